Source: an optimization exercise on an open RTL-to-GDS flow (aim: small area). Production flows keep margins and buffers that such runs may drop.
Where RTL was checked, it was by simulation tests only, not by an equivalence proof against the original.
Runs are listed by start time; runs that overlapped did not see each other's results, and the first one shown may already differ from the original design.
Some runs may be left out. An edit can pass the tests and still lose a function that they never use.
Only the layout flow was run in runs 1 and 2; the RTL was not checked for function there.
Power is estimated from default activity; no workload was simulated.

===== flow/constraint.sdc =====
create_clock -name core_clock -period 12.0 [get_ports {clk}]
set_input_delay 2.4000 -clock core_clock [delete_from_list [all_inputs] [get_ports {clk}]]
set_output_delay 2.4000 -clock core_clock [all_outputs]
set_load 0.01 [all_outputs]

===== flow/design.v =====
module ControlUnit(
    input [6:0] opcode,
    input [2:0] funct3,
    input [6:0] funct7,
    output reg regWrite,
    output reg aluSrc,
    output reg memWrite,
    output reg memRead,
    output reg memToReg,
    output reg branch,
    output reg jump,
    output reg jumpback,
    output reg [3:0] aluControl
);
always @(*) begin
    regWrite = 0; aluSrc = 0; memWrite = 0; memRead = 0; memToReg = 0; branch = 0; jump = 0; jumpback = 0; aluControl = 4'b1111;
    case (opcode)
        7'b0110011: begin  
            regWrite = 1; aluSrc = 0; memWrite = 0; memRead = 0; memToReg = 0; branch = 0; jump = 0;
            case (funct3)
                3'b000: aluControl = (funct7 == 7'b0000000) ? 4'b0000 :  
                                      (funct7 == 7'b0100000) ? 4'b0001 :  
                                      4'b1111;  
                3'b111: aluControl = 4'b0010;  
                3'b110: aluControl = 4'b0011;  
                3'b100: aluControl = 4'b0100;  
                default: aluControl = 4'b1111;  
            endcase
        end
         7'b0000011: begin  
             aluControl=4'b0000; regWrite = 1; aluSrc = 1; memWrite = 0; memRead = 1; memToReg = 1; branch = 0; jump = 0;
            end
        7'b0100011: begin  
            aluControl = 4'b0000; regWrite = 0; aluSrc = 1; memWrite = 1; memRead = 0; memToReg = 0; branch = 0; jump = 0;jumpback=0;
            end
        7'b0010011: begin  
            regWrite = 1; aluSrc = 1; memWrite = 0; memRead = 0; memToReg = 0; branch = 0; jump = 0;
            case (funct3)
                3'b000: aluControl = 4'b0000;  
                3'b111: aluControl = 4'b0010;  
                3'b110: aluControl = 4'b0011;  
                3'b100: aluControl = 4'b0100;  
                default: aluControl = 4'b1111;  
            endcase
        end
        7'b1100011: begin  
            aluSrc = 0; regWrite = 0; memWrite = 0; memRead = 0; memToReg = 0; branch = 1; jump = 0;
            case (funct3)
                3'b000: aluControl = 4'b0101;  
                3'b001: aluControl = 4'b0110;  
                3'b100: aluControl = 4'b0111;  
                3'b101: aluControl = 4'b1000;  
                3'b110: aluControl = 4'b1001;  
                3'b111: aluControl = 4'b1010;  
                default: aluControl = 4'b1111;  
            endcase
        end
        7'b1101111: begin  
            aluControl = 4'b0000; regWrite = 1; aluSrc = 1; memWrite = 0; memRead = 0; memToReg = 0; branch = 0; jump = 1;
        end
         7'b1100111: begin  
            aluControl = 4'b0000; regWrite = 1; aluSrc = 1; memWrite = 0; memRead = 0; memToReg = 0; branch = 0; jump = 0;jumpback=1;
        end
        default: begin
            aluControl=4'b1111;regWrite = 0; aluSrc = 0; memWrite = 0; memRead = 0; memToReg = 0; branch = 0; jump = 0;jumpback=0;
        end
    endcase
end
endmodule
module ImmediateExtender(
    input [31:0] instruction,
    output reg [31:0] immExt
);
wire [6:0] opcode = instruction[6:0];
always @(*) begin
    case (opcode)
        7'b0010011: immExt = {{20{instruction[31]}}, instruction[31:20]};  
        7'b0000011: immExt = {{20{instruction[31]}}, instruction[31:20]};  
        7'b0100011: immExt = {{20{instruction[31]}}, instruction[31:25], instruction[11:7]};  
        7'b1100011: immExt = {{20{instruction[31]}}, instruction[7], instruction[30:25], instruction[11:8], 1'b0};  
        7'b1101111: immExt = {{12{instruction[31]}}, instruction[19:12], instruction[20], instruction[30:21], 1'b0};  
        7'b1100111: immExt = {{20{instruction[31]}}, instruction[31:20]};  
        default: immExt = 32'b0;
    endcase
end
endmodule
module RegisterFile(
    input clk,
    input reset,
    input regWrite,
    input [4:0] rs1,
    input [4:0] rs2,
    input [4:0] rd,
    input [31:0] writeData,
    output [31:0] rd1,
    output [31:0] rd2
);
integer i;
reg [31:0] regFile [1:31];
always @(posedge clk or posedge reset) begin
    if (reset) begin
          for ( i = 1; i < 32; i = i + 1)
            regFile[i] <= 32'b0;
    end else if (regWrite && rd != 5'd0)
        regFile[rd] <= writeData;
end
assign rd1 = (rs1 == 5'd0) ? 32'b0 : regFile[rs1];
assign rd2 = (rs2 == 5'd0) ? 32'b0 : regFile[rs2];
endmodule
module ID(
    input clk,
    input reset,
    input [31:0] instruction,
    input [31:0] writeData,
    output regWrite,
    output [4:0] rd,
    output [4:0] rs1,
    output [4:0] rs2,
    output [31:0] rd1,
    output [31:0] rd2,
    output aluSrc,
    output memWrite,
    output memRead,
    output memToReg,
    output branch,
    output jump,
    output jumpback,
    output [3:0] aluControl
);
assign rd = instruction[11:7];
assign rs1 = instruction[19:15];
assign rs2 = instruction[24:20];
wire [6:0] opcode = instruction[6:0];
wire [2:0] funct3 = instruction[14:12];
wire [6:0] funct7 = instruction[31:25];
ControlUnit control_unit(
    .opcode(opcode),
    .funct3(funct3),
    .funct7(funct7),
    .regWrite(regWrite),
    .aluSrc(aluSrc),
    .memWrite(memWrite),
    .memRead(memRead),
    .memToReg(memToReg),
    .branch(branch),
    .jump(jump),
    .jumpback(jumpback),
    .aluControl(aluControl)
);
RegisterFile register_file(
    .clk(clk),
    .reset(reset),
    .regWrite(regWrite),
    .rs1(rs1),
    .rs2(rs2),
    .rd(rd),
    .writeData(writeData),
    .rd1(rd1),
    .rd2(rd2)
);
endmodule
module EX(
    input [31:0] rd1,
    input [31:0] rd2,
    input [31:0] immExt,
    input aluSrc,
    input [3:0] aluControl,
    output reg [31:0] aluResult,
    output reg zero
);
always @(*) begin
    case (aluControl)
        4'b0000: aluResult = rd1 + (aluSrc ? immExt : rd2);  
        4'b0001: aluResult = rd1 - (aluSrc ? immExt : rd2);  
        4'b0010: aluResult = rd1 & (aluSrc ? immExt : rd2);  
        4'b0011: aluResult = rd1 | (aluSrc ? immExt : rd2);  
        4'b0100: aluResult = rd1 ^ (aluSrc ? immExt : rd2);  
        4'b0101: aluResult = (rd1 == rd2) ? 32'b1 : 32'b0;  
        4'b0110: aluResult = (rd1 != rd2) ? 32'b1 : 32'b0;  
        4'b0111: aluResult = ($signed(rd1) < $signed(rd2)) ? 32'b1 : 32'b0;  
        4'b1000: aluResult = ($signed(rd1) >= $signed(rd2)) ? 32'b1 : 32'b0;  
        4'b1001: aluResult = (rd1 < rd2) ? 32'b1 : 32'b0;  
        4'b1010: aluResult = (rd1 >= rd2) ? 32'b1 : 32'b0;  
        default: aluResult = 32'b0;
    endcase
    zero = (aluResult == 32'b0)?1'b1:1'b0;
end
endmodule
module MEM(
    input [31:0]instruction,
    input memWrite,
    input memRead,
    input [31:0] aluResult,
    input [31:0] rd2,
    output reg [31:0] memReadData,
    output [31:0] dmem_addr,
    output        dmem_re,
    output reg [3:0] dmem_wmask,
    output [31:0] dmem_wdata,
    input  [31:0] dmem_rdata
);
wire [2:0]func3;
assign func3=instruction[14:12];
assign dmem_addr  = aluResult;    
assign dmem_re    = memRead;
assign dmem_wdata = rd2;
always @(*) begin
    dmem_wmask = 4'b0000;
    if (memWrite) begin
        case (func3)
            3'b000: dmem_wmask = 4'b0001;  
            3'b001: dmem_wmask = 4'b0011;  
            3'b010: dmem_wmask = 4'b1111;  
            default: dmem_wmask = 4'b0000;
        endcase
    end
end
always @(*) begin
    memReadData = 32'b0;
    if (memRead) begin
        case (func3)
            3'b000: memReadData = {{24{dmem_rdata[7]}}, dmem_rdata[7:0]};  
            3'b001: memReadData = {{16{dmem_rdata[15]}}, dmem_rdata[15:0]};  
            3'b010: memReadData = dmem_rdata;  
            default: memReadData = 32'b0;
        endcase
    end
end
endmodule
module WB(
    input [31:0] aluResult,
    input [31:0] caller_reg,
    input [31:0] memReadData,
    input memToReg,
    input branch,
    input jump,
    output reg [31:0] writeData
);
always @(*) begin
    if (branch | jump) 
        writeData = caller_reg;   
    else
        writeData = memToReg ? memReadData : aluResult;
end
endmodule
module SingleCycleRiscV(
    input clk,
    input reset,
    output [31:0] pc,
    input  [31:0] instr,
    output [31:0] dmem_addr,
    output        dmem_re,
    output [3:0]  dmem_wmask,
    output [31:0] dmem_wdata,
    input  [31:0] dmem_rdata
);
reg [31:0] pcNext,caller_reg;
reg [31:0] pcReg;
wire [31:0]immExt,memReadData,rd1,rd2, writeData,instruction,aluResult;
wire [4:0] rd, rs1, rs2;
wire regWrite, aluSrc, memWrite, memRead, memToReg, jump,jumpback;
wire [3:0] aluControl;
wire zero,branch;
assign pc = pcReg;
assign instruction = instr;
always @(posedge clk or posedge reset) begin
    if (reset)
        pcReg <= 0;
    else
        pcReg<= pcNext;
end
ImmediateExtender imm_ext(
    .instruction(instruction),
    .immExt(immExt)
);
ID id_stage(
    .clk(clk),
    .reset(reset),
    .instruction(instruction),
    .writeData(writeData),
    .regWrite(regWrite),
    .rd(rd),
    .rs1(rs1),
    .rs2(rs2),
    .rd1(rd1),
    .rd2(rd2),
    .aluSrc(aluSrc),
    .memWrite(memWrite),
    .memRead(memRead),
    .memToReg(memToReg),
    .branch(branch),
    .jump(jump),
    .jumpback(jumpback),
    .aluControl(aluControl)
);
EX ex_stage(
    .rd1(rd1),
    .rd2(rd2),
    .immExt(immExt),
    .aluSrc(aluSrc),
    .aluControl(aluControl),
    .aluResult(aluResult),
    .zero(zero)
);
MEM mem_stage(
    .instruction(instruction),
    .memWrite(memWrite),
    .memRead(memRead),
    .aluResult(aluResult),
    .rd2(rd2),
    .memReadData(memReadData),
    .dmem_addr(dmem_addr),
    .dmem_re(dmem_re),
    .dmem_wmask(dmem_wmask),
    .dmem_wdata(dmem_wdata),
    .dmem_rdata(dmem_rdata)
);
WB wb_stage(
    .aluResult(aluResult),
    .caller_reg(caller_reg),
    .memReadData(memReadData),
    .memToReg(memToReg),
    .branch(branch),
    .jump(jump | jumpback),
    .writeData(writeData)
);
always @(*) begin
    caller_reg=pcReg+4;
    if (branch && !zero)begin
        pcNext = pcReg + immExt;  
        end
    else if (jump)begin
        pcNext = pcReg + immExt;  
        end
    else if (jumpback)begin
        pcNext = {aluResult[31:1], 1'b0};
        end
    else
        pcNext = pcReg + 4;  
end
endmodule

===== flow/config.mk =====
export PLATFORM = sky130hd
export DESIGN_NAME = SingleCycleRiscV
export DESIGN_NICKNAME = SingleCycleRiscV
export VERILOG_FILES = /design/flow/design.v
export SDC_FILE = /design/flow/constraint.sdc
export NUM_CORES = 4
export LEC_CHECK = 0
export CAP_MARGIN = 20
export CORE_MARGIN = 2
export CORE_UTILIZATION = 30
export PLACE_DENSITY = 0.45
export SETUP_SLACK_MARGIN = 0.3
export SLEW_MARGIN = 20

===== flow/run.sh =====
#!/bin/bash
# synth_recipe.tcl (not shown) runs the flow's synth.tcl, then flattens the netlist and writes it again
# the make line also repeats each setting of config.mk as NAME=value (left out here)
make -C /OpenROAD-flow-scripts/flow DESIGN_CONFIG=/design/flow/config.mk WORK_HOME=/design/flow/orfs CLKGATE_MAP_FILE= SYNTH_SCRIPT=/design/flow/synth_recipe.tcl finish

==> results.py, run 1 <==
metrics = {
    "outcome": {
        "outcome": "complete, no violations",
    },
    "finish": {
        "drive_gt1_share_pct": 12.6,
        "nets": 7223,
        "fillers": 20100,
        "design_area_mm2": 0.0700,
        "syn_to_final_growth_pct": 19.3,
        "layout.cells.non_filler": 9653,
    },
    "logic_synthesis": {
        "syn_nets": 7120,
        "synth_cells": 6892,
        "syn_area_mm2": 0.0587,
        "seq_area_frac_synth_pct": 43.7,
        "synth_area_leaders": "dfrtp_1, o21ai_0, nand2_1",
        "ys_async_sr_fraction_pct": 100,
        "synth.avg_cell_area_um2": 8.51,
        "ys.flop_type": "dfrtp_1",
        "synth_edf_count": 0,
        "yosysMostFrequentCell": "nand2_1",
        "ys_seq_elements": 1024,
        "synth_top_area_share_pct": 43.7,
        "synth_top_cell_by_area": "dfrtp_1",
        "ys_types": 104,
        "yosys_warnings": 8,
        "synth_common_cells": "nand2_1, o21ai_0, dfrtp_1",
    },
    "critical_path": {
        "r2r.worst_path.cells": 28,
        "cp-start-kind": "input port",
        "criticalPathCategory": "input port to output port",
        "r2r-end": "id_stage.register_file.regFile[4][25]",
        "r2r_slack_ns": 4.58,
        "worstPathArrival_ns": 9.21,
        "required_ns": 9.60,
        "end_kind": "output port",
        "timing.rr.start": "id_stage.register_file.regFile[3][9]",
        "critPathMaxFanout": 21,
    },
    "timing": {
        "final_hold_viol_count": 0,
        "fin_crit_sh_pct": 96.7,
        "min_period_ns": 11.61,
        "finClkSkew_ns": 0.0588,
        "finalMaxSlewViolations": 0,
        "rsz0062_at_grt": "no",
        "tightest_slew_ns": 1.20,
        "relSlewSlack_pct": 19.5,
        "setup_viol": 0,
        "max_freq_ghz": 0.0862,
    },
    "place": {
        "dp_cells": 9379,
        "hpwl_um": 239000,
        "place.gp.congestion": 1.00,
        "port_buffers": 166,
        "placed_area_mm2": 0.0653,
    },
    "power": {
        "swShare_pct": 29.3,
        "power.leakage_nw": 31.0,
        "p_sw_w": 0.00251,
        "power.total_w": 0.00857,
        "pwr-share-seq_pct": 42.1,
        "power_frac_comb_pct": 13.9,
        "power.internal_w": 0.00606,
        "peakVddDrop_uv": 123,
        "p_per_area_mw_per_mm2": 122,
        "pwr-share-clk_pct": 44.0,
    },
    "floorplan": {
        "ios": 167,
        "die-area_mm2": 0.199,
        "fp.dieW_um": 446,
        "die_h_um": 446,
        "initial_core_util_pct": 30.1,
        "num_rows": 162,
        "core_area_mm2": 0.195,
    },
    "grt": {
        "grt_pass1_wl_um": 486000,
        "gr-usage-all-layers_pct": 34.9,
        "grt_pass1_vias": 56900,
        "grt_max_degree": 172,
        "antenna_found_initial": 28,
        "gr-total-overflow": 0,
    },
    "min_path": {
        "hold_path.class": "flip-flop to flip-flop",
        "whs_endpoint": "id_stage.register_file.regFile[25][5]",
        "hold_path_depth": 2,
        "min-delay-start": "id_stage.register_file.regFile[25][5]",
    },
    "clock_tree": {
        "clk-insertion-delay-late_ns": 0.81,
        "root_buffer": "clkbuf_16",
        "clk_pin_slew_ns": 0.06,
        "cts_buffers": 116,
        "cts_tree": "yes",
        "cts_hold_buf": 0,
        "clockBufferDepth": 3,
        "htreeDepth": 3,
        "numClockSinks": 1024,
    },
    "detailed_routing": {
        "vias": 61300,
        "vias_per_cell": 6.35,
        "drc": 0,
        "ant_nets": 0,
        "dr.pass1.iters": 10,
        "drtIter0Drc": 9619,
        "routed_wl_um": 356000,
        "wire_per_inst_um": 36.9,
    },
    "flow_run": {
        "max-cap-violations": 0,
    },
}
## per-stage QoR
stage / setup TNS (ns) / hold WS [ns] / setup slack [ns] / util, %
floorplan: -4622.27 / 0.462 / -4.51 / -
global placement: 0 / 0.480 / 0.0412 / 33.6
detailed placement: 0 / 0.487 / 0.159 / 33.6
CTS: 0 / 0.501 / 0.297 / 35.6
global route: 0 / 0.526 / 0.296 / 35.9
finish: 0 / 0.504 / 0.395 / 36.0
## worst max path at each step
stage	start	end	slack, ns	depth (start not counted)
global placement	instr[24]	dmem_addr[31]	0.04	30
global route	instr[24]	dmem_addr[30]	0.30	30
floorplan	reset	id_stage.register_file.regFile[10][0]	-4.51	1
detailed placement	instr[24]	dmem_addr[31]	0.16	30
CTS	instr[24]	dmem_addr[25]	0.30	28
finish	instr[24]	dmem_addr[25]	0.39	27
## cells by family (layout without fill, tap and decap cells)
logic type      count (synthesis)  after routing  synth area share (%)
buf+inv                       796            991                  5.42
other cells                     0             24                     0
xor+xnor                      115            115                  1.74
mux                            27             27                 0.497
flops                        1024           1024                  43.7
fa+ha+maj                     162            162                  3.48
simple gates                 2328           2328                  18.3
compound gates               2440           2440                  26.9
## registers in the layout (all words and copies together), names as in the netlist
register / count
pcReg: 32
id_stage.register_file.regFile: 992
## per-layer routing
| layer | share of wire (%) | GRT usage [%] | wire length, um | up-vias |
|---|---|---|---|---|
| li1 | - | - | - | 25300 |
| met1 | 39 | 45.3 | 140000 | 30100 |
| met2 | 42 | 51.4 | 149000 | 4570 |
| met3 | 12 | 9.85 | 41700 | 1285 |
| met4 | 7.1 | 20.3 | 25300 | 22 |
| met5 | 0.071 | 0.537 | 254 | - |
## critical path, cell delays in order
cell and delay, ns:
clkbuf_4 0.28, buf_6 0.30, or3_1 0.38, o32ai_1 0.18
buf_4 0.18, a221oi_1 0.47, and4_1 0.31, a21oi_1 0.17
mux2i_2 0.29, inv_2 0.09, or4_4 0.47, nor2_4 0.23
a21oi_1 0.11, xnor2_1 0.14, ha_1 0.37, o21a_1 0.13
a21oi_1 0.21, a31oi_1 0.13, o22a_1 0.19, o211ai_1 0.21
a21boi_0 0.19, o21ai_1 0.30, a21oi_1 0.14, o21a_1 0.20
o31ai_1 0.37, buf_4 0.19, clkdlybuf4s50_1 0.52
## cell usage in the layout (no fill, tap or decap), types with 31 or more instances in the layout
cell type and n:
nand2_1 1166, o21ai_0 1091, dfrtp_1 1024, a22oi_1 494, buf_4 418, and3_1 262, nand3_1 233, nor2_1 219
a21oi_1 208, ha_1 158, clkdlybuf4s50_1 158, inv_1 147, a22o_1 139, clkbuf_16 119, nand4_1 117, a221oi_1 115
xnor2_1 71, nor2_4 60, a2111oi_0 46, xor2_1 42, o211ai_1 40, a21o_1 40, buf_12 36, a222oi_1 32
o31ai_2 31
## power by group through the flow
stage / combinational [W] / sequential (W) / clock, W
floorplan: 0.000602 / 0.00366 / 0
global placement: 0.00114 / 0.00367 / 0
detailed placement: 0.00115 / 0.00367 / 0
CTS: 0.00115 / 0.00361 / 0.00380
global route: 0.00126 / 0.00361 / 0.00393
finish: 0.00119 / 0.00361 / 0.00377
## final cells by class
cell class	count	area, um2	share of cell area, %
timing repair buffer	626	5590	7.99
clock inverter	35	475	0.679
clock buffer	175	3450	4.93
sequential	1024	25600	36.6
multi-input combinational	5072	31000	44.3
inverter	155	586	0.837
antenna	24	60.1	0.0858
tap	2542	3180	4.55
## repair_timing
action	in CTS	in global routing
cloned	0	1
pin swaps	1	14
setup endpoints to repair	3	13
gates resized for setup	5	63
buffers inserted	1	38
==> inputs of run 2 (changes only) <==
==> flow/design.v (replaced) <==
module RegBit(
    input clk,
    input we,
    input keep,
    input wd,
    output reg q
);
always @(posedge clk)
    q <= (q & keep) | (wd & we);
endmodule
module Aoi222(input a0, s0, a1, s1, a2, s2, output y);
assign y = ~((a0 & s0) | (a1 & s1) | (a2 & s2));
endmodule
module Nand3(input a, b, c, output y);
assign y = ~(a & b & c);
endmodule
module Nand4(input a, b, c, d, output y);
assign y = ~(a & b & c & d);
endmodule
module Or3(input a, b, c, output y);
assign y = a | b | c;
endmodule
module ReadBit(
    input [31:1] sel,
    input [31:1] d,
    output y
);
wire [10:0] n;
genvar k;
generate
    for (k = 0; k < 10; k = k + 1) begin : g
        Aoi222 u(.a0(d[3*k+1]), .s0(sel[3*k+1]), .a1(d[3*k+2]), .s1(sel[3*k+2]),
                 .a2(d[3*k+3]), .s2(sel[3*k+3]), .y(n[k]));
    end
endgenerate
Nand2 u31(.a(d[31]), .b(sel[31]), .y(n[10]));
wire o0, o1, o2;
Nand4 c0(.a(n[0]), .b(n[1]), .c(n[2]), .d(n[3]), .y(o0));
Nand4 c1(.a(n[4]), .b(n[5]), .c(n[6]), .d(n[7]), .y(o1));
Nand3 c2(.a(n[8]), .b(n[9]), .c(n[10]), .y(o2));
Or3 c3(.a(o0), .b(o1), .c(o2), .y(y));
endmodule
module RegDecode(
    input clk,
    input reset,
    input regWrite,
    input [4:0] rs1,
    input [4:0] rs2,
    input [4:0] rd,
    output reg [31:1] we,
    output reg [31:1] keep,
    output reg [31:1] sel1,
    output reg [31:1] sel2
);
reg [31:1] valid;
integer i;
always @(posedge clk or posedge reset) begin
    if (reset)
        valid <= 31'b0;
    else
        valid <= valid | we;
end
always @(*) begin
    for (i = 1; i < 32; i = i + 1) begin
        we[i]   = regWrite && rd == i;
        keep[i] = !we[i];
        sel1[i] = valid[i] && rs1 == i;
        sel2[i] = valid[i] && rs2 == i;
    end
end
endmodule
module RegisterFile(
    input clk,
    input reset,
    input regWrite,
    input [4:0] rs1,
    input [4:0] rs2,
    input [4:0] rd,
    input [31:0] writeData,
    output [31:0] rd1,
    output [31:0] rd2
);
wire [31:1] we, keep, sel1, sel2;
RegDecode dec(
    .clk(clk), .reset(reset), .regWrite(regWrite),
    .rs1(rs1), .rs2(rs2), .rd(rd),
    .we(we), .keep(keep), .sel1(sel1), .sel2(sel2)
);
genvar r, b;
generate
    for (b = 0; b < 32; b = b + 1) begin : rbit
        wire [31:1] col;
        for (r = 1; r < 32; r = r + 1) begin : row
            RegBit u(.clk(clk), .we(we[r]), .keep(keep[r]), .wd(writeData[b]), .q(col[r]));
        end
        ReadBit p1(.sel(sel1), .d(col), .y(rd1[b]));
        ReadBit p2(.sel(sel2), .d(col), .y(rd2[b]));
    end
endgenerate
endmodule
module Nand2(input a, b, output y);
assign y = ~(a & b);
endmodule
module CarE(input p, g, c, output cn);
assign cn = ~((p & c) | g);
endmodule
module CarO(input pn, gn, cn, output c);
assign c = ~((pn | cn) & gn);
endmodule
module PGn(input a, b, output pn, gn);
Xnor2 x(.a(a), .b(b), .y(pn));
Nand2 n(.a(a), .b(b), .y(gn));
endmodule
module Ha(input a, b, output s, c);
assign s = a ^ b;
assign c = a & b;
endmodule
module Xnor2(input a, b, output y);
assign y = ~(a ^ b);
endmodule
module BlkGP(input [3:0] p, g, output G, P);
wire g1 = g[1] | (p[1] & g[0]);
wire g2 = g[2] | (p[2] & g1);
assign G = g[3] | (p[3] & g2);
assign P = &p;
endmodule
module BlkC(input [2:0] p, g, input ci, output c1, c2, c3);
assign c1 = g[0] | (p[0] & ci);
assign c2 = g[1] | (p[1] & c1);
assign c3 = g[2] | (p[2] & c2);
endmodule
module PreGP(input Gh, Ph, Gl, Pl, output G, P);
assign G = Gh | (Ph & Gl);
assign P = Ph & Pl;
endmodule
module PreG(input Gh, Ph, Gl, output G);
assign G = Gh | (Ph & Gl);
endmodule
module Cla32(input [31:0] p, g, input cin, output [32:1] c);
wire [7:0] G, P;
wire [8:0] C;
genvar k;
assign C[0] = cin;
generate
    for (k = 1; k < 9; k = k + 1) begin : co
        assign C[k] = c[4*k];
    end
endgenerate
generate
    for (k = 0; k < 8; k = k + 1) begin : blk
        BlkGP gp(.p(p[4*k+3:4*k]), .g(g[4*k+3:4*k]), .G(G[k]), .P(P[k]));
    end
endgenerate
wire a3, a5, a7, q3, q5, q7;          
wire b6, b7, r6, r7;                  
PreG  l0 (.Gh(G[0]), .Ph(P[0]), .Gl(cin), .G(c[4]));
PreG  l1 (.Gh(G[1]), .Ph(P[1]), .Gl(c[4]), .G(c[8]));
PreGP l3 (.Gh(G[3]), .Ph(P[3]), .Gl(G[2]), .Pl(P[2]), .G(a3), .P(q3));
PreGP l5 (.Gh(G[5]), .Ph(P[5]), .Gl(G[4]), .Pl(P[4]), .G(a5), .P(q5));
PreGP l7 (.Gh(G[7]), .Ph(P[7]), .Gl(G[6]), .Pl(P[6]), .G(a7), .P(q7));
PreG  m2 (.Gh(G[2]), .Ph(P[2]), .Gl(c[8]), .G(c[12]));
PreG  m3 (.Gh(a3), .Ph(q3), .Gl(c[8]), .G(c[16]));
PreGP m6 (.Gh(G[6]), .Ph(P[6]), .Gl(a5), .Pl(q5), .G(b6), .P(r6));
PreGP m7 (.Gh(a7), .Ph(q7), .Gl(a5), .Pl(q5), .G(b7), .P(r7));
PreG  n4 (.Gh(G[4]), .Ph(P[4]), .Gl(c[16]), .G(c[20]));
PreG  n5 (.Gh(a5), .Ph(q5), .Gl(c[16]), .G(c[24]));
PreG  n6 (.Gh(b6), .Ph(r6), .Gl(c[16]), .G(c[28]));
PreG  n7 (.Gh(b7), .Ph(r7), .Gl(c[16]), .G(c[32]));
generate
    for (k = 0; k < 8; k = k + 1) begin : rin
        BlkC bc(.p(p[4*k+2:4*k]), .g(g[4*k+2:4*k]), .ci(C[k]),
                .c1(c[4*k+1]), .c2(c[4*k+2]), .c3(c[4*k+3]));
    end
endgenerate
endmodule
module CarryChain #(parameter N = 16) (
    input  [2*N-1:0] pg_p,
    input  [2*N-1:0] pg_g,
    input  cin,
    output [2*N:1] cc
);
genvar k;
generate
    for (k = 0; k < N; k = k + 1) begin : s
        if (k == 0) begin : f
            CarE e(.p(pg_p[0]), .g(pg_g[0]), .c(cin), .cn(cc[1]));
        end else begin : n
            CarE e(.p(pg_p[2*k]), .g(pg_g[2*k]), .c(cc[2*k]), .cn(cc[2*k+1]));
        end
        CarO o(.pn(pg_p[2*k+1]), .gn(pg_g[2*k+1]), .cn(cc[2*k+1]), .c(cc[2*k+2]));
    end
endgenerate
endmodule
module SingleCycleRiscV(
    input clk,
    input reset,
    output [31:0] pc,
    input  [31:0] instr,
    output [31:0] dmem_addr,
    output        dmem_re,
    output [3:0]  dmem_wmask,
    output [31:0] dmem_wdata,
    input  [31:0] dmem_rdata
);
reg [31:1] pcReg;
wire [31:0] pcFull = {pcReg, 1'b0};
assign pc = pcFull;
wire [6:0] op = instr[6:0];
wire [2:0] f3 = instr[14:12];
wire isOp     = op == 7'b0110011;
wire isOpImm  = op == 7'b0010011;
wire isLoad   = op == 7'b0000011;
wire isStore  = op == 7'b0100011;
wire isBranch = op == 7'b1100011;
wire isJal    = op == 7'b1101111;
wire isJalr   = op == 7'b1100111;
wire isAlu    = isOp | isOpImm;
wire regWrite = isAlu | isLoad | isJal | isJalr;
wire f3is000  = f3 == 3'b000;
wire f7ok     = !instr[31] && instr[29:25] == 5'b0;
wire [31:0] a, r2, writeData;
RegisterFile rf(
    .clk(clk), .reset(reset), .regWrite(regWrite),
    .rs1(instr[19:15]), .rs2(instr[24:20]), .rd(instr[11:7]),
    .writeData(writeData), .rd1(a), .rd2(r2)
);
wire s = instr[31];
wire [31:0] imm = {{21{s}}, instr[30:25], isStore ? instr[11:7] : instr[24:20]};
wire selR = isOp | isBranch;
wire sub  = isBranch | (isOp & f3is000 & instr[30]);
wire [31:0] b = selR ? (r2 ^ {32{sub}}) : imm;
genvar i;
wire [31:0] p = a ^ b;
wire [31:0] g = a & b;
wire [32:0] cc;
assign cc[0] = sub;
Cla32 aluc(.p(p), .g(g), .cin(sub), .c(cc[32:1]));
wire [31:0] sum = p ^ cc[31:0];
wire eq  = &p;
wire ltu = !cc[32];
wire lt  = p[31] ? sum[31] : g[31];
wire cnd = f3[2] ? (f3[1] ? ltu : lt) : eq;
wire taken = isBranch & (f3[2] | !f3[1]) & (cnd ^ f3[0]);
wire [31:0] pc4;
wire [31:3] c4;
assign pc4[1:0] = pcFull[1:0];
assign pc4[2] = !pcFull[2];
assign c4[3] = pcFull[2];
generate
    for (i = 3; i < 31; i = i + 1) begin : inc
        Ha h(.a(pcFull[i]), .b(c4[i]), .s(pc4[i]), .c(c4[i+1]));
    end
endgenerate
assign pc4[31] = pcFull[31] ^ c4[31];
wire [31:0] immBJ = isJal ? {{12{s}}, instr[19:12], instr[20], instr[30:21], 1'b0}
                          : {{20{s}}, instr[7], instr[30:25], instr[11:8], 1'b0};
wire [31:0] tP, tG;
wire [32:0] tc;
assign tP[1:0] = 2'b00; assign tG[1:0] = 2'b00;
generate
    for (i = 2; i < 32; i = i + 2) begin : tpe
        assign tP[i] = pcFull[i] ^ immBJ[i];
        assign tG[i] = pcFull[i] & immBJ[i];
        PGn po(.a(pcFull[i+1]), .b(immBJ[i+1]), .pn(tP[i+1]), .gn(tG[i+1]));
    end
endgenerate
wire c2 = pcFull[1] & immBJ[1];
assign tc[2] = c2;
CarryChain #(15) pcc(.pg_p(tP[31:2]), .pg_g(tG[31:2]), .cin(c2), .cc(tc[32:3]));
wire [31:0] pcImm;
assign pcImm[0] = 1'b0;
assign pcImm[1] = pcFull[1] ^ immBJ[1];
generate
    for (i = 2; i < 32; i = i + 2) begin : tsum
        assign pcImm[i] = tP[i] ^ tc[i];
        assign pcImm[i+1] = tP[i+1] ^ tc[i+1];
    end
endgenerate
wire sSum = isAlu & f3is000 & (isOpImm | f7ok);
wire sP   = isAlu & f3[2] & !f3[0];                  
wire sG   = isAlu & f3[2] & f3[1];                   
wire sLink = isJal | isJalr;
wire ldB = isLoad & f3 == 3'b000;
wire ldH = isLoad & f3 == 3'b001;
wire ldW = isLoad & f3 == 3'b010;
wire [31:0] ld = {dmem_rdata[31:16] & {16{ldW}},
                  dmem_rdata[15:8] & {8{ldW | ldH}},
                  dmem_rdata[7:0] & {8{ldW | ldH | ldB}}};
wire ext8  = ldB & dmem_rdata[7];
wire ext16 = ext8 | (ldH & dmem_rdata[15]);
wire [31:0] ext = {{16{ext16}}, {8{ext8}}, 8'b0};
assign writeData = (sum & {32{sSum}}) | (p & {32{sP}}) | (g & {32{sG}}) |
                   (pc4 & {32{sLink}}) | ld | ext;
assign dmem_addr  = sum;
assign dmem_re    = isLoad;
assign dmem_wdata = r2;
assign dmem_wmask = {{2{isStore & f3 == 3'b010}},
                     isStore & (f3 == 3'b001 | f3 == 3'b010),
                     isStore & (f3 == 3'b000 | f3 == 3'b001 | f3 == 3'b010)};
wire selImm = isJal | taken;
wire sel4   = !(isJal | isJalr | taken);
wire [31:1] pcNext = (sum[31:1] & {31{isJalr}}) | (pcImm[31:1] & {31{selImm}}) |
                     (pc4[31:1] & {31{sel4}});
always @(posedge clk or posedge reset) begin
    if (reset)
        pcReg <= 31'b0;
    else
        pcReg <= pcNext;
end
endmodule
==> flow/flow/run.sh (new file) <==
#!/bin/bash
# The standard layout (standard.sh, unchanged synthesis and steps) with two
# settings passed through the environment:
#  - port buffers are buf_1 cells instead of the default clkdlybuf4s50_1
#  - clock tree synthesis without dummy loads and with larger sink clusters
# make's full output goes to standard.log in the work folder; the tools' own
# logs stay under orfs/logs.
set -euo pipefail
export BUFFER_PORTS_ARGS="-buffer_cell sky130_fd_sc_hd__buf_1"
export CTS_ARGS="-sink_clustering_enable -repair_clock_nets -dont_use_dummy_load -buf_list sky130_fd_sc_hd__clkbuf_8 -sink_clustering_size 12 -sink_clustering_max_diameter 80"
bash standard.sh > standard.log 2>&1
==> flow/standard.sh (new file) <==
#!/bin/bash
# synth_recipe.tcl (not shown) runs the flow's synth.tcl, then flattens the netlist and writes it again
# the make line also repeats each setting of config.mk as NAME=value (left out here)
make -C /OpenROAD-flow-scripts/flow DESIGN_CONFIG=/design/flow/config.mk WORK_HOME=/design/flow/orfs CLKGATE_MAP_FILE= SYNTH_SCRIPT=/design/flow/synth_recipe.tcl "${@:-finish}"
--- a/flow/config.mk
+++ b/flow/config.mk
@@ -7,7 +7,8 @@
 export LEC_CHECK = 0
 export CAP_MARGIN = 20
 export CORE_MARGIN = 2
-export CORE_UTILIZATION = 30
-export PLACE_DENSITY = 0.45
-export SETUP_SLACK_MARGIN = 0.3
+export CORE_UTILIZATION = 40
+export PLACE_DENSITY = 0.5
+export SETUP_SLACK_MARGIN = 0.1
 export SLEW_MARGIN = 20
+export SYNTH_HIERARCHICAL = 1
removed: flow/run.sh
==> run 2 against run 1 <==
  * Design area down 28%
  * Critical path type unchanged
  * Critical path depth down 7
  * Sequential share of layout area up 5.7 points
  * Synthesized cell count down 42%
==> results.py, run 2 <==
metrics = {
    "power": {
        "p_per_area_mw_per_mm2": 125,
        "pwr-share-clk_pct": 31.4,
        "power.total_w": 0.00633,
        "power.leakage_nw": 19.3,
        "peakVddDrop_uv": 84.7,
        "pwr-share-seq_pct": 57.3,
        "p_sw_w": 0.00178,
        "power_frac_comb_pct": 11.3,
        "power.internal_w": 0.00455,
        "swShare_pct": 28.1,
    },
    "detailed_routing": {
        "wire_per_inst_um": 40.5,
        "vias_per_cell": 7.78,
        "drtIter0Drc": 10500,
        "drc": 0,
        "dr.pass1.iters": 14,
        "ant_nets": 0,
        "routed_wl_um": 238000,
        "vias": 45700,
    },
    "clock_tree": {
        "root_buffer": "clkbuf_8",
        "cts_hold_buf": 0,
        "ctsResizeCount": 0,
        "cts_tree": "yes",
        "clk-insertion-delay-late_ns": 0.83,
        "htreeDepth": 3,
        "cts_setup_buffers": 0,
        "clk_pin_slew_ns": 0.06,
        "clockBufferDepth": 3,
        "numClockSinks": 1054,
        "cts_buffers": 99,
    },
    "floorplan": {
        "die-area_mm2": 0.116,
        "fp.dieW_um": 341,
        "ios": 167,
        "die_h_um": 341,
        "num_rows": 123,
        "initial_core_util_pct": 40.3,
        "core_area_mm2": 0.112,
    },
    "finish": {
        "fin_util_pct": 45.0,
        "drive_gt1_share_pct": 9.57,
        "multi_input_area_mm2": 0.0239,
        "seq_area_mm2": 0.0214,
        "nets": 4515,
        "largest_reg_flops": 992,
        "largestRegisters": "rf.rbit.row.u.q: 992 flops, pcReg: 31 flops, rf.dec.valid: 31 flops",
        "final_cell_mix": "a22o_1, dfxtp_1, a222oi_1, buf_1, buf_4",
        "fillers": 10700,
        "syn_to_final_growth_pct": 11.7,
        "largest_register": "rf.rbit.row.u.q",
    },
    "timing": {
        "tns_ns": 0,
        "relSlewSlack_pct": 12.9,
        "finalMaxSlewViolations": 0,
        "setup_viol": 0,
        "tightest_slew_ns": 1.29,
        "fin_ws_ns": 1.11,
        "finClkSkew_ns": 0.103,
        "whs_ns": 0.465,
        "fin_crit_sh_pct": 90.7,
        "min_period_ns": 10.89,
        "rsz0062_at_grt": "no",
        "final_hold_viol_count": 0,
        "max_freq_ghz": 0.0919,
    },
    "critical_path": {
        "required_ns": 9.60,
        "r2r.worst_path.cells": 32,
        "cp.depth": 20,
        "criticalPathCategory": "input port to output port",
        "cp-start-kind": "input port",
        "cpLargestDelayFamily": "compound AO/OA/AOI/OAI gates",
        "worst_path_most_repeated_cell": "a21o_1",
        "worst_path_max_delay_cell": "and3_2",
        "slowest_delay_ns": 1.02,
        "critPathMaxFanout": 32,
        "worst-path-buf-inv": 2,
        "cp_cell_sequence": "buf_1 > nor3b_1 > and3_2 > a222oi_1 > nand4_1 > or3_1 > xnor2_1 > nor2_1 > a21oi_1 > ha_1 > a21oi_1 > o21ai_1 > a21o_1 > a21o_1 > a21o_1 > a21o_1 > a21o_1 > a31o_1 > fa_1 > buf_1",
        "r2r_slack_ns": 3.91,
        "worstPathArrival_ns": 8.49,
        "end_kind": "output port",
    },
    "grt": {
        "antenna_found_initial": 14,
        "grt_pass1_vias": 41600,
        "grt_pass1_wl_um": 331000,
        "gr-total-overflow": 0,
        "grt_max_degree": 60,
        "gr-usage-all-layers_pct": 39.1,
    },
    "logic_synthesis": {
        "syn_nets": 4172,
        "synth.avg_cell_area_um2": 11.2,
        "syn_area_mm2": 0.0453,
        "yosys_warnings": 9,
        "synth_cells": 4029,
    },
    "flow_run": {
        "max-cap-violations": 0,
    },
    "place": {
        "dp_slack_ns": 1.38,
        "place.gp.congestion": 1.01,
        "port_buffers": 165,
        "hpwl_um": 152000,
    },
    "min_path": {
        "hold_path_depth": 1,
        "hold_path.class": "flip-flop to flip-flop",
    },
    "outcome": {
        "outcome": "complete, no violations",
    },
}
-- run 2: stage by stage --
step,cells,instance area [um2]
CTS,5868,50500
finish,5875,50600
floorplan,4029,45300
global route,5872,50600
detailed placement,5769,49100
global placement,5760,48900
-- run 2: path summary, 6_finish.rpt --
check,end,from
hold reg to reg,rf.dec.valid[7],rf.dec.valid[7]
hold / removal,rf.dec.valid[7],rf.dec.valid[7]
setup reg to reg,rf.rbit[30].row[31].u.q,pcReg[2]
setup / recovery,dmem_addr[31],instr[22]
min in group asynchronous,rf.dec.valid[13],reset
max in group asynchronous,pcReg[31],reset
-- run 2: power groups by stage --
stage / registers, W / logic, W / clock network, W
CTS: 0.00363 / 0.000701 / 0.00200
floorplan: 0.00370 / 0.000426 / 0
detailed placement: 0.00371 / 0.000697 / 0
global placement: 0.00371 / 0.000699 / 0
global route: 0.00364 / 0.000761 / 0.00213
finish: 0.00363 / 0.000717 / 0.00199
-- run 2: layout make-up --
type                            instances  share of cell area, %
Timing Repair Buffer                  325                   3.91
Antenna cell                            5                 0.0247
Inverter                                7                 0.0519
Tap cell                             1500                   3.71
Multi-Input combinational cell       2885                   47.3
Clock buffer                           99                   2.69
Sequential cell                      1054                   42.3
-- run 2: routing by layer --
layer	wire length [um]	share of wire (%)	global-route usage [%]
met1	94700	40	53.4
met2	96800	41	55.2
met3	30900	13	10.7
met4	15600	6.6	22.7
met5	70	0.029	0
==> inputs of run 3 (changes only) <==
--- a/flow/design.v
+++ b/flow/design.v
@@ -111,10 +111,6 @@
 Xnor2 x(.a(a), .b(b), .y(pn));
 Nand2 n(.a(a), .b(b), .y(gn));
 endmodule
-module Ha(input a, b, output s, c);
-assign s = a ^ b;
-assign c = a & b;
-endmodule
 module Xnor2(input a, b, output y);
 assign y = ~(a ^ b);
 endmodule
@@ -242,16 +238,8 @@
 wire cnd = f3[2] ? (f3[1] ? ltu : lt) : eq;
 wire taken = isBranch & (f3[2] | !f3[1]) & (cnd ^ f3[0]);
 wire [31:0] pc4;
-wire [31:3] c4;
 assign pc4[1:0] = pcFull[1:0];
-assign pc4[2] = !pcFull[2];
-assign c4[3] = pcFull[2];
-generate
-    for (i = 3; i < 31; i = i + 1) begin : inc
-        Ha h(.a(pcFull[i]), .b(c4[i]), .s(pc4[i]), .c(c4[i+1]));
-    end
-endgenerate
-assign pc4[31] = pcFull[31] ^ c4[31];
+assign pc4[31:2] = pcFull[31:2] + 30'd1;
 wire [31:0] immBJ = isJal ? {{12{s}}, instr[19:12], instr[20], instr[30:21], 1'b0}
                           : {{20{s}}, instr[7], instr[30:25], instr[11:8], 1'b0};
 wire [31:0] tP, tG;
==> flow/run.sh (new file) <==
#!/bin/bash
# synth_recipe.tcl (not shown) runs the flow's synth.tcl, then flattens the netlist and writes it again
# the make line also repeats each setting of config.mk as NAME=value (left out here)
make -C /OpenROAD-flow-scripts/flow DESIGN_CONFIG=/design/flow/config.mk WORK_HOME=/design/flow/orfs CLKGATE_MAP_FILE= SYNTH_SCRIPT=/design/flow/synth_recipe.tcl finish
--- a/flow/config.mk
+++ b/flow/config.mk
@@ -7,8 +7,8 @@
 export LEC_CHECK = 0
 export CAP_MARGIN = 20
 export CORE_MARGIN = 2
-export CORE_UTILIZATION = 40
-export PLACE_DENSITY = 0.5
+export CORE_UTILIZATION = 45
+export PLACE_DENSITY = 0.6
 export SETUP_SLACK_MARGIN = 0.1
 export SLEW_MARGIN = 20
 export SYNTH_HIERARCHICAL = 1
removed: flow/flow/run.sh
removed: flow/standard.sh
==> run 3 against run 2 <==
  * Synthesized cell count grew 1.5%
  * Wire length is 3.5% lower
  * Register-to-register slack better by 0.45 ns
  * Maximum frequency decreased by 7.3%
  * Synthesized area increased by 0.38%
  * Global-route usage rose by 3.3 points
  * Setup slack worse by 0.85 ns
  * Power grew 30%
  * Critical path type unchanged
  * Largest cell class unchanged
  * Largest power group is now the clock network
==> results.py, run 3 <==
metrics = {
    "outcome": {
        "outcome": "complete, no violations",
    },
    "timing": {
        "setup_viol": 0,
        "tightest_slew_ns": 1.21,
        "final_hold_viol_count": 0,
        "whs_ns": 0.472,
        "rsz0062_at_grt": "no",
        "min_period_ns": 11.74,
        "tns_ns": 0,
        "fin_crit_sh_pct": 97.8,
        "max_freq_ghz": 0.0852,
        "relSlewSlack_pct": 19.4,
        "finClkSkew_ns": 0.0351,
        "finalMaxSlewViolations": 0,
    },
    "finish": {
        "fillers": 8833,
        "largest_register": "rf.rbit.row.u.q",
        "syn_to_final_growth_pct": 19.2,
        "nets": 4585,
        "final_cell_mix": "a22o_1, dfxtp_1, a222oi_1, nand2_1, buf_4",
        "largest_reg_flops": 992,
        "drive_gt1_share_pct": 10.7,
        "largestRegisters": "rf.rbit.row.u.q: 992 flops, pcReg: 31 flops, rf.dec.valid: 31 flops",
        "layout.cells.non_filler": 5863,
        "layout_commonest_cell": "a22o_1",
    },
    "logic_synthesis": {
        "synth.avg_cell_area_um2": 11.1,
        "yosys_warnings": 9,
        "syn_area_mm2": 0.0455,
        "synth_cells": 4088,
        "syn_nets": 4204,
    },
    "floorplan": {
        "fp.dieW_um": 322,
        "initial_core_util_pct": 45.4,
        "die-area_mm2": 0.104,
        "core_area_mm2": 0.100,
        "die_h_um": 322,
        "ios": 167,
        "num_rows": 116,
    },
    "grt": {
        "grt_pass1_vias": 42800,
        "gr-total-overflow": 0,
        "antenna_found_initial": 7,
        "gr-usage-all-layers_pct": 42.5,
        "grt_pass1_wl_um": 322000,
        "grt_max_degree": 44,
    },
    "clock_tree": {
        "clk-insertion-delay-late_ns": 0.72,
        "root_buffer": "clkbuf_16",
        "cts_tree": "yes",
        "htreeDepth": 3,
        "clockBufferDepth": 3,
        "numClockSinks": 1054,
        "cts_hold_buf": 0,
        "cts_buffers": 109,
        "clk_pin_slew_ns": 0.07,
        "cts_setup_buffers": 0,
        "ctsResizeCount": 0,
    },
    "power": {
        "power.total_w": 0.00820,
        "power.leakage_nw": 20.9,
        "p_per_area_mw_per_mm2": 151,
        "peakVddDrop_uv": 125,
    },
    "place": {
        "port_buffers": 165,
        "dp_cells": 5652,
        "place.gp.congestion": 0.998,
        "hpwl_um": 144000,
    },
    "critical_path": {
        "required_ns": 9.60,
        "worst_path_max_delay_cell": "and3_2",
        "worst_path_most_repeated_cell": "a21o_1",
        "worstPathArrival_ns": 9.34,
        "slowest_delay_ns": 1.02,
        "criticalPathCategory": "input port to output port",
        "cp_cell_sequence": "clkdlybuf4s50_1 > nor2b_1 > and3_2 > a222oi_1 > nand4_1 > or3_1 > xor2_1 > nor2_1 > a21oi_1 > ha_1 > and4_1 > a21o_1 > a21o_1 > a21o_1 > a21o_1 > a21o_1 > a31o_1 > fa_1 > clkdlybuf4s50_1",
        "critPathMaxFanout": 32,
        "cpLargestDelayFamily": "simple AND/OR/NAND/NOR gates",
        "cp-start-kind": "input port",
        "end_kind": "output port",
        "worst-path-buf-inv": 2,
    },
    "detailed_routing": {
        "dr.pass1.iters": 15,
        "vias_per_cell": 8.01,
        "drtIter0Drc": 11600,
        "routed_wl_um": 230000,
        "wire_per_inst_um": 39.2,
        "vias": 47000,
        "drc": 0,
        "ant_nets": 0,
    },
    "min_path": {
        "hold_path.class": "flip-flop to flip-flop",
    },
    "flow_run": {
        "max-cap-violations": 0,
    },
}
-- run 3: cell type report --
type / count / area (um2) / share of cell area (%)
multi-input cells: 2934 / 23900 / 44.2
repair buffers: 347 / 3150 / 5.82
inverters: 23 / 86.3 / 0.159
well taps: 1298 / 1620 / 3.00
diodes: 4 / 10.0 / 0.0185
clock buffers: 158 / 3260 / 6.01
flip-flops and latches: 1054 / 21400 / 39.5
clock inverters: 45 / 704 / 1.30
-- run 3: path summary, 6_finish.rpt --
check                            startpoint              end  slack [ns]  cells past startpoint
setup / recovery                  instr[20]    dmem_addr[31]        0.26                     19
hold reg to reg             rf.dec.valid[8]  rf.dec.valid[8]        0.47                      1
setup reg to reg           rf.dec.valid[22]        pcReg[17]        4.36                     24
min in group asynchronous             reset  rf.dec.valid[6]        2.28                      3
hold / removal              rf.dec.valid[8]  rf.dec.valid[8]        0.47                      1
max in group asynchronous             reset        pcReg[16]        9.27                      3
-- run 3: per-layer routing --
metal | track usage, % | up-vias | wire length (um)
li1 | - | 18900 | -
met1 | 55.8 | 23000 | 87000
met2 | 59.2 | 4190 | 91700
met5 | 1.75 | - | 320
met3 | 13.6 | 840 | 33200
met4 | 27.7 | 12 | 17600
-- run 3: power breakdown --
part / internal, W / switching (W) / leakage (nW)
sequential: 0.00356 / 0.000109 / 8.78
clock: 0.00223 / 0.00153 / 1.94
combinational: 0.000329 / 0.000444 / 10.2
total: 0.00612 / 0.00209 / 20.9
-- run 3: metrics by stage --
stage                     cell area [um2]  utilization (%)  setup slack, ns
after floorplan                     45500                -             1.85
after detailed placement            50100             50.1            0.612
after global placement              50100             50.0            0.717
final                               54200             54.1            0.260
after CTS                           54100             54.0            0.597
after global routing                54200             54.1            0.107
==> inputs of run 4 (changes only) <==
--- a/flow/design.v
+++ b/flow/design.v
@@ -111,6 +111,10 @@
 Xnor2 x(.a(a), .b(b), .y(pn));
 Nand2 n(.a(a), .b(b), .y(gn));
 endmodule
+module Ha(input a, b, output s, c);
+assign s = a ^ b;
+assign c = a & b;
+endmodule
 module Xnor2(input a, b, output y);
 assign y = ~(a ^ b);
 endmodule
@@ -224,7 +228,8 @@
 wire [31:0] imm = {{21{s}}, instr[30:25], isStore ? instr[11:7] : instr[24:20]};
 wire selR = isOp | isBranch;
 wire sub  = isBranch | (isOp & f3is000 & instr[30]);
-wire [31:0] b = selR ? (r2 ^ {32{sub}}) : imm;
+wire [31:0] k = selR ? {32{sub}} : imm;
+wire [31:0] b = (r2 & {32{selR}}) ^ k;
 genvar i;
 wire [31:0] p = a ^ b;
 wire [31:0] g = a & b;
@@ -238,8 +243,16 @@
 wire cnd = f3[2] ? (f3[1] ? ltu : lt) : eq;
 wire taken = isBranch & (f3[2] | !f3[1]) & (cnd ^ f3[0]);
 wire [31:0] pc4;
+wire [31:3] c4;
 assign pc4[1:0] = pcFull[1:0];
-assign pc4[31:2] = pcFull[31:2] + 30'd1;
+assign pc4[2] = !pcFull[2];
+assign c4[3] = pcFull[2];
+generate
+    for (i = 3; i < 31; i = i + 1) begin : inc
+        Ha h(.a(pcFull[i]), .b(c4[i]), .s(pc4[i]), .c(c4[i+1]));
+    end
+endgenerate
+assign pc4[31] = pcFull[31] ^ c4[31];
 wire [31:0] immBJ = isJal ? {{12{s}}, instr[19:12], instr[20], instr[30:21], 1'b0}
                           : {{20{s}}, instr[7], instr[30:25], instr[11:8], 1'b0};
 wire [31:0] tP, tG;
==> flow/flow/run.sh (new file) <==
#!/bin/bash
# The standard layout (standard.sh, unchanged synthesis and steps) with two
# settings passed through the environment:
#  - port buffers are buf_1 cells instead of the default clkdlybuf4s50_1
#  - clock tree synthesis without dummy loads and with larger sink clusters
# make's full output goes to standard.log in the work folder; the tools' own
# logs stay under orfs/logs.
set -euo pipefail
export BUFFER_PORTS_ARGS="-buffer_cell sky130_fd_sc_hd__buf_1"
export CTS_ARGS="-sink_clustering_enable -repair_clock_nets -dont_use_dummy_load -buf_list sky130_fd_sc_hd__clkbuf_8 -sink_clustering_size 12 -sink_clustering_max_diameter 80"
bash standard.sh > standard.log 2>&1
==> flow/standard.sh (new file) <==
#!/bin/bash
# synth_recipe.tcl (not shown) runs the flow's synth.tcl, then flattens the netlist and writes it again
# the make line also repeats each setting of config.mk as NAME=value (left out here)
make -C /OpenROAD-flow-scripts/flow DESIGN_CONFIG=/design/flow/config.mk WORK_HOME=/design/flow/orfs CLKGATE_MAP_FILE= SYNTH_SCRIPT=/design/flow/synth_recipe.tcl "${@:-finish}"
--- a/flow/config.mk
+++ b/flow/config.mk
@@ -7,8 +7,8 @@
 export LEC_CHECK = 0
 export CAP_MARGIN = 20
 export CORE_MARGIN = 2
-export CORE_UTILIZATION = 45
-export PLACE_DENSITY = 0.6
+export CORE_UTILIZATION = 40
+export PLACE_DENSITY = 0.5
 export SETUP_SLACK_MARGIN = 0.1
 export SLEW_MARGIN = 20
 export SYNTH_HIERARCHICAL = 1
removed: flow/run.sh
==> run 4 against run 3 <==
  * Global-route usage fell by 2.2 points
  * Wire length is 6.4% higher
  * Sequential share of layout area increased by 3.1 points
  * Core utilization down 9.4 points
  * Synthesized area down 0.61%
  * Setup slack better by 0.49 ns
  * Via count down 2.4%
  * First-iteration DRC count is 4.8% lower
  * Critical path type unchanged
  * Critical endpoint unchanged
==> results.py, run 4 <==
metrics = {
    "finish": {
        "largest_reg_flops": 992,
        "drive_gt1_share_pct": 9.13,
        "largest_register": "rf.rbit.row.u.q",
        "largestRegisters": "rf.rbit.row.u.q: 992 flops, pcReg: 31 flops, rf.dec.valid: 31 flops",
        "design_area_mm2": 0.0503,
        "nets": 4481,
        "layout.cells.non_filler": 5846,
        "final_cell_mix": "a22o_1, dfxtp_1, a222oi_1, buf_1, nand4_1",
        "fillers": 10800,
        "syn_to_final_growth_pct": 11.2,
    },
    "place": {
        "place.gp.congestion": 0.987,
        "hpwl_um": 156000,
        "dp_cells": 5734,
        "dp_slack_ns": 0.950,
        "port_buffers": 165,
        "placed_area_mm2": 0.0488,
    },
    "logic_synthesis": {
        "yosys_warnings": 9,
        "synth.avg_cell_area_um2": 11.2,
        "syn_area_mm2": 0.0452,
        "syn_nets": 4161,
        "synth_cells": 4018,
    },
    "clock_tree": {
        "htreeDepth": 3,
        "clk-insertion-delay-late_ns": 0.82,
        "clockBufferDepth": 3,
        "numClockSinks": 1054,
        "cts_tree": "yes",
        "ctsResizeCount": 0,
        "cts_buffers": 98,
        "root_buffer": "clkbuf_8",
        "cts_hold_buf": 0,
        "cts_setup_buffers": 0,
        "clk_pin_slew_ns": 0.09,
    },
    "detailed_routing": {
        "wire_per_inst_um": 41.8,
        "vias_per_cell": 7.84,
        "vias": 45800,
        "drtIter0Drc": 11000,
        "ant_nets": 0,
        "dr.pass1.iters": 14,
        "routed_wl_um": 245000,
        "drc": 0,
    },
    "critical_path": {
        "timing.rr.start": "rf.dec.valid[9]",
        "end_kind": "output port",
        "r2r-end": "pcReg[23]",
        "criticalPathCategory": "input port to output port",
        "worstPathArrival_ns": 8.85,
        "critPathMaxFanout": 32,
        "required_ns": 9.60,
        "r2r.worst_path.cells": 23,
        "startpoint": "instr[24]",
        "r2r_slack_ns": 3.70,
        "cp-start-kind": "input port",
        "cp-endpoint": "dmem_addr[31]",
    },
    "timing": {
        "finClkSkew_ns": 0.0824,
        "relSlewSlack_pct": 14.8,
        "whs_ns": 0.479,
        "fin_ws_ns": 0.749,
        "finalMaxSlewViolations": 0,
        "min_period_ns": 11.25,
        "final_hold_viol_count": 0,
        "setup_viol": 0,
        "tightest_slew_ns": 1.28,
        "rsz0062_at_grt": "no",
        "tns_ns": 0,
        "max_freq_ghz": 0.0889,
        "fin_crit_sh_pct": 93.8,
    },
    "outcome": {
        "outcome": "complete, no violations",
    },
    "power": {
        "power.leakage_nw": 19.2,
        "p_per_area_mw_per_mm2": 124,
        "peakVddDrop_uv": 87.3,
    },
    "grt": {
        "grt_pass1_vias": 42200,
        "grt_pass1_wl_um": 338000,
        "gr-usage-all-layers_pct": 40.3,
        "grt_max_degree": 38,
        "antenna_found_initial": 19,
        "gr-total-overflow": 0,
    },
    "floorplan": {
        "fp.dieW_um": 340,
        "ios": 167,
        "die_h_um": 340,
        "core_area_mm2": 0.112,
        "num_rows": 123,
        "initial_core_util_pct": 40.2,
        "die-area_mm2": 0.116,
    },
    "flow_run": {
        "max-cap-violations": 0,
    },
    "min_path": {
        "hold_path.class": "flip-flop to flip-flop",
    },
}
[run 4: cell types whose count changed in the layout (fill, tap and decap cells not counted), sizes merged, moves of 27 or more]
cell | before | now
buf | 182 | 295
xnor2 | 81 | 29
ha | 49 | 76
nor2b | 8 | 36
clkbuf | 159 | 99
clkdlybuf4s50 | 164 | 0
[run 4: how the worst min path moves through the flow]
| stage | startpoint | cells after the start | slack [ns] | endpoint |
|---|---|---|---|---|
| floorplan | rf.dec.valid[10] | 1 | 0.43 | rf.dec.valid[10] |
| global placement | rf.dec.valid[13] | 1 | 0.45 | rf.dec.valid[13] |
| detailed placement | rf.dec.valid[30] | 1 | 0.45 | rf.dec.valid[30] |
| CTS | rf.dec.valid[30] | 1 | 0.48 | rf.dec.valid[30] |
| global route | rf.dec.valid[13] | 1 | 0.49 | rf.dec.valid[13] |
| finish | rf.dec.valid[30] | 1 | 0.48 | rf.dec.valid[30] |
[run 4: area by class of cell]
class,instances,area [um2],share of cell area (%)
inverter,15,56.3,0.112
antenna,10,25.0,0.0498
multi-input combinational,2873,23800,47.4
tap,1500,1880,3.73
timing repair buffer,296,1730,3.44
sequential,1054,21400,42.6
clock buffer,98,1350,2.68
[run 4: stage by stage]
stage	power [W]	utilization, %
finish	0.00623	44.8
detailed placement	0.00431	43.5
CTS	0.00623	44.7
global placement	0.00431	43.4
global route	0.00641	44.7
floorplan	0.00405	-
[run 4: routing by layer]
metal	wire length (um)	GRT usage [%]	vias to the layer above
li1	-	-	18500
met2	101000	58.6	3713
met1	97000	54.4	22900
met3	29900	9.75	742
met4	16700	22.8	12
met5	100	0	-
[run 4: worst max-delay path, cell delays in order]
cell,delay (ns)
buf_1,0.36
and3b_1,0.32
and3_2,0.64
a222oi_1,0.59
nand4_1,0.33
or3_1,0.52
mux2_2,0.29
o21ai_1,0.13
ha_1,0.36
and4_1,0.24
a21o_1,0.26
a21o_1,0.31
a21o_1,0.37
a21o_1,0.27
a21o_1,0.22
a31o_1,0.25
fa_1,0.76
buf_1,0.20
[run 4: power by group]
part	switching (W)	leakage [nW]	internal (W)
Sequential	0.0000668	8.80	0.00355
Combinational	0.000407	9.65	0.000224
Clock	0.00126	0.705	0.000725
==> inputs of run 5 (changes only) <==
--- a/flow/flow/run.sh
+++ b/flow/flow/run.sh
@@ -7,5 +7,5 @@
 # logs stay under orfs/logs.
 set -euo pipefail
 export BUFFER_PORTS_ARGS="-buffer_cell sky130_fd_sc_hd__buf_1"
-export CTS_ARGS="-sink_clustering_enable -repair_clock_nets -dont_use_dummy_load -buf_list sky130_fd_sc_hd__clkbuf_8 -sink_clustering_size 12 -sink_clustering_max_diameter 80"
+export CTS_ARGS="-sink_clustering_enable -repair_clock_nets -dont_use_dummy_load -buf_list sky130_fd_sc_hd__clkbuf_8 -sink_clustering_size 13 -sink_clustering_max_diameter 80"
 bash standard.sh > standard.log 2>&1
==> flow/config.mk (replaced) <==
export PLATFORM = sky130hd
export DESIGN_NAME = SingleCycleRiscV
export DESIGN_NICKNAME = SingleCycleRiscV
export VERILOG_FILES = /design/flow/design.v
export SDC_FILE = /design/flow/constraint.sdc
export NUM_CORES = 4
export LEC_CHECK = 0
export CAP_MARGIN = 10
export CORE_MARGIN = 2
export CORE_UTILIZATION = 45
export PLACE_DENSITY = 0.65
export SETUP_SLACK_MARGIN = 0.1
export SLEW_MARGIN = 10
export SYNTH_HIERARCHICAL = 1
==> run 5 against run 4 <==
  * Still clean on timing, DRC and antenna
  * Sequential share of layout area is 0.43 points higher
  * Maximum frequency is 1.7% lower
  * Wire length is 8.4% lower
  * Register-to-register slack better by 0.20 ns
  * Final cell count is 3.5% lower
  * Design area is 0.99% lower
  * Setup slack worse by 0.19 ns
  * Clock skew is 0.015 ns higher
  * Critical path depth is 1 higher
  * Via count is 0.57% higher
  * Non-clock buffer count is 2 higher
  * Global-route usage is 1.2 points higher
  * Critical path type unchanged
==> results.py, run 5 <==
metrics = {
    "outcome": {
        "outcome": "complete, no violations",
    },
    "min_path": {
        "hold_path.class": "flip-flop to flip-flop",
    },
    "timing": {
        "rsz0062_at_grt": "no",
        "finClkSkew_ns": 0.0973,
        "tns_ns": 0,
        "relSlewSlack_pct": 6.66,
        "final_hold_viol_count": 0,
        "min_period_ns": 11.44,
        "max_freq_ghz": 0.0874,
        "setup_viol": 0,
        "fin_crit_sh_pct": 95.3,
        "finalMaxSlewViolations": 0,
        "tightest_slew_ns": 1.40,
        "whs_ns": 0.473,
        "fin_ws_ns": 0.559,
    },
    "finish": {
        "fin_util_pct": 49.8,
        "drive_gt1_share_pct": 8.28,
        "final_cell_mix": "a22o_1, dfxtp_1, a222oi_1, buf_1, nand2_1",
        "nets": 4479,
        "largestRegisters": "rf.rbit.row.u.q: 992 flops, pcReg: 31 flops, rf.dec.valid: 31 flops",
        "syn_to_final_growth_pct": 10.1,
        "largest_reg_flops": 992,
        "largest_register": "rf.rbit.row.u.q",
    },
    "clock_tree": {
        "cts_buffers": 94,
        "clk_pin_slew_ns": 0.10,
        "htreeDepth": 3,
        "numClockSinks": 1054,
        "root_buffer": "clkbuf_8",
        "ctsResizeCount": 0,
        "cts_hold_buf": 0,
        "cts_tree": "yes",
        "clk-insertion-delay-late_ns": 0.83,
        "clockBufferDepth": 3,
        "cts_setup_buffers": 0,
    },
    "critical_path": {
        "worstPathArrival_ns": 9.04,
        "critPathMaxFanout": 17,
        "required_ns": 9.60,
        "cp-start-kind": "input port",
        "criticalPathCategory": "input port to output port",
        "end_kind": "output port",
    },
    "detailed_routing": {
        "vias": 46100,
        "routed_wl_um": 224000,
        "wire_per_inst_um": 39.7,
        "ant_nets": 0,
        "drc": 0,
        "drtIter0Drc": 11400,
        "dr.pass1.iters": 13,
        "vias_per_cell": 8.17,
    },
    "floorplan": {
        "num_rows": 116,
        "fp.dieW_um": 321,
        "die_h_um": 321,
        "initial_core_util_pct": 45.3,
        "core_area_mm2": 0.0999,
        "die-area_mm2": 0.103,
        "ios": 167,
    },
    "logic_synthesis": {
        "synth.avg_cell_area_um2": 11.2,
        "syn_area_mm2": 0.0452,
        "synth_cells": 4018,
        "yosys_warnings": 9,
        "syn_nets": 4161,
    },
    "grt": {
        "gr-usage-all-layers_pct": 41.5,
        "gr-total-overflow": 0,
        "grt_pass1_vias": 41800,
        "antenna_found_initial": 14,
        "grt_pass1_wl_um": 314000,
        "grt_max_degree": 39,
    },
    "place": {
        "hpwl_um": 140000,
        "place.gp.congestion": 1.04,
        "port_buffers": 165,
        "dp_slack_ns": 0.885,
    },
    "power": {
        "power.total_w": 0.00616,
        "power.leakage_nw": 19.0,
        "peakVddDrop_uv": 79.5,
        "p_per_area_mw_per_mm2": 124,
    },
    "flow_run": {
        "max-cap-violations": 0,
    },
}
run 5: layout make-up:
| class | count | area, um2 |
|---|---|---|
| Fill cell | 9186 | 50100 |
| Multi-Input combinational cell | 2873 | 23700 |
| Sequential cell | 1054 | 21400 |
| Timing Repair Buffer | 298 | 1630 |
| Tap cell | 1298 | 1620 |
| Clock buffer | 94 | 1290 |
| Inverter | 15 | 56.3 |
| Antenna cell | 12 | 30.0 |
run 5: routing by layer:
layer  track usage [%]  vias to the layer above  wire (um)
met5              1.99                        -        368
met4              26.1                       16      16600
met3              14.4                      794      33200
met2              58.2                     4170      90100
met1              54.0                    22600      83600
li1                  -                    18500          -
run 5: through the flow:
stage          instances  instance area [um2]
3_3_place_gp        5537                48400
2_1_floorplan       4018                45200
6_report            5644                49800
3_5_place_dp        5537                48400
5_1_grt             5635                49800
4_1_cts             5631                49700
run 5: final timing paths:
check,startpoint,endpoint,slack (ns),cells after the start
setup / recovery,instr[20],dmem_addr[31],0.56,19
hold / removal,rf.dec.valid[23],rf.dec.valid[23],0.47,1
setup reg to reg,rf.dec.valid[7],pcReg[5],3.90,23
hold reg to reg,rf.dec.valid[23],rf.dec.valid[23],0.47,1
max in group asynchronous,reset,pcReg[19],9.60,3
min in group asynchronous,reset,pcReg[1],1.62,2
run 5: report_power, final:
part / internal [W] / total [W] / switching [W] / leakage [nW]
sequential: 0.00355 / 0.00362 / 0.0000759 / 8.80
combinational: 0.000224 / 0.000623 / 0.000400 / 9.56
clock: 0.000697 / 0.00191 / 0.00122 / 0.676
run 5: worst max-delay path, stage by stage:
cell and delay (ns):
buf_1 0.22, nor2b_1 0.60, and3_1 1.07, buf_4 0.45, a222oi_1 0.16, nand4_1 0.19, or3_1 0.28, mux2_2 0.21
o21ai_1 0.06, ha_1 0.44, and4_1 0.25, a21o_1 0.27, a21o_1 0.32, a21o_1 0.34, a21o_1 0.25, a21o_1 0.23
a31o_1 0.27, fa_1 0.70, buf_1 0.29
==> inputs of run 6 (changes only) <==
--- a/flow/design.v
+++ b/flow/design.v
@@ -125,9 +125,9 @@
 assign P = &p;
 endmodule
 module BlkC(input [2:0] p, g, input ci, output c1, c2, c3);
-assign c1 = g[0] | (p[0] & ci);
-assign c2 = g[1] | (p[1] & c1);
-assign c3 = g[2] | (p[2] & c2);
+PreG u1(.Gh(g[0]), .Ph(p[0]), .Gl(ci), .G(c1));
+PreG u2(.Gh(g[1]), .Ph(p[1]), .Gl(c1), .G(c2));
+PreG u3(.Gh(g[2]), .Ph(p[2]), .Gl(c2), .G(c3));
 endmodule
 module PreGP(input Gh, Ph, Gl, Pl, output G, P);
 assign G = Gh | (Ph & Gl);
==> run 6 against run 5 <==
  * Still clean on timing, DRC and antenna
  * Sequential share of layout area is 0.096 points higher
  * Critical path depth stayed put
  * Wire length is 2.2% lower
  * Setup slack better by 0.22 ns
  * First-iteration DRC count is 14% higher
  * Core utilization hardly changed
  * Worst hold slack better by 0.0013 ns
  * Sequential power hardly changed
==> results.py, run 6 <==
metrics = {
    "outcome": {
        "outcome": "complete, no violations",
    },
    "floorplan": {
        "num_rows": 116,
        "die-area_mm2": 0.103,
        "ios": 167,
        "core_area_mm2": 0.0997,
        "initial_core_util_pct": 45.3,
        "fp.dieW_um": 321,
        "die_h_um": 321,
    },
    "logic_synthesis": {
        "yosys_warnings": 9,
        "syn_area_mm2": 0.0451,
        "synth.avg_cell_area_um2": 11.3,
        "syn_nets": 4153,
        "synth_cells": 4010,
    },
    "critical_path": {
        "r2r_slack_ns": 4.01,
        "worst_path_max_delay_cell": "and3_2",
        "required_ns": 9.60,
        "end_kind": "output port",
        "cp.depth": 19,
        "r2r-end": "pcReg[31]",
        "cpLargestDelayFamily": "compound AO/OA/AOI/OAI gates",
        "critPathMaxFanout": 32,
        "r2r.worst_path.cells": 22,
        "cp-start-kind": "input port",
        "timing.rr.start": "rf.dec.valid[9]",
        "worst-path-buf-inv": 2,
        "cp_cell_sequence": "buf_1 > and3b_1 > and3_2 > a222oi_1 > nand4_1 > or3_1 > mux2_2 > o21ai_0 > ha_1 > and4_1 > a21o_1 > a21o_1 > a21o_1 > a21o_1 > a21o_1 > a21o_1 > a21o_1 > fa_1 > buf_1",
        "startpoint": "instr[24]",
        "criticalPathCategory": "input port to output port",
        "worst_path_most_repeated_cell": "a21o_1",
        "worstPathArrival_ns": 8.82,
        "slowest_delay_ns": 0.66,
        "cp-endpoint": "dmem_addr[31]",
    },
    "power": {
        "swShare_pct": 27.8,
        "power_frac_comb_pct": 10.6,
        "pwr-share-seq_pct": 58.8,
        "pwr-share-clk_pct": 30.7,
        "power.internal_w": 0.00445,
        "peakVddDrop_uv": 75.6,
        "p_sw_w": 0.00172,
        "p_per_area_mw_per_mm2": 124,
        "power.leakage_nw": 19.0,
    },
    "grt": {
        "met1_usage_pct": 54.3,
        "top_usage_layer": "met2",
        "grt_util_met2_pct": 55.4,
        "gr-total-overflow": 0,
        "grt_pass1_wl_um": 309000,
        "grt_pass1_vias": 41600,
        "antenna_found_initial": 9,
        "grt_max_degree": 39,
        "use_met3_pct": 14.6,
        "gr-usage-all-layers_pct": 40.7,
    },
    "finish": {
        "nets": 4469,
        "seq_area_mm2": 0.0214,
        "syn_to_final_growth_pct": 10.0,
        "fillers": 9022,
        "fin_util_pct": 49.8,
        "layout.cells.non_filler": 5629,
        "drive_gt1_share_pct": 8.12,
        "largestRegisters": "rf.rbit.row.u.q: 992 flops, pcReg: 31 flops, rf.dec.valid: 31 flops",
        "largest_register": "rf.rbit.row.u.q",
        "largest_reg_flops": 992,
        "final_cell_mix": "a22o_1, dfxtp_1, a222oi_1, buf_1, nand2_1",
        "multi_input_area_mm2": 0.0236,
    },
    "timing": {
        "min_period_ns": 11.22,
        "max_freq_ghz": 0.0891,
        "final_hold_viol_count": 0,
        "rsz0062_at_grt": "no",
        "tightest_slew_ns": 1.41,
        "setup_viol": 0,
        "finalMaxSlewViolations": 0,
        "fin_crit_sh_pct": 93.5,
        "tns_ns": 0,
        "relSlewSlack_pct": 5.99,
        "finClkSkew_ns": 0.0758,
    },
    "detailed_routing": {
        "drtIter0Drc": 13000,
        "drc": 0,
        "vias": 46200,
        "ant_nets": 0,
        "vias_per_cell": 8.21,
        "dr.pass1.iters": 14,
        "routed_wl_um": 219000,
        "wire_per_inst_um": 38.9,
    },
    "clock_tree": {
        "cts_setup_buffers": 0,
        "clk-insertion-delay-late_ns": 0.81,
        "clockBufferDepth": 3,
        "clk_pin_slew_ns": 0.09,
        "numClockSinks": 1054,
        "cts_hold_buf": 0,
        "cts_buffers": 91,
        "cts_tree": "yes",
        "ctsResizeCount": 0,
        "root_buffer": "clkbuf_8",
        "htreeDepth": 3,
    },
    "place": {
        "place.gp.congestion": 1.06,
        "port_buffers": 165,
        "dp_cells": 5527,
        "hpwl_um": 134000,
    },
    "min_path": {
        "hold_path.class": "flip-flop to flip-flop",
    },
    "flow_run": {
        "max-cap-violations": 0,
    },
}
[run 6: power by group through the flow]
stage	Sequential, W	Clock (W)	Combinational (W)
after floorplan	0.00369	0	0.000359
after global placement	0.00370	0	0.000596
after detailed placement	0.00370	0	0.000603
after CTS	0.00362	0.00188	0.000607
after global routing	0.00363	0.00201	0.000679
final	0.00363	0.00189	0.000652
[run 6: worst min-delay path by stage]
stage,startpoint,endpoint,slack [ns],depth (start not counted)
final,rf.dec.valid[15],rf.dec.valid[15],0.47,1
after CTS,rf.dec.valid[15],rf.dec.valid[15],0.48,1
after detailed placement,rf.dec.valid[15],rf.dec.valid[15],0.45,1
after floorplan,rf.dec.valid[10],rf.dec.valid[10],0.43,1
after global placement,rf.dec.valid[13],rf.dec.valid[13],0.45,1
after global routing,rf.dec.valid[15],rf.dec.valid[15],0.50,1
[run 6: through the flow]
stage | setup WS (ns) | cell area (um2) | hold slack, ns | total power [W]
after floorplan | 1.74 | 45100 | 0.433 | 0.00405
after global placement | 1.30 | 48300 | 0.447 | 0.00430
after detailed placement | 1.21 | 48300 | 0.455 | 0.00431
after CTS | 1.19 | 49600 | 0.478 | 0.00611
after global routing | 0.743 | 49700 | 0.498 | 0.00632
final | 0.779 | 49700 | 0.475 | 0.00617
[run 6: cell type report]
cell class | instances | area share, %
Antenna cell | 7 | 0.0353
Clock buffer | 91 | 2.52
Inverter | 15 | 0.113
Multi-Input combinational cell | 2865 | 47.6
Sequential cell | 1054 | 43.1
Tap cell | 1298 | 3.27
Timing Repair Buffer | 299 | 3.37
[run 6: per-layer routing]
metal,routed length [um],vias up
met5,223,-
met4,16800,17
met3,35100,812
met2,85200,4453
met1,81600,22500
li1,-,18400
==> inputs of run 7 (changes only) <==
--- a/flow/flow/run.sh
+++ b/flow/flow/run.sh
@@ -7,5 +7,5 @@
 # logs stay under orfs/logs.
 set -euo pipefail
 export BUFFER_PORTS_ARGS="-buffer_cell sky130_fd_sc_hd__buf_1"
-export CTS_ARGS="-sink_clustering_enable -repair_clock_nets -dont_use_dummy_load -buf_list sky130_fd_sc_hd__clkbuf_8 -sink_clustering_size 13 -sink_clustering_max_diameter 80"
+export CTS_ARGS="-sink_clustering_enable -repair_clock_nets -dont_use_dummy_load -buf_list sky130_fd_sc_hd__clkbuf_8 -sink_clustering_size 14 -sink_clustering_max_diameter 80"
 bash standard.sh > standard.log 2>&1
--- a/flow/config.mk
+++ b/flow/config.mk
@@ -7,8 +7,8 @@
 export LEC_CHECK = 0
 export CAP_MARGIN = 10
 export CORE_MARGIN = 2
-export CORE_UTILIZATION = 45
-export PLACE_DENSITY = 0.65
+export CORE_UTILIZATION = 50
+export PLACE_DENSITY = 0.7
 export SETUP_SLACK_MARGIN = 0.1
 export SLEW_MARGIN = 10
 export SYNTH_HIERARCHICAL = 1
==> run 7 against run 6 <==
  * Synthesized cell count stayed put
  * Clock skew rose by 0.020 ns
  * Design area fell by 0.42%
  * Largest power group unchanged
  * Wire length fell by 2.7%
  * Non-clock buffer count grew 9
  * Critical path type unchanged
  * Maximum frequency fell by 2.3%
  * Synthesized area unchanged
  * Die area shrank 9.9%
  * Final cell count shrank 2.1%
  * Global-route usage rose by 2.9 points
  * Worst hold slack improved by 0.0096 ns
  * First-iteration DRC count rose by 1.7%
==> results.py, run 7 <==
metrics = {
    "grt": {
        "antenna_found_initial": 14,
        "gr-total-overflow": 0,
        "gr-usage-all-layers_pct": 43.6,
        "grt_max_degree": 39,
        "grt_pass1_wl_um": 303000,
        "grt_pass1_vias": 42200,
    },
    "timing": {
        "max_freq_ghz": 0.0871,
        "tightest_slew_ns": 1.41,
        "min_period_ns": 11.48,
        "fin_ws_ns": 0.519,
        "setup_viol": 0,
        "rsz0062_at_grt": "no",
        "tns_ns": 0,
        "fin_crit_sh_pct": 95.7,
        "final_hold_viol_count": 0,
        "finalMaxSlewViolations": 0,
        "finClkSkew_ns": 0.0956,
        "relSlewSlack_pct": 5.53,
    },
    "floorplan": {
        "core_area_mm2": 0.0897,
        "initial_core_util_pct": 50.3,
        "fp.dieW_um": 304,
        "die-area_mm2": 0.0927,
        "num_rows": 110,
        "ios": 167,
        "die_h_um": 304,
    },
    "min_path": {
        "hold_path.class": "flip-flop to flip-flop",
        "hold_path_depth": 1,
    },
    "logic_synthesis": {
        "synth.avg_cell_area_um2": 11.3,
        "syn_nets": 4153,
        "yosys_warnings": 9,
        "syn_area_mm2": 0.0451,
        "synth_cells": 4010,
    },
    "finish": {
        "nets": 4473,
        "final_cell_mix": "a22o_1, dfxtp_1, a222oi_1, buf_1, nand2_1",
        "seq_area_mm2": 0.0214,
        "drive_gt1_share_pct": 7.65,
        "largest_reg_flops": 992,
        "fillers": 7959,
        "multi_input_area_mm2": 0.0236,
        "largest_register": "rf.rbit.row.u.q",
        "syn_to_final_growth_pct": 9.58,
        "largestRegisters": "rf.rbit.row.u.q: 992 flops, pcReg: 31 flops, rf.dec.valid: 31 flops",
    },
    "clock_tree": {
        "root_buffer": "clkbuf_8",
        "cts_hold_buf": 0,
        "cts_tree": "yes",
        "ctsResizeCount": 0,
        "clk_pin_slew_ns": 0.10,
        "cts_setup_buffers": 0,
        "numClockSinks": 1054,
        "clk-insertion-delay-late_ns": 0.82,
        "clockBufferDepth": 3,
        "cts_buffers": 86,
        "htreeDepth": 3,
    },
    "place": {
        "port_buffers": 165,
        "place.gp.congestion": 1.07,
        "hpwl_um": 131000,
        "dp_slack_ns": 1.08,
    },
    "critical_path": {
        "worst_path_most_repeated_cell": "a21o_1",
        "cp_cell_sequence": "buf_1 > nor2b_1 > and3_1 > buf_4 > a222oi_1 > nand4_1 > or3_1 > nor2_1 > a221o_1 > ha_1 > and4_1 > a21o_1 > a21o_1 > a21o_1 > a21o_1 > a21o_1 > a21o_1 > fa_1 > buf_1",
        "worstPathArrival_ns": 9.08,
        "critPathMaxFanout": 17,
        "worst-path-buf-inv": 3,
        "cp.depth": 19,
        "cp-start-kind": "input port",
        "criticalPathCategory": "input port to output port",
        "slowest_delay_ns": 1.19,
        "end_kind": "output port",
        "cpLargestDelayFamily": "simple AND/OR/NAND/NOR gates",
        "required_ns": 9.60,
        "worst_path_max_delay_cell": "and3_1",
        "r2r.worst_path.cells": 25,
    },
    "detailed_routing": {
        "vias": 46600,
        "wire_per_inst_um": 38.6,
        "dr.pass1.iters": 17,
        "ant_nets": 0,
        "routed_wl_um": 213000,
        "drtIter0Drc": 13200,
        "drc": 0,
        "vias_per_cell": 8.46,
    },
    "power": {
        "power.leakage_nw": 19.0,
        "power.total_w": 0.00612,
        "peakVddDrop_uv": 77.7,
        "p_per_area_mw_per_mm2": 124,
    },
    "outcome": {
        "outcome": "complete, no violations",
    },
    "flow_run": {
        "max-cap-violations": 0,
    },
}
run 7: cell types whose count changed in the layout (fill, tap and decap cells not counted), moves of 2 or more:
cell and change:
nor2_2 +2, and3_2 -22, and3_1 +22, nor2_4 -2
clkbuf_8 -5, buf_4 +10
run 7: power breakdown:
part | switching, W | internal (W) | total [W]
registers | 0.0000815 | 0.00355 | 0.00363
logic | 0.000422 | 0.000226 | 0.000649
clock network | 0.00120 | 0.000640 | 0.00184
total | 0.00171 | 0.00442 | 0.00612
run 7: worst paths after layout:
| path | from | to | slack [ns] |
|---|---|---|---|
| setup / recovery | instr[20] | dmem_addr[31] | 0.52 |
| hold / removal | rf.dec.valid[5] | rf.dec.valid[5] | 0.48 |
| setup reg to reg | rf.dec.valid[15] | pcReg[2] | 3.50 |
| hold reg to reg | rf.dec.valid[5] | rf.dec.valid[5] | 0.48 |
| max in group asynchronous | reset | pcReg[19] | 9.77 |
| min in group asynchronous | reset | rf.dec.valid[14] | 1.74 |
run 7: final cells by class:
class,instances,area share [%]
Antenna cell,8,0.0405
Sequential cell,1054,43.3
Inverter,15,0.114
Tap cell,1176,2.98
Clock buffer,86,2.39
Timing Repair Buffer,308,3.49
Multi-Input combinational cell,2865,47.7
run 7: worst register-to-register path, cell delays in order (launching register included):
cell,delay [ns]
dfrtp_1,0.49
and3_1,0.50
buf_4,0.41
a222oi_1,0.33
nand4_1,0.39
or3_1,0.52
mux2_2,0.27
o21ai_0,0.15
ha_1,0.34
and4_1,0.22
a21o_1,0.24
a21o_1,0.27
a21o_1,0.34
a21o_1,0.28
a21o_1,0.22
a21o_1,0.21
a21o_1,0.23
fa_1,0.41
mux2i_1,0.26
nand2_1,0.16
and3_1,0.27
mux2i_1,0.63
buf_4,0.36
and3_1,0.21
buf_4,0.42
a221o_1,0.25
run 7: layer usage:
metal	track usage, %	up-vias	share of wire [%]
met2	58.1	4815	38
met3	16.3	940	17
li1	-	18500	-
met5	1.24	-	0.077
met4	29.0	12	8.2
met1	58.2	22400	37
run 7: stage by stage:
stage,std cells,cell area (um2),hold WS [ns],utilization (%)
2_1_floorplan,4010,45100,0.433,-
3_3_place_gp,5416,48200,0.452,53.7
3_5_place_dp,5416,48200,0.461,53.7
4_1_cts,5502,49400,0.481,55.0
5_1_grt,5507,49400,0.503,55.1
6_report,5512,49500,0.484,55.1
==> inputs of run 8 (changes only) <==
--- a/flow/flow/run.sh
+++ b/flow/flow/run.sh
@@ -7,5 +7,5 @@
 # logs stay under orfs/logs.
 set -euo pipefail
 export BUFFER_PORTS_ARGS="-buffer_cell sky130_fd_sc_hd__buf_1"
-export CTS_ARGS="-sink_clustering_enable -repair_clock_nets -dont_use_dummy_load -buf_list sky130_fd_sc_hd__clkbuf_8 -sink_clustering_size 14 -sink_clustering_max_diameter 80"
+export CTS_ARGS="-sink_clustering_enable -repair_clock_nets -dont_use_dummy_load -buf_list sky130_fd_sc_hd__clkbuf_8 -sink_clustering_size 16 -sink_clustering_max_diameter 80"
 bash standard.sh > standard.log 2>&1
==> run 8 against run 7 <==
  * Final cell count is 0.15% lower
  * Synthesized cell count stayed put
  * Sequential share of layout area is 0.11 points higher
  * Power is 1.4% lower
  * First-iteration DRC count is 4.7% higher
  * Clock-buffer cell count is 9 lower
  * Critical path type unchanged
  * Largest power group unchanged
==> results.py, run 8 <==
metrics = {
    "clock_tree": {
        "cts_setup_buffers": 0,
        "clk-insertion-delay-late_ns": 0.80,
        "clockBufferDepth": 3,
        "cts_buffers": 77,
        "numClockSinks": 1054,
        "htreeDepth": 3,
        "cts_hold_buf": 0,
        "clk_pin_slew_ns": 0.07,
        "root_buffer": "clkbuf_8",
        "cts_tree": "yes",
        "ctsResizeCount": 0,
    },
    "place": {
        "hpwl_um": 131000,
        "place.gp.congestion": 1.07,
        "dp_slack_ns": 1.08,
        "port_buffers": 165,
    },
    "grt": {
        "grt_pass1_wl_um": 303000,
        "gr-total-overflow": 0,
        "grt_pass1_vias": 42000,
        "gr-usage-all-layers_pct": 43.7,
        "grt_max_degree": 39,
        "antenna_found_initial": 19,
    },
    "floorplan": {
        "ios": 167,
        "die_h_um": 304,
        "core_area_mm2": 0.0897,
        "num_rows": 110,
        "die-area_mm2": 0.0927,
        "fp.dieW_um": 304,
        "initial_core_util_pct": 50.3,
    },
    "critical_path": {
        "critPathMaxFanout": 17,
        "cp-start-kind": "input port",
        "end_kind": "output port",
        "required_ns": 9.60,
        "worstPathArrival_ns": 9.08,
        "criticalPathCategory": "input port to output port",
        "r2r.worst_path.cells": 25,
    },
    "timing": {
        "min_period_ns": 11.48,
        "fin_ws_ns": 0.515,
        "finalMaxSlewViolations": 0,
        "tns_ns": 0,
        "setup_viol": 0,
        "fin_crit_sh_pct": 95.7,
        "final_hold_viol_count": 0,
        "finClkSkew_ns": 0.0918,
        "rsz0062_at_grt": "no",
        "relSlewSlack_pct": 4.89,
        "tightest_slew_ns": 1.42,
        "max_freq_ghz": 0.0871,
        "whs_ns": 0.486,
    },
    "min_path": {
        "hold_path_depth": 1,
        "hold_path.class": "flip-flop to flip-flop",
    },
    "finish": {
        "syn_to_final_growth_pct": 9.32,
        "nets": 4464,
        "largest_reg_flops": 992,
        "drive_gt1_share_pct": 7.46,
        "largest_register": "rf.rbit.row.u.q",
        "largestRegisters": "rf.rbit.row.u.q: 992 flops, pcReg: 31 flops, rf.dec.valid: 31 flops",
        "fin_util_pct": 55.0,
        "final_cell_mix": "a22o_1, dfxtp_1, a222oi_1, buf_1, nand2_1",
    },
    "power": {
        "power.internal_w": 0.00435,
        "power_frac_comb_pct": 10.9,
        "p_per_area_mw_per_mm2": 122,
        "p_sw_w": 0.00169,
        "pwr-share-clk_pct": 29.0,
        "swShare_pct": 27.9,
        "power.leakage_nw": 18.9,
        "peakVddDrop_uv": 78.2,
        "power.total_w": 0.00604,
        "pwr-share-seq_pct": 60.1,
    },
    "logic_synthesis": {
        "syn_nets": 4153,
        "syn_area_mm2": 0.0451,
        "synth.avg_cell_area_um2": 11.3,
        "synth_cells": 4010,
        "yosys_warnings": 9,
    },
    "detailed_routing": {
        "routed_wl_um": 213000,
        "dr.pass1.iters": 17,
        "ant_nets": 0,
        "drtIter0Drc": 13800,
        "vias_per_cell": 8.48,
        "wire_per_inst_um": 38.8,
        "drc": 0,
        "vias": 46700,
    },
    "flow_run": {
        "max-cap-violations": 0,
    },
    "outcome": {
        "outcome": "complete, no violations",
    },
}
-- run 8: cell types whose count changed in the layout (fill, tap and decap cells not counted), sizes merged --
cell and change:
clkbuf -9, diode +1
-- run 8: through the flow --
step,cells,cell area (um2)
CTS,5493,49300
detailed placement,5416,48200
finish,5504,49300
global placement,5416,48200
floorplan,4010,45100
global route,5497,49300
-- run 8: layout make-up --
type	count	area, um2
repair buffers	308	1730
clock buffers	77	1060
fillers	7956	40400
flip-flops and latches	1054	21400
diodes	9	22.5
multi-input cells	2865	23600
well taps	1176	1470
inverters	15	56.3
-- run 8: worst paths after layout --
check                      slack [ns]          endpoint        startpoint
max                              0.52     dmem_addr[31]         instr[20]
min                              0.49  rf.dec.valid[12]  rf.dec.valid[12]
max reg2reg                      3.04          pcReg[2]  rf.dec.valid[15]
min reg2reg                      0.49  rf.dec.valid[12]  rf.dec.valid[12]
max in group asynchronous        9.74         pcReg[28]             reset
min in group asynchronous        1.80  rf.dec.valid[14]             reset
-- run 8: power by group through the flow --
stage | Sequential, W | Combinational, W | Clock, W
final | 0.00363 | 0.000657 | 0.00175
after global routing | 0.00363 | 0.000680 | 0.00185
after CTS | 0.00362 | 0.000595 | 0.00173
after detailed placement | 0.00370 | 0.000592 | 0
after global placement | 0.00370 | 0.000584 | 0
after floorplan | 0.00369 | 0.000359 | 0
-- run 8: critical path: stages --
cell and delay (ns):
buf_1 0.19, nor2b_1 0.71, and3_1 1.05, buf_4 0.45, a222oi_1 0.16, nand4_1 0.37, or3_1 0.22, nor2_1 0.06
a221o_1 0.29, ha_1 0.44, and4_1 0.24, a21o_1 0.26, a21o_1 0.34, a21o_1 0.28, a21o_1 0.22, a21o_1 0.21
a21o_1 0.23, fa_1 0.68, buf_1 0.22
-- run 8: routing by layer --
metal	global-route usage [%]	routed length (um)
met1	58.5	77500
met2	58.7	82200
met5	0.362	64
met3	16.6	36600
met4	27.0	17000

==> afterwards: timing with drivers on the ports <==
The flow's constraints put no driver on any port. The routed layouts listed below were extracted and timed again, unchanged, in two steps.
Step 1: set_driving_cell puts a clkbuf_16 on clk and a buf_2 on each other input, an assumption about the parent block.
Step 2 times the ports against the registers' clock, not the clock port: input delays grow and output delays shrink by t, the midpoint of the rising clock arrivals with the driver on.
Slacks: no drivers / after step 1 / after step 2; pairs: no drivers / after step 1.
run | shift t [ns] | setup slack, ns | worst data-port slew with drivers (ns)
run 1 | 0.873 | 0.395 / 0.331 / 0.331 | 0.09
run 2 | 0.863 | 1.114 / 1.053 / 1.053 | 0.06
run 3 | 0.774 | 0.260 / 0.227 / 0.227 | 0.09
run 4 | 0.853 | 0.749 / 0.679 / 0.679 | 0.07
run 5 | 0.855 | 0.559 / 0.521 / 0.521 | 0.11
run 6 | 0.846 | 0.779 / 0.753 / 0.753 | 0.15
run 7 | 0.840 | 0.519 / 0.472 / 0.472 | 0.05
run 8 | 0.819 | 0.515 / 0.468 / 0.319 | 0.05
After both steps every run listed still meets setup and hold. The setup slack of run 8, which loses most, moves by -0.047 ns with the drivers and by -0.196 ns with both steps.
